From an optimization exercise on the open Yosys and OpenROAD flow, aimed at small area; shortcuts taken in it are not production practice.
Function was checked by simulation only, so behaviour that the tests miss may differ from the original.
Runs are listed by start time; runs that overlapped did not see each other's results, and the first one shown may already differ from the original design.
The series may have gaps, and a smaller design here may also do less where the tests do not look.
Power figures rest on the tool's default switching activity, not on a simulated workload.

==> design/flow/design.v <==
module baud_gen #(
    parameter DIV_WIDTH = 20
)(
    input  wire                 clk,
    input  wire                 rst_n,
    input  wire [DIV_WIDTH-1:0] divisor,
    output reg                  tick_16x
);
    reg [DIV_WIDTH-1:0] counter;
    always @(posedge clk or negedge rst_n) begin
        if (!rst_n) begin
            counter  <= 0;
            tick_16x <= 0;
        end else begin
            if (divisor <= 1) begin
                tick_16x <= 1'b0;
                counter  <= 0;
            end
            else if (counter == divisor - 1) begin
                tick_16x <= 1'b1;
                counter  <= 0;
            end 
            else begin
                tick_16x <= 1'b0;
                counter  <= counter + 1;
            end
        end
    end
endmodule
module sync_fifo #(
    parameter DATA_WIDTH = 8,
    parameter DEPTH      = 16
)(
    input  wire                  clk,
    input  wire                  rst_n,
    input  wire                  wr_en,
    input  wire [DATA_WIDTH-1:0] din,
    input  wire                  rd_en,
    output wire [DATA_WIDTH-1:0] dout,  
    output wire                  full,
    output wire                  empty
);
    localparam PTR_WIDTH = $clog2(DEPTH);
    reg [DATA_WIDTH-1:0] mem [0:DEPTH-1];
    reg [PTR_WIDTH:0]    count;
    reg [PTR_WIDTH-1:0]  wr_ptr, rd_ptr;
    assign dout  = mem[rd_ptr];
    assign full  = (count == DEPTH);
    assign empty = (count == 0);
    always @(posedge clk or negedge rst_n) begin
        if (!rst_n) begin
            count  <= 0;
            wr_ptr <= 0;
            rd_ptr <= 0;
        end else begin
            case ({wr_en && !full, rd_en && !empty})
                2'b10: begin  
                    mem[wr_ptr] <= din;
                    wr_ptr      <= (wr_ptr == DEPTH-1) ? 0 : wr_ptr + 1;
                    count       <= count + 1;
                end
                2'b01: begin  
                    rd_ptr      <= (rd_ptr == DEPTH-1) ? 0 : rd_ptr + 1;
                    count       <= count - 1;
                end
                2'b11: begin  
                    mem[wr_ptr] <= din;
                    wr_ptr      <= (wr_ptr == DEPTH-1) ? 0 : wr_ptr + 1;
                    rd_ptr      <= (rd_ptr == DEPTH-1) ? 0 : rd_ptr + 1;
                end
                default: ; 
            endcase
        end
    end
endmodule
module uart_tx (
    input  wire       clk,
    input  wire       rst_n,
    input  wire       tx_start,     
    input  wire [7:0] din,          
    input  wire       s_tick,
    output reg        tx_busy,     
    output reg        tx
);
    localparam [1:0] IDLE=0, START=1, DATA=2, STOP=3;
    reg [1:0] state, next_state;
    reg [3:0] s_count;
    reg [2:0] n_count;
    reg [7:0] tx_reg;
    always @(posedge clk or negedge rst_n) begin
        if (!rst_n) begin
            state   <= IDLE;
            s_count <= 0;
            n_count <= 0;
            tx_reg  <= 0;
            tx      <= 1'b1;
        end else begin
            state <= next_state;
            case (state)
                IDLE: begin
                    tx <= 1'b1;
                    if (tx_start) begin
                        tx_reg  <= din;
                        s_count <= 0;
                    end
                end
                START: begin
                    tx <= 1'b0;
                    n_count <= 0; 
                    if (s_tick) s_count <= (s_count == 15) ? 0 : s_count + 1;
                end
                DATA: begin
                    tx <= tx_reg[0];  
                    if (s_tick) begin
                        if (s_count == 15) begin
                            s_count <= 0;
                            tx_reg  <= tx_reg >> 1;
                            if (n_count < 7) n_count <= n_count + 1;
                        end else s_count <= s_count + 1;
                    end
                end
                STOP: begin
                    tx <= 1'b1;
                    if (s_tick) begin
                        if (s_count == 15) s_count <= 0;
                        else s_count <= s_count + 1;
                    end
                end
            endcase
        end
    end
    always @(*) begin
        next_state = state;
        tx_busy    = 1'b1; 
        case (state)
            IDLE: begin
                tx_busy = 1'b0; 
                if (tx_start) next_state = START;
            end
            START: if (s_tick && s_count == 15) next_state = DATA;
            DATA:  if (s_tick && s_count == 15 && n_count == 7) next_state = STOP;
            STOP:  if (s_tick && s_count == 15) next_state = IDLE;
        endcase
    end
endmodule
module uart_rx (
    input  wire       clk,
    input  wire       rst_n,
    input  wire       rx,          
    input  wire       s_tick,
    output reg  [7:0] dout,
    output reg        rx_done_tick
);
    localparam [1:0] IDLE=0, START=1, DATA=2, STOP=3;
    reg [1:0] state, next_state;
    reg [3:0] s_count;
    reg [2:0] n_count;
    reg [7:0] rx_reg;
    always @(posedge clk or negedge rst_n) begin
        if (!rst_n) begin
            state   <= IDLE;
            s_count <= 0;
            n_count <= 0;
            rx_reg  <= 0;
            dout    <= 0;
            rx_done_tick <= 0;
        end else begin
            state <= next_state;
            rx_done_tick <= 1'b0;
            case (state)
                IDLE: if (~rx) s_count <= 0;
                START: begin
                    n_count <= 0;  
                    if (s_tick) s_count <= (s_count == 7) ? 0 : s_count + 1;
                end
                DATA: if (s_tick) begin
                    if (s_count == 15) begin
                        s_count <= 0;
                        rx_reg <= {rx, rx_reg[7:1]};
                        if (n_count < 7) n_count <= n_count + 1;
                    end else s_count <= s_count + 1;
                end
                STOP: if (s_tick) begin
                    if (s_count == 15) begin
                         rx_done_tick <= 1'b1;
                         dout <= rx_reg;
                         s_count <= 0;
                    end else s_count <= s_count + 1;
                end
            endcase
        end
    end
    always @(*) begin
        next_state = state;
        case (state)
            IDLE:  if (~rx) next_state = START;
            START: if (s_tick && s_count == 7) next_state = (~rx) ? DATA : IDLE;
            DATA:  if (s_tick && s_count == 15 && n_count == 7) next_state = STOP;
            STOP:  if (s_tick && s_count == 15) next_state = IDLE;
        endcase
    end
endmodule
    module apb_uart (
    input  wire        pclk,
    input  wire        presetn,
    input  wire [31:0] paddr,
    input  wire        psel,
    input  wire        penable,
    input  wire        pwrite,
    input  wire [31:0] pwdata,
    output reg  [31:0] prdata,
    output wire        pready,
    output wire        pslverr,
    output wire        tx_o,
    input  wire        rx_i
);
    initial begin
        if (16 < 2) $error("FIFO DEPTH must be >= 2");
    end
    wire rst_n = presetn; 
    assign pready  = 1'b1;   
    assign pslverr = 1'b0;
    reg rx_sync1, rx_sync2;
    always @(posedge pclk or negedge rst_n) begin
        if (!rst_n) begin
            rx_sync1 <= 1'b1;
            rx_sync2 <= 1'b1;
        end else begin
            rx_sync1 <= rx_i;
            rx_sync2 <= rx_sync1; 
        end
    end
    reg  [19:0] baud_divisor;
    wire        s_tick;
    wire [7:0]  tx_fifo_out, rx_fifo_out, rx_data_raw;
    wire        tx_full, tx_empty, rx_full, rx_empty;
    wire        rx_done_tick;
    wire        uart_tx_busy;
    reg         tx_fifo_rd_en;
    reg         uart_tx_start;
    reg  [7:0]  uart_tx_data_latched;
    wire wr_en = psel & penable & pwrite;
    wire rd_en = psel & penable & ~pwrite;
    wire [3:0] addr = paddr[3:0];
    localparam [1:0] S_TX_IDLE = 0, S_TX_POP = 1, S_TX_START = 2;
    reg [1:0] tx_fsm_state;
    always @(posedge pclk or negedge rst_n) begin
        if (!rst_n) begin
            tx_fsm_state   <= S_TX_IDLE;
            tx_fifo_rd_en  <= 0;
            uart_tx_start  <= 0;
            uart_tx_data_latched <= 0;
        end else begin
            tx_fifo_rd_en <= 0;
            uart_tx_start <= 0;
            case (tx_fsm_state)
                S_TX_IDLE: begin
                    if (!tx_empty && !uart_tx_busy && !uart_tx_start) begin  
                        tx_fifo_rd_en <= 1; 
                        uart_tx_data_latched <= tx_fifo_out;
                        tx_fsm_state <= S_TX_START;
                    end
                end
                S_TX_START: begin
                    uart_tx_start <= 1; 
                    tx_fsm_state  <= S_TX_IDLE;
                end
                default: tx_fsm_state <= S_TX_IDLE;
            endcase
        end
    end
    always @(posedge pclk or negedge rst_n) begin
        if (!rst_n) baud_divisor <= 20'd325;
        else if (wr_en && addr == 4'h08) baud_divisor <= pwdata[19:0];
    end
    always @(*) begin
        prdata = 32'b0;
        case (addr)
            4'h00: prdata = {24'b0, rx_fifo_out}; 
            4'h04: prdata = {30'b0, rx_empty, tx_full};
            4'h08: prdata = {12'b0, baud_divisor};
            default: prdata = 32'b0;
        endcase
    end
    baud_gen #(.DIV_WIDTH(20)) u_baud (
        .clk(pclk), .rst_n(rst_n),
        .divisor(baud_divisor), .tick_16x(s_tick)
    );
    sync_fifo #(.DATA_WIDTH(8), .DEPTH(16)) u_tx_fifo (
        .clk(pclk), .rst_n(rst_n),
        .wr_en(wr_en && (addr == 4'h00)),
        .din(pwdata[7:0]),
        .rd_en(tx_fifo_rd_en), 
        .dout(tx_fifo_out), 
        .full(tx_full), .empty(tx_empty)
    );
    uart_tx u_tx (
        .clk(pclk), .rst_n(rst_n),
        .tx_start(uart_tx_start),
        .din(uart_tx_data_latched),
        .s_tick(s_tick),
        .tx_busy(uart_tx_busy),
        .tx(tx_o)
    );
    sync_fifo #(.DATA_WIDTH(8), .DEPTH(16)) u_rx_fifo (
        .clk(pclk), .rst_n(rst_n),
        .wr_en(rx_done_tick),
        .din(rx_data_raw),
        .rd_en(rd_en && (addr == 4'h00)),
        .dout(rx_fifo_out),
        .full(rx_full), .empty(rx_empty)
    );
    uart_rx u_rx (
        .clk(pclk), .rst_n(rst_n),
        .rx(rx_sync2), 
        .s_tick(s_tick),
        .dout(rx_data_raw),
        .rx_done_tick(rx_done_tick)
    );
endmodule
==> design/flow/run.sh <==
#!/bin/bash
# synth_recipe.tcl (not shown) runs the flow's synth.tcl, then flattens the netlist and writes it again
# the make line also repeats each setting of config.mk as NAME=value (left out here)
make -C /OpenROAD-flow-scripts/flow DESIGN_CONFIG=/design/flow/config.mk WORK_HOME=/design/flow/orfs CLKGATE_MAP_FILE= SYNTH_SCRIPT=/design/flow/synth_recipe.tcl finish
==> design/flow/config.mk <==
export PLATFORM = sky130hd
export DESIGN_NAME = apb_uart
export DESIGN_NICKNAME = apb_uart
export VERILOG_FILES = /design/flow/design.v
export SDC_FILE = /design/flow/constraint.sdc
export NUM_CORES = 4
export LEC_CHECK = 0
export CAP_MARGIN = 20
export CORE_MARGIN = 2
export CORE_UTILIZATION = 40
export SLEW_MARGIN = 20
==> design/flow/constraint.sdc <==
create_clock -name core_clock -period 6.0 [get_ports {pclk}]
set_input_delay 1.2000 -clock core_clock [delete_from_list [all_inputs] [get_ports {pclk}]]
set_output_delay 1.2000 -clock core_clock [all_outputs]
set_load 0.01 [all_outputs]
==> results of run 1 <==
-- critical path, delay by kind of cell (launching register included) --
family	cells	cell delay, ps
AO/OA/AOI/OAI	4	810
adder cells (fa/ha/maj)	1	410
buffers and inverters	3	1050
flip-flops	1	400
AND/OR/NAND/NOR	2	620
-- cells in the mapped netlist (14+ instances only) --
cell type	count	area, um^2
and3_1	23	144
mux2i_1	23	230
mux2_2	35	394
buf_1	19	71.3
ha_1	42	526
a31oi_1	19	119
a22oi_1	24	180
a222oi_1	22	220
nor3_1	31	155
a21oi_1	43	215
nor2_1	64	240
nand2_1	130	488
o21ai_0	73	365
xnor2_1	35	307
a221oi_1	17	149
clkbuf_1	48	180
nand3_1	37	185
dfrtp_1	117	2930
edfxtp_1	256	7690
a22o_1	14	123
inv_1	38	143
buf_4	14	105
xor2_1	27	236
-- layer usage --
| layer | share of wire [%] | vias up | GRT usage (%) | routed length, um |
|---|---|---|---|---|
| met4 | 2.6 | 0 | 6.23 | 1030 |
| li1 | - | 4971 | - | - |
| met5 | 0 | - | 0 | 0 |
| met2 | 47 | 359 | 29.6 | 18800 |
| met3 | 6.1 | 50 | 3.07 | 2450 |
| met1 | 44 | 5340 | 25.4 | 17700 |
-- stage by stage --
step / std cells / util (%) / worst slack (ps)
after floorplan: 1316 / - / 2250
after global placement: 1844 / 42.7 / 1380
after detailed placement: 1844 / 42.7 / 1370
after CTS: 1917 / 45.7 / 931
after global routing: 1919 / 45.8 / 731
final: 1919 / 45.8 / 925
-- cell type report --
type	instances	area, um^2	area share (%)
clock buffer	52	1120	5.87
clock inverter	21	131	0.689
inverter	39	146	0.768
multi-input combinational	811	5490	28.8
sequential	380	10800	56.6
tap	539	674	3.54
timing repair buffer	77	708	3.71
-- worst min-delay path by stage --
stage,from,to,slack [ps]
3_3_place_gp,rx_sync1,rx_sync2,350
4_1_cts,rx_sync1,rx_sync2,360
6_report,rx_sync1,rx_sync2,360
3_5_place_dp,rx_sync1,rx_sync2,350
5_1_grt,rx_sync1,rx_sync2,360
2_1_floorplan,rx_sync1,rx_sync2,350
-- power by group through the flow --
| stage | clock [uW] | sequential [uW] | combinational [uW] |
|---|---|---|---|
| 2_1_floorplan | 0 | 3130 | 998 |
| 3_3_place_gp | 0 | 3180 | 1360 |
| 3_5_place_dp | 0 | 3190 | 1390 |
| 4_1_cts | 2430 | 3140 | 1400 |
| 5_1_grt | 2540 | 3170 | 1540 |
| 6_report | 2380 | 3140 | 1390 |
-- cell families after synthesis --
logic type,Yosys count,synth area share (%)
flip-flops,380,64.3
XOR/XNOR,62,3.23
multiplexers,61,4.12
other,2,0.0447
buffers and inverters,125,3.34
AO/OA/AOI/OAI,278,11.4
adder cells (fa/ha/maj),44,3.37
AND/OR/NAND/NOR,352,10.2
==> flow_summary.toml, run 1 <==
[global_routing]
grt_usage_pct = 18.4
grt_pass1_wl_mm = 61.9
grt_pass1_vias = 10500
grt_max_degree = 76
antenna_found_initial = 0
overflow = 0

[sta]
setup_viol = 0
fin_crit_sh_pct = 84.6
worst_pin_slew_ps = 1090
relSlewSlack_pct = 26.8
rsz0062_at_grt = "no"
report.final.slew_viol_count = 0
fin_worst_skew_ps = 19.3
fmax_mhz = 197
holdWs_ps = 356
post-route-min-period_ps = 5080
setup-tns-final_ps = 0
hold_viol = 0

[placed_design]
portBuffers = 50
placed_cell_area_um2 = 17800
dp_hpwl_mm = 25.0
gp_congestion = 0.828

[critical_path]
cp.required_ps = 4800
r2r_slack_ps = 2400
r2r-start = "u_tx_fifo.count[1]"
setup.worst_path.class = "reg -> out"
cpMaxStageDelayCell = "clkdlybuf4s50_1"
crit_path_start_kind = "register"
endpoint = "prdata[1]"
cp_common_cell = "a221o_1"
crit_chain = "inv_1 -> ha_1 -> buf_4 -> nor3_1 -> and2_1 -> a221o_1 -> a21oi_1 -> a221o_1 -> a211oi_1 -> clkdlybuf4s50_1"
critPathMaxFanout = 18
worstSetupEndpointType = "primary output"
critPathArrivalTime_ps = 3880
r2r_end = "u_tx_fifo.mem[10][6]"
cpPeakStageDelay_ps = 630
worstSetupStartpoint = "u_rx_fifo.rd_ptr[0]"
reg2regPathDepth = 7

[yosys]
synthCells = 1304
ys_seq_elements = 380
yosys.cell_types.count = 77
syn_area_um2 = 16800
yosys_warnings = 6
syn-mean-instance-area_um2 = 12.9
ys_async_sr_fraction_pct = 32.6
synth_flop_cell = "edfxtp_1"
synth-seq-area-share_pct = 64.3
synth_edf_count = 256

[die]
core_um2 = 41700
pin_count = 105
initial_core_util_pct = 40.3
die_w_um = 209
dieArea_um2 = 43700
rows = 75
die-height_um = 209

[routing]
postRouteAntennaNets = 0
via_per_inst = 5.59
dr.pass1.iters = 6
post-route-drc-count = 0
vias = 10700
wire_per_inst_um = 20.8
drtIter0Drc = 1036
wirelength_mm = 39.9

[clocking]
clkTransAtPathRegs_ps = 60
clock_sinks = 380
cts_inserted_buffers = 40
tritoncts = "built"
cts_root_buffer = "clkbuf_16"
ctsResizeCount = 0
cts_max_level = 2
post_cts_buffers = 0
cts_buffer_depth = 3
clock_latency_ps = 560
hold_buffers = 0

[worst_hold_path]
hold_depth = 0
hold_class = "reg -> reg"

[power_and_ir_drop]
switching_power_uw = 2040
comb_power_share_pct = 20.1
pwr-share-seq_pct = 45.5
power_frac_clock_pct = 34.4
p_int_uw = 4870
power.density_nw_per_um2 = 362
netSwitchingFraction_pct = 29.5
p_total_uw = 6900
peakVddDrop_uv = 221
power_leakage_uw = 0.00715

[finish]
fillers = 3728
final_common_cell = "edfxtp_1"
n_antenna_cell = 0
design_area_um2 = 19100
drive_gt1_share_pct = 10.7
top_regs = "u_rx_fifo.mem x128, u_tx_fifo.mem x128"
synthToLayoutAreaGrowth_pct = 13.5
final_cell_mix = "edfxtp_1, nand2_1, dfrtp_1"
fin_nets = 1463

[status]
status = "no timing/DRC/antenna violations"

[job]
cap_violations = 0
==> inputs of run 2 (changes only) <==
==> design/flow/design.v (replaced) <==
module baud_gen #(
    parameter DIV_WIDTH = 20
)(
    input  wire                 clk,
    input  wire                 rst_n,
    input  wire [DIV_WIDTH-1:0] divisor,
    output reg                  tick_16x
);
    reg  [DIV_WIDTH-1:0] counter;
    wire [DIV_WIDTH-1:0] next = counter + 1'b1;
    wire off   = ~|divisor[DIV_WIDTH-1:1];
    wire match = (next == divisor);
    always @(posedge clk or negedge rst_n) begin
        if (!rst_n) begin
            counter  <= 0;
            tick_16x <= 0;
        end else begin
            tick_16x <= ~off & match;
            counter  <= (off | match) ? {DIV_WIDTH{1'b0}} : next;
        end
    end
endmodule
module sync_fifo #(
    parameter DATA_WIDTH = 8,
    parameter DEPTH      = 16
)(
    input  wire                  clk,
    input  wire                  rst_n,
    input  wire                  wr_en,
    input  wire [DATA_WIDTH-1:0] din,
    input  wire                  rd_en,
    output wire [DATA_WIDTH-1:0] dout,
    output wire                  full,
    output wire                  empty
);
    localparam PTR_WIDTH = $clog2(DEPTH);
    reg [DATA_WIDTH-1:0] mem [0:DEPTH-1];
    reg [PTR_WIDTH:0]    last;
    assign dout  = mem[last[PTR_WIDTH-1:0]];
    assign empty = last[PTR_WIDTH];
    assign full  = (last == DEPTH-1);
    wire push = wr_en & ~full;
    wire pop  = rd_en & ~empty;
    always @(posedge clk or negedge rst_n) begin
        if (!rst_n)
            last <= {(PTR_WIDTH+1){1'b1}};
        else if (push & ~pop)
            last <= last + 1'b1;
        else if (pop & ~push)
            last <= last - 1'b1;
    end
    integer i;
    always @(posedge clk) begin
        if (push) begin
            mem[0] <= din;
            for (i = 1; i < DEPTH; i = i + 1)
                mem[i] <= mem[i-1];
        end
    end
endmodule
module uart_tx (
    input  wire       clk,
    input  wire       rst_n,
    input  wire       fifo_empty,
    input  wire [7:0] fifo_dout,
    input  wire       s_tick,
    output wire       fifo_pop,
    output reg        tx
);
    localparam [7:0] C_IDLE = 8'd253, C_POP = 8'd254, C_LAST = 8'd159;
    reg [7:0] c;
    reg [7:0] rot;    
    wire       idle  = (c == C_IDLE);
    wire       pre   = &c[7:2];       
    wire [3:0] slot  = c[7:4];
    assign fifo_pop = (c == C_POP);
    always @(posedge clk or negedge rst_n) begin
        if (!rst_n) begin
            c  <= C_IDLE;
            tx <= 1'b1;
        end else begin
            if (idle) begin
                if (!fifo_empty) c <= c + 1'b1;
            end else if (pre) begin
                c <= c + 1'b1;
            end else if (s_tick) begin
                c <= (c == C_LAST) ? C_IDLE : c + 1'b1;
            end
            if (slot == 4'd0)
                tx <= 1'b0;
            else if (slot <= 4'd8)
                tx <= rot[slot[2:0]];
            else
                tx <= 1'b1;
        end
    end
    always @(posedge clk) begin
        if (idle) rot <= {fifo_dout[6:0], fifo_dout[7]};
    end
endmodule
module uart_rx (
    input  wire       clk,
    input  wire       rst_n,
    input  wire       rx,          
    input  wire       s_tick,
    output reg  [7:0] dout,        
    output reg        rx_done_tick
);
    localparam [1:0] IDLE=0, START=1, DATA=2, STOP=3;
    reg [1:0] state;
    reg [3:0] s_count;
    wire ev = s_tick & (&s_count);
    always @(posedge clk or negedge rst_n) begin
        if (!rst_n) begin
            state        <= IDLE;
            rx_done_tick <= 1'b0;
        end else begin
            rx_done_tick <= (state == STOP) & ev;
            case (state)
                IDLE:  if (~rx) state <= START;
                START: if (ev) state <= rx ? IDLE : DATA;
                DATA:  if (ev & dout[0]) state <= STOP;
                STOP:  if (ev) state <= IDLE;
            endcase
        end
    end
    always @(posedge clk) begin
        if (state == IDLE) begin
            s_count <= 4'd8;
            dout    <= 8'h80;
        end else begin
            if (s_tick) s_count <= s_count + 1'b1;
            if (state == DATA && ev) dout <= {rx, dout[7:1]};
        end
    end
endmodule
module apb_uart (
    input  wire        pclk,
    input  wire        presetn,
    input  wire [31:0] paddr,
    input  wire        psel,
    input  wire        penable,
    input  wire        pwrite,
    input  wire [31:0] pwdata,
    output reg  [31:0] prdata,
    output wire        pready,
    output wire        pslverr,
    output wire        tx_o,
    input  wire        rx_i
);
    wire rst_n = presetn;
    assign pready  = 1'b1;
    assign pslverr = 1'b0;
    reg rx_sync1, rx_sync2;
    always @(posedge pclk or negedge rst_n) begin
        if (!rst_n) begin
            rx_sync1 <= 1'b1;
            rx_sync2 <= 1'b1;
        end else begin
            rx_sync1 <= rx_i;
            rx_sync2 <= rx_sync1;
        end
    end
    reg  [19:0] baud_divisor;
    wire        s_tick;
    wire [7:0]  tx_fifo_out, rx_fifo_out, rx_data;
    wire        tx_full, tx_empty, rx_full, rx_empty;
    wire        rx_done_tick;
    wire        tx_fifo_pop;
    wire wr_en = psel & penable & pwrite;
    wire rd_en = psel & penable & ~pwrite;
    wire [3:0] addr = paddr[3:0];
    wire a0 = (addr == 4'h0);
    wire a4 = (addr == 4'h4);
    wire a8 = (addr == 4'h8);
    always @(posedge pclk or negedge rst_n) begin
        if (!rst_n) baud_divisor <= 20'd325;
        else if (wr_en && a8) baud_divisor <= pwdata[19:0];
    end
    always @(*) begin
        prdata = 32'b0;
        prdata[19:0] = {20{a8}} & baud_divisor;
        prdata[7:0]  = prdata[7:0] | ({8{a0}} & rx_fifo_out);
        prdata[1:0]  = prdata[1:0] | ({2{a4}} & {rx_empty, tx_full});
    end
    baud_gen #(.DIV_WIDTH(20)) u_baud (
        .clk(pclk), .rst_n(rst_n),
        .divisor(baud_divisor), .tick_16x(s_tick)
    );
    sync_fifo #(.DATA_WIDTH(8), .DEPTH(16)) u_tx_fifo (
        .clk(pclk), .rst_n(rst_n),
        .wr_en(wr_en & a0),
        .din(pwdata[7:0]),
        .rd_en(tx_fifo_pop),
        .dout(tx_fifo_out),
        .full(tx_full), .empty(tx_empty)
    );
    uart_tx u_tx (
        .clk(pclk), .rst_n(rst_n),
        .fifo_empty(tx_empty),
        .fifo_dout(tx_fifo_out),
        .s_tick(s_tick),
        .fifo_pop(tx_fifo_pop),
        .tx(tx_o)
    );
    sync_fifo #(.DATA_WIDTH(8), .DEPTH(16)) u_rx_fifo (
        .clk(pclk), .rst_n(rst_n),
        .wr_en(rx_done_tick),
        .din(rx_data),
        .rd_en(rd_en & a0),
        .dout(rx_fifo_out),
        .full(rx_full), .empty(rx_empty)
    );
    uart_rx u_rx (
        .clk(pclk), .rst_n(rst_n),
        .rx(rx_sync2),
        .s_tick(s_tick),
        .dout(rx_data),
        .rx_done_tick(rx_done_tick)
    );
endmodule
==> run 2 against run 1 <==
  * Largest cell class unchanged
  * Sequential share of layout area grew 1.0 points
  * Total power shrank 22%
  * Still clean on timing, DRC and antenna
  * Clock skew grew 2.8 ps
  * Critical endpoint is now prdata[2]
==> flow_summary.toml, run 2 <==
[status]
status = "no timing/DRC/antenna violations"

[yosys]
yosys.area.top_type = "edfxtp_1"
synth_xor_area_share_pct = 3.23
yosys_warnings = 6
synth_top_area_share_pct = 53.0
syn_area_um2 = 15000
synth-seq-area-share_pct = 65.7
synth_adder_area_share_pct = 1.77
ys_seq_elements = 341
syn-mean-instance-area_um2 = 13.5
ys_async_sr_fraction_pct = 19.1
post-synth-top-count-cell = "edfxtp_1"
synthSimpleGateAreaFrac_pct = 10.3
synth_mux_area_share_pct = 6.06
synth_flop_cell = "edfxtp_1"
synth.area.top_cells = "edfxtp_1, dfrtp_1, dfstp_2"
synth_top_family_by_area = "simple AND/OR/NAND/NOR gates"
yosys.cell_types.count = 72
synth_compound_area_share_pct = 9.97
synthCells = 1106
synth_edf_count = 264
ys_top_cells_by_count = "edfxtp_1, nand2_1, nor2_1"

[critical_path]
crit_path_start_kind = "register"
cp.required_ps = 4800
cpMaxStageDelayCell = "dfstp_2"
worstSetupEndpointType = "primary output"
critPathArrivalTime_ps = 4000
cpPeakStageDelay_ps = 950
critPathMaxFanout = 25
crit_chain = "inv_1 -> nor2_1 -> a22o_1 -> a21oi_1 -> o22a_1 -> a21oi_1 -> a21o_1 -> clkdlybuf4s50_1"
setup.worst_path.class = "reg -> out"
cp_common_cell = "a21oi_1"

[routing]
dr.pass1.iters = 5
wirelength_mm = 34.0
postRouteAntennaNets = 0
post-route-drc-count = 0
vias = 9317
wire_per_inst_um = 20.7
drtIter0Drc = 942
via_per_inst = 5.66

[die]
pin_count = 105
rows = 70
initial_core_util_pct = 40.8
core_um2 = 36700
dieArea_um2 = 39000
die-height_um = 197
die_w_um = 197

[placed_design]
portBuffers = 50
dp.cells = 1580
gp_congestion = 0.862
dp_hpwl_mm = 22.0

[sta]
setup_viol = 0
fin_crit_sh_pct = 86.7
report.final.slew_viol_count = 0
fin_worst_skew_ps = 22.1
hold_viol = 0
worst_pin_slew_ps = 1100
relSlewSlack_pct = 26.2
post-route-min-period_ps = 5200
fmax_mhz = 192
rsz0062_at_grt = "no"

[clocking]
post_cts_buffers = 0
cts_max_level = 2
clkTransAtPathRegs_ps = 60
ctsResizeCount = 0
clock_sinks = 341
cts_inserted_buffers = 37
clock_latency_ps = 530
cts_root_buffer = "clkbuf_16"
hold_buffers = 0
tritoncts = "built"
cts_buffer_depth = 3

[finish]
drive_gt1_share_pct = 12.8
fillers = 3236
fin_nets = 1242
top_regs = "u_rx_fifo.mem x128, u_tx_fifo.mem x128"
final_cell_mix = "edfxtp_1, nand2_1, nor2_1"
seq_area_um2 = 9820
post-route-util_pct = 46.5
synthToLayoutAreaGrowth_pct = 14.0
multiInputGateArea_um2 = 4810
final_common_cell = "edfxtp_1"
n_antenna_cell = 0
fin_cells = 1646

[global_routing]
overflow = 0
use_met2_pct = 27.3
grt.busiest_layer = "met2"
antenna_found_initial = 0
met3_usage_pct = 3.38
grt_pass1_wl_mm = 53.2
grt_max_degree = 129
groute.layer.met1.usage_pct = 25.1
grt_pass1_vias = 9193
grt_usage_pct = 17.6

[power_and_ir_drop]
power.density_nw_per_um2 = 318
peakVddDrop_uv = 208
power_leakage_uw = 0.00555

[job]
cap_violations = 0

[worst_hold_path]
hold_class = "reg -> reg"
==> run 2: cell types whose count changed after synthesis, sizes merged, moves of 14 or more <==
cell    previous run  this run
o21ai             73        48
a222oi            22         6
dfstp              7        24
dfrtp            117        41
inv               38        21
nand2            131        73
ha                42        18
and2               6        20
==> run 2: metrics by stage <==
step | setup TNS [ps] | power (uW) | setup slack [ps] | hold WS [ps] | cell area, um^2
after floorplan | -1940 | 3180 | -657 | 345 | 15100
after global placement | 0 | 3380 | 1140 | 346 | 15900
after detailed placement | 0 | 3380 | 1130 | 349 | 15900
after CTS | 0 | 5470 | 758 | 361 | 17000
after global routing | 0 | 5640 | 546 | 357 | 17000
final | 0 | 5420 | 795 | 358 | 17000
==> run 2: final timing paths <==
kind                                         from                  to  slack [ps]  cells past startpoint
worst max register to register  u_rx_fifo.last[3]   u_rx_fifo.last[4]        2270                     11
worst min register to register           rx_sync1            rx_sync2         360                      0
max in group asynchronous                 presetn           u_tx.c[1]        4580                      2
min in group asynchronous                 presetn  u_baud.counter[16]         880                      2
worst min-delay path                     rx_sync1            rx_sync2         360                      0
worst max-delay path            u_rx_fifo.last[2]           prdata[2]         800                      8
==> run 2: layer usage <==
metal  routed length (um)  vias up
met3                 2140       59
met4                  837        0
li1                     -     4302
met5                    0        -
met1                15500     4683
met2                15600      273
==> run 2: area by class of cell <==
| cell class | count | share of cell area (%) |
|---|---|---|
| multi-input combinational | 681 | 28.2 |
| sequential | 341 | 57.6 |
| clock inverter | 20 | 0.756 |
| tap | 468 | 3.44 |
| inverter | 25 | 0.551 |
| timing repair buffer | 66 | 3.82 |
| clock buffer | 45 | 5.61 |
==> run 2: kinds of logic after synthesis <==
group / count (synthesis)
buf+inv: 96
fa+ha+maj: 20
simple gates: 303
other cells: 2
compound gates: 215
mux: 77
flops: 341
xor+xnor: 52
==> run 2: report_power, final <==
group	internal, uW	leakage, uW	total, uW	switching [uW]
clock	1180	0.000533	2080	902
sequential	2590	0.00297	2690	94.1
combinational	272	0.00204	647	374
total	4050	0.00555	5420	1370
==> run 2: critical path, delay by kind of cell (launching register included) <==
family / cells / cell delay, ps
flip-flops: 1 / 950
AO/OA/AOI/OAI: 5 / 920
AND/OR/NAND/NOR: 1 / 550
buffers and inverters: 2 / 1040
==> inputs of run 3 (changes only) <==
--- a/design/flow/config.mk
+++ b/design/flow/config.mk
@@ -8,4 +8,5 @@
 export CAP_MARGIN = 20
 export CORE_MARGIN = 2
 export CORE_UTILIZATION = 40
+export CTS_BUF_LIST = sky130_fd_sc_hd__clkbuf_2 sky130_fd_sc_hd__clkbuf_4
 export SLEW_MARGIN = 20
==> run 3 against run 2 <==
  * Sequential share of layout area fell by 0.27 points
  * Die area did not move
  * Worst setup slack got worse by 240 ps
  * Final area rose by 0.48%
  * Non-clock buffer count did not move
  * Largest power group unchanged
==> flow_summary.toml, run 3 <==
[clocking]
tritoncts = "built"
cts_buffer_depth = 3
cts_max_level = 3
hold_buffers = 0
clkTransAtPathRegs_ps = 60
clock_latency_ps = 750
cts_inserted_buffers = 89
ctsResizeCount = 0
cts_root_buffer = "clkbuf_4"
post_cts_buffers = 0
clock_sinks = 341

[die]
die_w_um = 197
rows = 70
die-height_um = 197
pin_count = 105
dieArea_um2 = 39000
initial_core_util_pct = 40.8
core_um2 = 36700

[finish]
drive_gt1_share_pct = 19.7
design_area_um2 = 17100
fin_nets = 1294
synthToLayoutAreaGrowth_pct = 14.5
final_cell_mix = "edfxtp_1, clkbuf_4, nand2_1"
final_common_cell = "edfxtp_1"
top_regs = "u_rx_fifo.mem x128, u_tx_fifo.mem x128"

[yosys]
yosys_warnings = 6
synthCells = 1106
post-synth-top-count-cell = "edfxtp_1"
ys_top_cells_by_count = "edfxtp_1, nand2_1, nor2_1"
yosys.cell_types.count = 72
synth-seq-area-share_pct = 65.7
synth_top_area_share_pct = 53.0
ys_seq_elements = 341
ys_async_sr_fraction_pct = 19.1
syn-mean-instance-area_um2 = 13.5
synth_flop_cell = "edfxtp_1"
synth.area.top_cells = "edfxtp_1, dfrtp_1, dfstp_2"
synth_edf_count = 264
yosys.area.top_type = "edfxtp_1"
syn_area_um2 = 15000

[sta]
fmax_mhz = 184
report.final.slew_viol_count = 0
fin_ws_ps = 555
fin_worst_skew_ps = 56.5
post-route-min-period_ps = 5440
holdWs_ps = 356
fin_crit_sh_pct = 90.7
rsz0062_at_grt = "no"
hold_viol = 0
worst_pin_slew_ps = 1050
setup_viol = 0
relSlewSlack_pct = 29.5

[placed_design]
dp_slack_ps = 1130
gp_congestion = 0.862
dp_hpwl_mm = 22.0
placed_cell_area_um2 = 15900
portBuffers = 50

[status]
status = "no timing/DRC/antenna violations"

[global_routing]
grt_pass1_wl_mm = 54.6
grt_usage_pct = 18.0
antenna_found_initial = 2
grt_max_degree = 129
overflow = 0
grt_pass1_vias = 9773

[critical_path]
setup.worst_path.class = "reg -> out"
cp.required_ps = 4800
cpMaxStageDelayCell = "dfstp_2"
crit_path_start_kind = "register"
r2r_slack_ps = 2240
cp_common_cell = "a21oi_1"
cpPeakStageDelay_ps = 950
crit_chain = "inv_1 -> nor2_1 -> a22o_1 -> a21oi_1 -> o22a_1 -> a21oi_1 -> a21o_1 -> clkdlybuf4s50_1"
critPathMaxFanout = 25
worstSetupEndpointType = "primary output"
r2r-start = "u_rx_fifo.last[3]"
critPathArrivalTime_ps = 4240
r2r_end = "u_rx_fifo.last[4]"
reg2regPathDepth = 11

[routing]
drtIter0Drc = 822
dr.pass1.iters = 5
postRouteAntennaNets = 0
wire_per_inst_um = 20.0
via_per_inst = 5.53
wirelength_mm = 34.9
post-route-drc-count = 0
vias = 9660

[power_and_ir_drop]
p_total_uw = 5370
power_leakage_uw = 0.00571
peakVddDrop_uv = 158
power.density_nw_per_um2 = 313

[worst_hold_path]
hp-start = "rx_sync1"
hold_depth = 0
hold_class = "reg -> reg"
holdPathEnd = "rx_sync2"

[job]
cap_violations = 0
run 3: critical path, delay by kind of cell (launching register included):
family                 cells  cell delay [ps]
AOI/OAI and AO/OA          5              960
buffers and inverters      2             1040
DFF                        1              950
and+or+nand+nor            1              540
run 3: routing by layer:
layer  global-route usage [%]  vias up  share of wire, %  wire, um
met2                     27.9      309                47     16200
met5                        0        -                 0         0
met1                     25.1     4843                45     15800
li1                         -     4468                 -         -
met3                     4.39       40               6.8      2390
met4                     5.85        0               1.3       453
run 3: logic make-up (layout without fill, tap and decap cells):
logic type | count (synthesis) | after routing | synth area share, %
buffers and inverters | 96 | 253 | 2.93
flip-flops | 341 | 341 | 65.7
AND/OR/NAND/NOR | 303 | 303 | 10.3
XOR/XNOR | 52 | 52 | 3.23
other | 2 | 18 | 0.0502
AO/OA/AOI/OAI | 215 | 215 | 9.97
multiplexers | 77 | 77 | 6.06
adder cells (fa/ha/maj) | 20 | 20 | 1.77
run 3: layout make-up:
cell class              count  area (um^2)
fillers                  3294        19600
flip-flops and latches    341         9820
multi-input cells         681         4810
clock buffers             143         1070
repair buffers             66          652
well taps                 468          586
inverters                  25         93.8
clock inverters            19         82.6
diodes                      4         10.0
run 3: through the flow:
step	std cells	TNS, ps	util [%]
4_1_cts	1742	0	46.6
3_5_place_dp	1580	0	43.4
6_report	1747	0	46.7
3_3_place_gp	1580	0	43.4
2_1_floorplan	1118	-1940	-
5_1_grt	1747	0	46.7
run 3: worst max-delay path by stage:
stage	slack (ps)	end	cells past startpoint	from
2_1_floorplan	-660	u_tx_fifo.last[4]	11	paddr[2]
3_3_place_gp	1140	prdata[2]	6	paddr[0]
3_5_place_dp	1130	prdata[2]	6	paddr[0]
4_1_cts	550	prdata[2]	8	u_rx_fifo.last[2]
5_1_grt	330	prdata[2]	8	u_rx_fifo.last[2]
6_report	560	prdata[2]	8	u_rx_fifo.last[2]
run 3: where the power goes:
part           internal [uW]  switching [uW]
clock                   1080             951
combinational            272             377
sequential              2590            93.6
==> inputs of run 4 (changes only) <==
--- a/design/flow/config.mk
+++ b/design/flow/config.mk
@@ -8,5 +8,7 @@
 export CAP_MARGIN = 20
 export CORE_MARGIN = 2
 export CORE_UTILIZATION = 40
-export CTS_BUF_LIST = sky130_fd_sc_hd__clkbuf_2 sky130_fd_sc_hd__clkbuf_4
+export CTS_BUF_LIST = sky130_fd_sc_hd__clkbuf_8
+export CTS_CLUSTER_DIAMETER = 60
+export CTS_CLUSTER_SIZE = 18
 export SLEW_MARGIN = 20
==> run 4 against run 3 <==
  * Utilization shrank 1.4 points
  * Register-to-register slack is essentially flat
  * Critical path depth is the same
  * Die area is the same
  * Clock skew shrank 9.1 ps
  * Non-clock buffer count is the same
  * Clock power shrank 27%
  * Area after synthesis is the same
  * Global-route usage shrank 0.73 points
  * Final cell count shrank 6.4%
  * First-iteration DRC count grew 25%
  * Wire length shrank 2.7%
==> flow_summary.toml, run 4 <==
[global_routing]
grt_pass1_vias = 9076
grt_pass1_wl_mm = 52.9
grt_usage_pct = 17.3
overflow = 0
antenna_found_initial = 1
grt_max_degree = 129

[placed_design]
dp_hpwl_mm = 22.0
gp_congestion = 0.862
portBuffers = 50
dp.cells = 1580

[yosys]
synth_mux_area_share_pct = 6.06
synth-seq-area-share_pct = 65.7
synth_flop_cell = "edfxtp_1"
yosys_warnings = 6
yosys.cell_types.count = 72
syn-mean-instance-area_um2 = 13.5
synth_top_area_share_pct = 53.0
synth_xor_area_share_pct = 3.23
syn_area_um2 = 15000
post-synth-top-count-cell = "edfxtp_1"
yosys.area.top_type = "edfxtp_1"
synth_top_family_by_area = "simple AND/OR/NAND/NOR gates"
ys_async_sr_fraction_pct = 19.1
synth.area.top_cells = "edfxtp_1, dfrtp_1, dfstp_2"
synthCells = 1106
synth_edf_count = 264
synth_adder_area_share_pct = 1.77
synth_compound_area_share_pct = 9.97
ys_top_cells_by_count = "edfxtp_1, nand2_1, nor2_1"
synthSimpleGateAreaFrac_pct = 10.3
ys_seq_elements = 341

[sta]
setup_viol = 0
fmax_mhz = 191
fin_worst_skew_ps = 47.3
hold_viol = 0
post-route-min-period_ps = 5230
worst_pin_slew_ps = 1030
rsz0062_at_grt = "no"
holdWs_ps = 363
report.final.slew_viol_count = 0
fin_crit_sh_pct = 87.2
relSlewSlack_pct = 31.1

[critical_path]
cp_common_cell = "a21oi_1"
r2r-start = "u_rx_fifo.last[3]"
r2r_slack_ps = 2240
setup.worst_path.class = "reg -> out"
worstSetupEndpointType = "primary output"
r2r_end = "u_rx_fifo.last[4]"
cp.required_ps = 4800
cp_top_family = "buffers and inverters"
crit_chain = "inv_1 -> nor2_1 -> a22o_1 -> a21oi_1 -> o22a_1 -> a21oi_1 -> a21o_1 -> clkdlybuf4s50_1"
critPathArrivalTime_ps = 4030
reg2regPathDepth = 11
cpPeakStageDelay_ps = 960
cpMaxStageDelayCell = "dfstp_2"
crit_path_start_kind = "register"
critPathMaxFanout = 25
critical_path_buf_inv_count = 2

[status]
status = "no timing/DRC/antenna violations"

[routing]
postRouteAntennaNets = 0
via_per_inst = 5.67
drtIter0Drc = 1024
wire_per_inst_um = 20.8
vias = 9264
dr.pass1.iters = 5
post-route-drc-count = 0
wirelength_mm = 34.0

[clocking]
tritoncts = "built"
clock_latency_ps = 610
cts_root_buffer = "clkbuf_8"
cts_inserted_buffers = 29
hold_buffers = 0
cts_buffer_depth = 3
cts_max_level = 1
ctsResizeCount = 0
clock_sinks = 341
clkTransAtPathRegs_ps = 100
post_cts_buffers = 0

[finish]
fin_nets = 1234
synthToLayoutAreaGrowth_pct = 11.1
fin_cells = 1635
final_common_cell = "edfxtp_1"
drive_gt1_share_pct = 13.0
top_regs = "u_rx_fifo.mem x128, u_tx_fifo.mem x128"
final_cell_mix = "edfxtp_1, nand2_1, nor2_1"

[power_and_ir_drop]
comb_power_share_pct = 13.5
peakVddDrop_uv = 178
netSwitchingFraction_pct = 27.4
p_int_uw = 3500
power.density_nw_per_um2 = 290
power_frac_clock_pct = 30.8
p_total_uw = 4820
switching_power_uw = 1320
pwr-share-seq_pct = 55.7
power_leakage_uw = 0.00536

[die]
pin_count = 105
rows = 70
dieArea_um2 = 39000
core_um2 = 36700
initial_core_util_pct = 40.8
die-height_um = 197
die_w_um = 197

[worst_hold_path]
hold_depth = 0
hold_class = "reg -> reg"
holdPathEnd = "rx_sync2"
hp-start = "rx_sync1"

[job]
cap_violations = 0
[run 4: cell counts after synthesis]
Identical to the previous run, type by type.
[run 4: worst reg2reg max path, stage by stage, from the launching register on]
cell	delay [ps]
dfstp_2	990
and2_1	370
nor2b_1	630
a21boi_4	280
ha_1	290
inv_1	150
ha_1	290
a21o_1	190
a21oi_1	170
xnor2_1	140
nor2_1	70
xnor2_1	140
[run 4: worst max path at each step]
stage | from | to | slack [ps] | cells past startpoint
2_1_floorplan | paddr[2] | u_tx_fifo.last[4] | -660 | 11
4_1_cts | u_rx_fifo.last[2] | prdata[2] | 710 | 8
6_report | u_rx_fifo.last[2] | prdata[2] | 770 | 8
5_1_grt | u_rx_fifo.last[2] | prdata[2] | 500 | 8
3_5_place_dp | paddr[0] | prdata[2] | 1130 | 6
3_3_place_gp | paddr[0] | prdata[2] | 1140 | 6
[run 4: metrics by stage]
step	util, %	cell area [um^2]	setup TNS (ps)	worst slack [ps]
2_1_floorplan	-	15100	-1940	-657
3_3_place_gp	43.4	15900	0	1140
3_5_place_dp	43.4	15900	0	1130
4_1_cts	45.2	16600	0	714
5_1_grt	45.3	16600	0	498
6_report	45.3	16600	0	769
[run 4: area by class of cell]
type | instances | area [um^2]
fillers | 3264 | 20100
flip-flops and latches | 341 | 9820
multi-input cells | 681 | 4810
repair buffers | 66 | 652
well taps | 468 | 586
clock buffers | 30 | 413
clock inverters | 23 | 244
inverters | 25 | 93.8
diodes | 1 | 2.50
[run 4: logic make-up after synthesis]
kind of cell / count (synthesis)
other: 2
adder cells (fa/ha/maj): 20
AO/OA/AOI/OAI: 215
flip-flops: 341
multiplexers: 77
AND/OR/NAND/NOR: 303
buffers and inverters: 96
XOR/XNOR: 52
[run 4: layer usage]
layer	track usage, %	vias to the layer above	wire length (um)
met2	27.2	264	15600
li1	-	4267	-
met5	0	-	0
met4	3.79	0	541
met3	2.66	40	1990
met1	25.4	4693	15800
[run 4: power groups by stage]
| stage | registers [uW] | logic (uW) | clock network (uW) |
|---|---|---|---|
| 2_1_floorplan | 2680 | 496 | 0 |
| 3_3_place_gp | 2740 | 640 | 0 |
| 3_5_place_dp | 2740 | 644 | 0 |
| 4_1_cts | 2690 | 647 | 1530 |
| 5_1_grt | 2700 | 717 | 1610 |
| 6_report | 2680 | 650 | 1480 |
==> inputs of run 5 (changes only) <==
--- a/design/flow/config.mk
+++ b/design/flow/config.mk
@@ -8,7 +8,7 @@
 export CAP_MARGIN = 20
 export CORE_MARGIN = 2
 export CORE_UTILIZATION = 40
-export CTS_BUF_LIST = sky130_fd_sc_hd__clkbuf_8
-export CTS_CLUSTER_DIAMETER = 60
-export CTS_CLUSTER_SIZE = 18
+export CTS_BUF_LIST = sky130_fd_sc_hd__clkbuf_16
+export CTS_CLUSTER_DIAMETER = 80
+export CTS_CLUSTER_SIZE = 22
 export SLEW_MARGIN = 20
==> run 5 against run 4 <==
  * Final area fell by 0.29%
  * Area after synthesis is the same
  * Critical path type unchanged
  * Clock power is 3% lower
  * Clock skew decreased by 24 ps
  * Still clean
  * Largest cell class unchanged
==> flow_summary.toml, run 5 <==
[status]
status = "no timing/DRC/antenna violations"

[yosys]
yosys.cell_types.count = 72
ys_async_sr_fraction_pct = 19.1
synth_flop_cell = "edfxtp_1"
post-synth-top-count-cell = "edfxtp_1"
yosys.area.top_type = "edfxtp_1"
synth_top_area_share_pct = 53.0
synth-seq-area-share_pct = 65.7
synthCells = 1106
yosys_warnings = 6
synth.area.top_cells = "edfxtp_1, dfrtp_1, dfstp_2"
ys_top_cells_by_count = "edfxtp_1, nand2_1, nor2_1"
syn-mean-instance-area_um2 = 13.5
ys_seq_elements = 341
syn_area_um2 = 15000
synth_edf_count = 264

[sta]
post-route-min-period_ps = 5190
fmax_mhz = 193
setup_viol = 0
holdWs_ps = 360
fin_crit_sh_pct = 86.5
worst_pin_slew_ps = 1080
fin_worst_skew_ps = 23.4
report.final.slew_viol_count = 0
relSlewSlack_pct = 27.3
rsz0062_at_grt = "no"
hold_viol = 0

[routing]
via_per_inst = 5.71
wire_per_inst_um = 20.8
postRouteAntennaNets = 0
drtIter0Drc = 956
wirelength_mm = 33.7
post-route-drc-count = 0
dr.pass1.iters = 5
vias = 9236

[clocking]
clkTransAtPathRegs_ps = 90
clock_latency_ps = 540
cts_root_buffer = "clkbuf_16"
cts_inserted_buffers = 20
cts_buffer_depth = 3
clock_sinks = 341
cts_max_level = 1
hold_buffers = 0
ctsResizeCount = 0
post_cts_buffers = 0
tritoncts = "built"

[finish]
top_regs = "u_rx_fifo.mem x128, u_tx_fifo.mem x128"
final_common_cell = "edfxtp_1"
fillers = 3269
design_area_um2 = 16600
seq_area_um2 = 9820
multiInputGateArea_um2 = 4810
drive_gt1_share_pct = 11.1
synthToLayoutAreaGrowth_pct = 10.8
fin_nets = 1225
final_cell_mix = "edfxtp_1, nand2_1, nor2_1"
n_antenna_cell = 0
post-route-util_pct = 45.2

[critical_path]
r2r_slack_ps = 2240
crit_chain = "inv_1 -> nor2_1 -> a22o_1 -> a21oi_1 -> o22a_1 -> a21oi_1 -> a21o_1 -> clkdlybuf4s50_1"
worstSetupEndpointType = "primary output"
cp_top_family = "buffers and inverters"
critPathMaxFanout = 25
cpPeakStageDelay_ps = 960
critPathArrivalTime_ps = 3990
cp_num_cells = 8
crit_path_start_kind = "register"
cpMaxStageDelayCell = "dfstp_2"
setup.worst_path.class = "reg -> out"
critical_path_buf_inv_count = 2
cp_common_cell = "a21oi_1"
cp.required_ps = 4800
reg2regPathDepth = 11

[power_and_ir_drop]
peakVddDrop_uv = 204
pwr-share-seq_pct = 56.3
power_frac_clock_pct = 30.1
p_total_uw = 4770
power.density_nw_per_um2 = 288
switching_power_uw = 1250
comb_power_share_pct = 13.6
netSwitchingFraction_pct = 26.3
power_leakage_uw = 0.00535
p_int_uw = 3510

[worst_hold_path]
hold_class = "reg -> reg"
hold_depth = 0

[placed_design]
placed_cell_area_um2 = 15900
dp_hpwl_mm = 22.0
portBuffers = 50
gp_congestion = 0.862

[die]
core_um2 = 36700
rows = 70
pin_count = 105
dieArea_um2 = 39000
initial_core_util_pct = 40.8
die-height_um = 197
die_w_um = 197

[job]
cap_violations = 0

[global_routing]
grt_pass1_wl_mm = 52.7
grt_pass1_vias = 9043
antenna_found_initial = 0
grt_usage_pct = 17.3
overflow = 0
grt_max_degree = 129
==> run 5: cell counts after synthesis <==
No cell type changed its count.
==> run 5: layout make-up <==
cell class | instances | area share, %
multi-input cells | 681 | 29.0
clock inverters | 15 | 0.521
clock buffers | 21 | 3.17
flip-flops and latches | 341 | 59.3
inverters | 25 | 0.566
repair buffers | 66 | 3.93
well taps | 468 | 3.53
==> run 5: cell families (layout without fill, tap and decap cells) <==
family / count (synthesis) / count (layout) / synth area share (%)
other: 2 / 14 / 0.0502
adder cells (fa/ha/maj): 20 / 20 / 1.77
buffers and inverters: 96 / 127 / 2.93
flip-flops: 341 / 341 / 65.7
AO/OA/AOI/OAI: 215 / 215 / 9.97
multiplexers: 77 / 77 / 6.06
AND/OR/NAND/NOR: 303 / 303 / 10.3
XOR/XNOR: 52 / 52 / 3.23
==> run 5: path summary, 6_finish.rpt <==
check                                  startpoint                end
worst max-delay path            u_rx_fifo.last[2]          prdata[2]
worst min-delay path                     rx_sync1           rx_sync2
worst max register to register  u_rx_fifo.last[3]  u_rx_fifo.last[4]
worst min register to register           rx_sync1           rx_sync2
max in group asynchronous                 presetn   baud_divisor[19]
min in group asynchronous                 presetn  u_baud.counter[9]
==> run 5: worst register-to-register path: cells and delay by family (launching register included) <==
family | cells | cell delay, ps
adder cells (fa/ha/maj) | 2 | 580
AO/OA/AOI/OAI | 3 | 650
XOR/XNOR | 2 | 280
AND/OR/NAND/NOR | 3 | 1050
flip-flops | 1 | 990
buffers and inverters | 1 | 150
==> run 5: per-layer routing <==
layer | track usage, % | routed length [um]
met2 | 27.0 | 15400
met1 | 25.5 | 15800
met4 | 4.29 | 666
met5 | 0 | 0
met3 | 2.46 | 1860
==> run 5: power by group through the flow <==
| stage | Combinational (uW) | Clock, uW | Sequential (uW) |
|---|---|---|---|
| 2_1_floorplan | 496 | 0 | 2680 |
| 3_3_place_gp | 640 | 0 | 2740 |
| 3_5_place_dp | 644 | 0 | 2740 |
| 4_1_cts | 647 | 1480 | 2690 |
| 5_1_grt | 717 | 1550 | 2700 |
| 6_report | 648 | 1430 | 2680 |
==> run 5: metrics by stage <==
stage                     setup TNS, ps  setup WS (ps)  cells
final                                 0            812   1617
after global routing                  0            576   1617
after CTS                             0            801   1616
after detailed placement              0           1130   1580
after global placement                0           1140   1580
after floorplan                   -1940           -657   1118
==> inputs of run 6 (changes only) <==
--- a/design/flow/design.v
+++ b/design/flow/design.v
@@ -7,9 +7,18 @@
     output reg                  tick_16x
 );
     reg  [DIV_WIDTH-1:0] counter;
-    wire [DIV_WIDTH-1:0] next = counter + 1'b1;
+    reg  [DIV_WIDTH-1:0] next;
+    reg  [DIV_WIDTH:0]   cy;
+    integer i;
+    always @(*) begin
+        cy[0] = 1'b1;
+        for (i = 0; i < DIV_WIDTH; i = i + 1) begin
+            next[i]  = counter[i] ^ cy[i];
+            cy[i+1]  = counter[i] & cy[i];
+        end
+    end
     wire off   = ~|divisor[DIV_WIDTH-1:1];
-    wire match = (next == divisor);
+    wire match = &(next ~^ divisor);
     always @(posedge clk or negedge rst_n) begin
         if (!rst_n) begin
             counter  <= 0;
@@ -41,13 +50,22 @@
     assign full  = (last == DEPTH-1);
     wire push = wr_en & ~full;
     wire pop  = rd_en & ~empty;
+    wire dn = pop & ~push;
+    reg  [PTR_WIDTH:0]   last_nx;
+    reg  [PTR_WIDTH+1:0] cy;
+    integer j;
+    always @(*) begin
+        cy[0] = push ^ pop;
+        for (j = 0; j <= PTR_WIDTH; j = j + 1) begin
+            last_nx[j] = last[j] ^ cy[j];
+            cy[j+1]    = cy[j] & (last[j] ^ dn);
+        end
+    end
     always @(posedge clk or negedge rst_n) begin
         if (!rst_n)
             last <= {(PTR_WIDTH+1){1'b1}};
-        else if (push & ~pop)
-            last <= last + 1'b1;
-        else if (pop & ~push)
-            last <= last - 1'b1;
+        else
+            last <= last_nx;
     end
     integer i;
     always @(posedge clk) begin
@@ -70,6 +88,16 @@
     localparam [7:0] C_IDLE = 8'd253, C_POP = 8'd254, C_LAST = 8'd159;
     reg [7:0] c;
     reg [7:0] rot;    
+    reg  [7:0] c_inc;
+    reg  [8:0] cy;
+    integer j;
+    always @(*) begin
+        cy[0] = 1'b1;
+        for (j = 0; j < 8; j = j + 1) begin
+            c_inc[j] = c[j] ^ cy[j];
+            cy[j+1]  = cy[j] & c[j];
+        end
+    end
     wire       idle  = (c == C_IDLE);
     wire       pre   = &c[7:2];       
     wire [3:0] slot  = c[7:4];
@@ -80,11 +108,11 @@
             tx <= 1'b1;
         end else begin
             if (idle) begin
-                if (!fifo_empty) c <= c + 1'b1;
+                if (!fifo_empty) c <= c_inc;
             end else if (pre) begin
-                c <= c + 1'b1;
+                c <= c_inc;
             end else if (s_tick) begin
-                c <= (c == C_LAST) ? C_IDLE : c + 1'b1;
+                c <= (c == C_LAST) ? C_IDLE : c_inc;
             end
             if (slot == 4'd0)
                 tx <= 1'b0;
@@ -129,7 +157,8 @@
             s_count <= 4'd8;
             dout    <= 8'h80;
         end else begin
-            if (s_tick) s_count <= s_count + 1'b1;
+            if (s_tick) s_count <= {s_count[3] ^ (&s_count[2:0]), s_count[2] ^ (&s_count[1:0]),
+                                   s_count[1] ^ s_count[0], ~s_count[0]};
             if (state == DATA && ev) dout <= {rx, dout[7:1]};
         end
     end
==> design/flow/flow/run.sh (new file) <==
#!/bin/bash
# Own layout flow: the standard synthesis, then the combinational logic
# between its registers re-mapped by ABC for area (registers untouched:
# same instances, names and cell types), then the standard ORFS layout with
# smaller port buffers and a leaner clock tree.
set -euo pipefail
W=$(pwd)
F=$W/flow
R=$W/orfs/results/${FLOW_PLATFORM:-sky130hd}/apb_uart/base
LIB=$FLOW_HOME/platforms/sky130hd/lib/sky130_fd_sc_hd__tt_025C_1v80.lib
YOSYS=$(command -v yosys || echo "$FLOW_HOME/../tools/install/yosys/bin/yosys")

bash standard.sh synth > "$W/log_1_standard_synth.txt" 2>&1
cp "$R/1_2_yosys.v" "$W/standard_synth.v"

DU=""
for c in sky130_fd_sc_hd__probe_p_8 sky130_fd_sc_hd__probec_p_8 'sky130_fd_sc_hd__lpflow_*'; do
  DU="$DU -dont_use $c"
done
SEQ=$(tr '\n' ' ' < "$F/seqcells.txt")
cat > "$W/remap.ys" <<EOY
read_liberty -ignore_miss_func $LIB
blackbox $SEQ
read_verilog $W/standard_synth.v
hierarchy -top $FLOW_TOP
flatten
opt_clean -purge
abc -liberty $LIB $DU -script $F/remap.abc
opt_clean -purge
write_verilog -noattr -nohex -nodec -selected $W/remap_abc.v
design -reset
read_liberty -lib $LIB
read_verilog $W/remap_abc.v
hierarchy -top $FLOW_TOP
hilomap -hicell sky130_fd_sc_hd__conb_1 HI -locell sky130_fd_sc_hd__conb_1 LO
splitnets
opt_clean -purge
rename -enumerate -pattern _r%_
tee -o $W/remap_stat.txt stat -liberty $LIB
check -assert -mapped
write_verilog -noattr -nohex -nodec $W/remapped.v
EOY
"$YOSYS" -s "$W/remap.ys" > "$W/log_2_remap.txt" 2>&1
cp "$W/remapped.v" "$R/1_2_yosys.v"
touch "$R/1_2_yosys.v"

bash standard.sh \
  "BUFFER_PORTS_ARGS=-buffer_cell sky130_fd_sc_hd__buf_1" \
  "CTS_ARGS=-sink_clustering_enable -repair_clock_nets -dont_use_dummy_load -buf_list sky130_fd_sc_hd__clkbuf_16 -sink_clustering_size 22 -sink_clustering_max_diameter 80" \
  finish > "$W/log_3_layout.txt" 2>&1
==> design/flow/flow/remap.abc (new file) <==
strash
dc2
&get -n
&dch -f
&nf -a -R 1000
&put
topo
==> design/flow/flow/seqcells.txt (new file) <==
sky130_fd_sc_hd__dfbbn_1
sky130_fd_sc_hd__dfbbn_2
sky130_fd_sc_hd__dfbbp_1
sky130_fd_sc_hd__dfrbp_1
sky130_fd_sc_hd__dfrbp_2
sky130_fd_sc_hd__dfrtn_1
sky130_fd_sc_hd__dfrtp_1
sky130_fd_sc_hd__dfrtp_2
sky130_fd_sc_hd__dfrtp_4
sky130_fd_sc_hd__dfsbp_1
sky130_fd_sc_hd__dfsbp_2
sky130_fd_sc_hd__dfstp_1
sky130_fd_sc_hd__dfstp_2
sky130_fd_sc_hd__dfstp_4
sky130_fd_sc_hd__dfxbp_1
sky130_fd_sc_hd__dfxbp_2
sky130_fd_sc_hd__dfxtp_1
sky130_fd_sc_hd__dfxtp_2
sky130_fd_sc_hd__dfxtp_4
sky130_fd_sc_hd__dlclkp_1
sky130_fd_sc_hd__dlclkp_2
sky130_fd_sc_hd__dlclkp_4
sky130_fd_sc_hd__dlrbn_1
sky130_fd_sc_hd__dlrbn_2
sky130_fd_sc_hd__dlrbp_1
sky130_fd_sc_hd__dlrbp_2
sky130_fd_sc_hd__dlrtn_1
sky130_fd_sc_hd__dlrtn_2
sky130_fd_sc_hd__dlrtn_4
sky130_fd_sc_hd__dlrtp_1
sky130_fd_sc_hd__dlrtp_2
sky130_fd_sc_hd__dlrtp_4
sky130_fd_sc_hd__dlxbn_1
sky130_fd_sc_hd__dlxbn_2
sky130_fd_sc_hd__dlxbp_1
sky130_fd_sc_hd__dlxtn_1
sky130_fd_sc_hd__dlxtn_2
sky130_fd_sc_hd__dlxtn_4
sky130_fd_sc_hd__dlxtp_1
sky130_fd_sc_hd__edfxbp_1
sky130_fd_sc_hd__edfxtp_1
sky130_fd_sc_hd__lpflow_inputisolatch_1
sky130_fd_sc_hd__sdfbbn_1
sky130_fd_sc_hd__sdfbbn_2
sky130_fd_sc_hd__sdfbbp_1
sky130_fd_sc_hd__sdfrbp_1
sky130_fd_sc_hd__sdfrbp_2
sky130_fd_sc_hd__sdfrtn_1
sky130_fd_sc_hd__sdfrtp_1
sky130_fd_sc_hd__sdfrtp_2
sky130_fd_sc_hd__sdfrtp_4
sky130_fd_sc_hd__sdfsbp_1
sky130_fd_sc_hd__sdfsbp_2
sky130_fd_sc_hd__sdfstp_1
sky130_fd_sc_hd__sdfstp_2
sky130_fd_sc_hd__sdfstp_4
sky130_fd_sc_hd__sdfxbp_1
sky130_fd_sc_hd__sdfxbp_2
sky130_fd_sc_hd__sdfxtp_1
sky130_fd_sc_hd__sdfxtp_2
sky130_fd_sc_hd__sdfxtp_4
sky130_fd_sc_hd__sdlclkp_1
sky130_fd_sc_hd__sdlclkp_2
sky130_fd_sc_hd__sdlclkp_4
sky130_fd_sc_hd__sedfxbp_1
sky130_fd_sc_hd__sedfxbp_2
sky130_fd_sc_hd__sedfxtp_1
sky130_fd_sc_hd__sedfxtp_2
sky130_fd_sc_hd__sedfxtp_4
==> design/flow/standard.sh (new file) <==
#!/bin/bash
# synth_recipe.tcl (not shown) runs the flow's synth.tcl, then flattens the netlist and writes it again
# the make line also repeats each setting of config.mk as NAME=value (left out here)
make -C /OpenROAD-flow-scripts/flow DESIGN_CONFIG=/design/flow/config.mk WORK_HOME=/design/flow/orfs CLKGATE_MAP_FILE= SYNTH_SCRIPT=/design/flow/synth_recipe.tcl "${@:-finish}"
==> design/flow/config.mk (replaced) <==
export PLATFORM = sky130hd
export DESIGN_NAME = apb_uart
export DESIGN_NICKNAME = apb_uart
export VERILOG_FILES = /design/flow/design.v
export SDC_FILE = /design/flow/constraint.sdc
export NUM_CORES = 4
export LEC_CHECK = 0
export ABC_AREA = 1
export CAP_MARGIN = 20
export CORE_MARGIN = 2
export CORE_UTILIZATION = 40
export SLEW_MARGIN = 20
removed: design/flow/run.sh
==> run 6 against run 5 <==
  * Worst setup slack gained 710 ps
  * Die area shrank 13%
  * Sequential share of layout area grew 9.3 points
  * Hold slack gained 0.59 ps
==> flow_summary.toml, run 6 <==
[status]
status = "no timing/DRC/antenna violations"

[finish]
top_regs = "u_rx_fifo.mem x128, u_tx_fifo.mem x128"
synthToLayoutAreaGrowth_pct = 10.3
final_cell_mix = "edfxtp_1, nor2_1, a222oi_1"
fillers = 2795
fin_nets = 967
drive_gt1_share_pct = 7.60
n_antenna_cell = 0
final_common_cell = "edfxtp_1"

[sta]
fmax_mhz = 224
relSlewSlack_pct = 28.4
setup_viol = 0
worst_pin_slew_ps = 1070
hold_viol = 0
post-route-min-period_ps = 4470
fin_worst_skew_ps = 17.9
report.final.slew_viol_count = 0
setup-tns-final_ps = 0
rsz0062_at_grt = "no"
fin_crit_sh_pct = 74.6

[routing]
post-route-drc-count = 0
wirelength_mm = 28.5
drtIter0Drc = 882
postRouteAntennaNets = 0
dr.pass1.iters = 9
via_per_inst = 5.85
vias = 7588
wire_per_inst_um = 22.0

[power_and_ir_drop]
power.density_nw_per_um2 = 315
power_leakage_uw = 0.00493
p_total_uw = 4520
peakVddDrop_uv = 253

[die]
rows = 65
die_w_um = 184
initial_core_util_pct = 40.9
dieArea_um2 = 33900
die-height_um = 184
core_um2 = 31700
pin_count = 105

[placed_design]
dp_hpwl_mm = 17.9
portBuffers = 50
gp_congestion = 0.782

[clocking]
ctsResizeCount = 0
cts_inserted_buffers = 19
clock_latency_ps = 510
cts_root_buffer = "clkbuf_16"
hold_buffers = 0
cts_max_level = 1
cts_buffer_depth = 3
tritoncts = "built"
post_cts_buffers = 0
clkTransAtPathRegs_ps = 90
clock_sinks = 341

[global_routing]
overflow = 0
grt_pass1_wl_mm = 43.7
antenna_found_initial = 0
grt_usage_pct = 16.9
grt_pass1_vias = 7256
grt_max_degree = 131

[critical_path]
cp.required_ps = 4800
worstSetupEndpointType = "primary output"
crit_path_start_kind = "register"
setup.worst_path.class = "reg -> out"
critPathMaxFanout = 15
critPathArrivalTime_ps = 3270

[worst_hold_path]
hold_class = "reg -> reg"

[yosys]
syn_area_um2 = 13000
synthCells = 810
yosys_warnings = 6
syn-mean-instance-area_um2 = 16.0

[job]
cap_violations = 0
run 6: layout make-up:
type	count	area [um^2]	area share (%)
clock buffers	19	475	3.32
repair buffers	66	322	2.25
flip-flops and latches	341	9820	68.6
well taps	402	503	3.51
inverters	7	28.8	0.201
multi-input cells	462	3160	22.1
run 6: critical path, stage by stage (launching register included):
cell	delay, ps
dfstp_2	740
nand2_1	200
nor2_1	760
a222oi_1	280
and4_1	270
a21oi_1	220
a21o_1	110
buf_1	180
run 6: path summary, 6_finish.rpt:
check	from	to	slack [ps]	depth (start not counted)
hold / removal	rx_sync1	rx_sync2	360	0
setup / recovery	u_rx_fifo.last[1]	prdata[7]	1530	7
hold reg to reg	rx_sync1	rx_sync2	360	0
setup reg to reg	u_baud.counter[0]	u_baud.counter[12]	2200	17
max in group asynchronous	presetn	baud_divisor[9]	4590	2
min in group asynchronous	presetn	baud_divisor[12]	870	2
run 6: through the flow:
stage | setup slack (ps) | util, % | cell area [um^2] | hold WS (ps) | cells
final | 1530 | 45.1 | 14300 | 361 | 1297
after global routing | 1350 | 45.1 | 14300 | 363 | 1297
after CTS | 1480 | 45.1 | 14300 | 361 | 1297
after detailed placement | 1700 | 43.6 | 13800 | 349 | 1278
after global placement | 1810 | 43.6 | 13800 | 347 | 1278
after floorplan | 706 | - | 13000 | 345 | 810
run 6: routing by layer:
layer	vias up	track usage (%)	share of wire (%)
met5	-	0	0
met4	0	4.00	2.1
met3	48	2.11	7.6
met2	305	26.2	46
met1	3843	25.5	44
li1	3392	-	-
run 6: power by group:
| part | switching, uW | internal, uW | total, uW |
|---|---|---|---|
| logic | 315 | 204 | 519 |
| clock network | 717 | 567 | 1280 |
| registers | 100 | 2610 | 2710 |
==> inputs of run 7 (changes only) <==
--- a/design/flow/flow/run.sh
+++ b/design/flow/flow/run.sh
@@ -46,5 +46,5 @@
 
 bash standard.sh \
   "BUFFER_PORTS_ARGS=-buffer_cell sky130_fd_sc_hd__buf_1" \
-  "CTS_ARGS=-sink_clustering_enable -repair_clock_nets -dont_use_dummy_load -buf_list sky130_fd_sc_hd__clkbuf_16 -sink_clustering_size 22 -sink_clustering_max_diameter 80" \
+  "CTS_ARGS=-sink_clustering_enable -repair_clock_nets -dont_use_dummy_load -buf_list sky130_fd_sc_hd__clkbuf_16 -root_buf sky130_fd_sc_hd__clkbuf_8 -tree_buf sky130_fd_sc_hd__clkbuf_8 -sink_clustering_size 30 -sink_clustering_max_diameter 100" \
   finish > "$W/log_3_layout.txt" 2>&1
==> run 7 against run 6 <==
  * Clock power is 15% lower
  * Critical endpoint unchanged
  * Fmax is 1.1% lower
  * Synthesized cell count stayed put
  * Count of clock-buffer cells in the layout is 4 lower
  * Register-to-register slack hardly changed
  * First-iteration DRC count is 17% higher
  * Critical path type unchanged
  * Final area is 0.94% lower
  * Non-clock buffer count stayed put
  * Hold slack better by 2.2 ps
  * Total power is 4.3% lower
  * Sequential cell count stayed put
  * Utilization is 0.42 points lower
==> flow_summary.toml, run 7 <==
[global_routing]
grt_pass1_vias = 7243
grt_pass1_wl_mm = 43.3
overflow = 0
grt_max_degree = 131
grt_usage_pct = 16.7
antenna_found_initial = 0

[clocking]
cts_max_level = 1
cts_root_buffer = "clkbuf_8"
cts_buffer_depth = 3
tritoncts = "built"
ctsResizeCount = 0
clock_sinks = 341
clkTransAtPathRegs_ps = 110
post_cts_buffers = 0
hold_buffers = 0
clock_latency_ps = 550
cts_inserted_buffers = 15

[sta]
report.final.slew_viol_count = 0
hold_viol = 0
rsz0062_at_grt = "no"
fin_ws_ps = 1480
post-route-min-period_ps = 4520
worst_pin_slew_ps = 1080
fmax_mhz = 221
setup-tns-final_ps = 0
fin_worst_skew_ps = 49.5
setup_viol = 0
relSlewSlack_pct = 27.7
fin_crit_sh_pct = 75.4

[critical_path]
crit_chain = "nand2_1 -> nor2_1 -> a222oi_1 -> and4_1 -> a21oi_1 -> a21o_1 -> buf_1"
worstSetupEndpointType = "primary output"
r2r_end = "u_baud.counter[12]"
worstSetupStartpoint = "u_rx_fifo.last[1]"
critical_path_buf_inv_count = 1
setup.worst_path.class = "reg -> out"
cp_top_family = "simple AND/OR/NAND/NOR gates"
endpoint = "prdata[7]"
cp.required_ps = 4800
r2r_slack_ps = 2190
cp_num_cells = 7
r2r-start = "u_baud.counter[0]"
cpPeakStageDelay_ps = 750
critPathArrivalTime_ps = 3320
cpMaxStageDelayCell = "dfstp_2"
reg2regPathDepth = 17
crit_path_start_kind = "register"
critPathMaxFanout = 15

[yosys]
synthCells = 810
syn_area_um2 = 13000
yosys_warnings = 6
syn-mean-instance-area_um2 = 16.0

[power_and_ir_drop]
power_leakage_uw = 0.00487
peakVddDrop_uv = 200
p_total_uw = 4320
power.density_nw_per_um2 = 305

[placed_design]
dp.cells = 1278
portBuffers = 50
placed_cell_area_um2 = 13800
dp_slack_ps = 1700
dp_hpwl_mm = 17.9
gp_congestion = 0.782

[die]
dieArea_um2 = 33900
rows = 65
die-height_um = 184
die_w_um = 184
pin_count = 105
core_um2 = 31700
initial_core_util_pct = 40.9

[worst_hold_path]
hold_depth = 0
hold_class = "reg -> reg"

[finish]
fin_cells = 1293
final_cell_mix = "edfxtp_1, nor2_1, a222oi_1"
fin_nets = 963
final_common_cell = "edfxtp_1"
design_area_um2 = 14200
n_antenna_cell = 0
top_regs = "u_rx_fifo.mem x128, u_tx_fifo.mem x128"
drive_gt1_share_pct = 7.18
synthToLayoutAreaGrowth_pct = 9.26

[status]
status = "no timing/DRC/antenna violations"

[routing]
dr.pass1.iters = 6
wirelength_mm = 28.5
post-route-drc-count = 0
postRouteAntennaNets = 0
drtIter0Drc = 1028
wire_per_inst_um = 22.0
vias = 7503
via_per_inst = 5.80

[job]
cap_violations = 0
run 7: cell count changes in the layout (fill, tap and decap cells not counted):
cell,previous run,this run
clkbuf_16,19,12
clkbuf_8,0,3
run 7: per-layer routing:
layer	track usage [%]	part of all wire (%)	vias to the layer above
met5	0	0	-
met4	3.42	1.6	0
li1	-	-	3381
met3	2.05	7.4	37
met2	26.2	46	305
met1	25.2	45	3780
run 7: report_power, final:
group	total (uW)	switching (uW)	leakage, uW	internal [uW]
clock	1090	686	0.000169	408
sequential	2710	101	0.00343	2610
combinational	516	311	0.00128	204
run 7: per-stage QoR:
step	util [%]	hold slack (ps)
after floorplan	-	345
after global placement	43.6	347
after detailed placement	43.6	349
after CTS	44.7	364
after global routing	44.7	366
final	44.7	363
run 7: cell type report:
type | instances | area (um^2)
Clock buffer | 15 | 342
Tap cell | 402 | 503
Timing Repair Buffer | 66 | 322
Fill cell | 2807 | 17500
Multi-Input combinational cell | 462 | 3160
Sequential cell | 341 | 9820
Inverter | 7 | 28.8
run 7: worst min path at each step:
stage	startpoint	to	slack, ps
after detailed placement	rx_sync1	rx_sync2	350
after global routing	rx_sync1	rx_sync2	370
after global placement	rx_sync1	rx_sync2	350
final	rx_sync1	rx_sync2	360
after floorplan	rx_sync1	rx_sync2	350
after CTS	rx_sync1	rx_sync2	360
run 7: worst register-to-register path: cells and delay by family, from the launching register on:
family                 cells  cell delay, ps
AO/OA/AOI/OAI              1             100
XOR/XNOR                   2             410
buffers and inverters      1             250
flip-flops                 1             440
AND/OR/NAND/NOR           13            2510
==> inputs of run 8 (changes only) <==
--- a/design/flow/design.v
+++ b/design/flow/design.v
@@ -85,7 +85,7 @@
     output wire       fifo_pop,
     output reg        tx
 );
-    localparam [7:0] C_IDLE = 8'd253, C_POP = 8'd254, C_LAST = 8'd159;
+    localparam [7:0] C_IDLE = 8'd253;
     reg [7:0] c;
     reg [7:0] rot;    
     reg  [7:0] c_inc;
@@ -98,10 +98,11 @@
             cy[j+1]  = cy[j] & c[j];
         end
     end
-    wire       idle  = (c == C_IDLE);
-    wire       pre   = &c[7:2];       
+    wire       pre   = &c[7:2];               
+    wire       idle  = pre & ~c[1];           
+    wire       last  = c[7] & c[4] & (&c[3:0]);  
     wire [3:0] slot  = c[7:4];
-    assign fifo_pop = (c == C_POP);
+    assign fifo_pop = pre & c[1] & ~c[0];     
     always @(posedge clk or negedge rst_n) begin
         if (!rst_n) begin
             c  <= C_IDLE;
@@ -112,14 +113,14 @@
             end else if (pre) begin
                 c <= c_inc;
             end else if (s_tick) begin
-                c <= (c == C_LAST) ? C_IDLE : c_inc;
+                c <= last ? C_IDLE : c_inc;
             end
             if (slot == 4'd0)
                 tx <= 1'b0;
-            else if (slot <= 4'd8)
+            else if (slot[3] & slot[0])
+                tx <= 1'b1;
+            else
                 tx <= rot[slot[2:0]];
-            else
-                tx <= 1'b1;
         end
     end
     always @(posedge clk) begin
==> run 8 against run 7 <==
  * Largest power group unchanged
  * Sequential power about the same
  * Synthesized cell count rose by 1.7%
  * Highest routed layer unchanged
  * Sequential share of layout area is 0.15 points higher
  * Still clean on timing, DRC and antenna
  * Non-clock buffer count decreased by 5
  * Sequential cell count stayed put
  * Clock skew increased by 0.97 ps
  * Count of clock-buffer cells in the layout unchanged
==> flow_summary.toml, run 8 <==
[sta]
setup-tns-final_ps = 0
fin_crit_sh_pct = 74.7
report.final.slew_viol_count = 0
post-route-min-period_ps = 4480
relSlewSlack_pct = 30.1
fmax_mhz = 223
fin_ws_ps = 1520
rsz0062_at_grt = "no"
hold_viol = 0
setup_viol = 0
fin_worst_skew_ps = 50.4
worst_pin_slew_ps = 1040

[critical_path]
r2r_end = "u_baud.counter[14]"
cpMaxStageDelayCell = "nor2_1"
r2r-start = "u_baud.counter[0]"
endpoint = "prdata[5]"
setup.worst_path.class = "reg -> out"
r2r_slack_ps = 1780
crit_path_start_kind = "register"
cpPeakStageDelay_ps = 770
critPathArrivalTime_ps = 3280
worstSetupStartpoint = "u_rx_fifo.last[1]"
reg2regPathDepth = 17
crit_chain = "nand2b_1 -> nor2_1 -> a222oi_1 -> nand3_1 -> o221ai_1 -> nand2_1 -> buf_1"
cp.required_ps = 4800
worstSetupEndpointType = "primary output"
critPathMaxFanout = 10

[job]
cap_violations = 0

[worst_hold_path]
hp-start = "rx_sync1"
hold_depth = 0
hold_class = "reg -> reg"

[placed_design]
gp_congestion = 0.766
dp_slack_ps = 1730
dp_hpwl_mm = 17.9
portBuffers = 50

[power_and_ir_drop]
power_leakage_uw = 0.00477
peakVddDrop_uv = 190
power.density_nw_per_um2 = 290

[routing]
post-route-drc-count = 0
dr.pass1.iters = 6
postRouteAntennaNets = 0
wirelength_mm = 28.3
wire_per_inst_um = 21.8
vias = 7540
via_per_inst = 5.79
drtIter0Drc = 900

[clocking]
cts_buffer_depth = 3
clkTransAtPathRegs_ps = 110
post_cts_buffers = 0
cts_inserted_buffers = 15
clock_latency_ps = 560
ctsResizeCount = 0
hold_buffers = 0
cts_max_level = 1
clock_sinks = 341
cts_root_buffer = "clkbuf_8"
tritoncts = "built"

[global_routing]
antenna_found_initial = 0
grt_max_degree = 73
grt_usage_pct = 16.8
overflow = 0
grt_pass1_wl_mm = 43.4
grt_pass1_vias = 7277

[die]
core_um2 = 31700
rows = 65
die-height_um = 184
die_w_um = 184
pin_count = 105
dieArea_um2 = 33800
initial_core_util_pct = 40.8

[finish]
top_regs = "u_rx_fifo.mem x128, u_tx_fifo.mem x128"
fin_nets = 972
drive_gt1_share_pct = 7.22
final_cell_mix = "edfxtp_1, nand2_1, nor2_1"
synthToLayoutAreaGrowth_pct = 9.27
final_common_cell = "edfxtp_1"
n_antenna_cell = 0

[status]
status = "no timing/DRC/antenna violations"

[yosys]
syn-mean-instance-area_um2 = 15.7
syn_area_um2 = 13000
yosys_warnings = 6
synthCells = 824
-- run 8: cell types whose count changed in the layout (fill, tap and decap cells not counted), moves of 4 or more --
cell      before  now
nand2_1       44   60
a22oi_1       16   30
a21oi_1       10   19
nand2b_1      16    7
a221oi_1      13    8
a222oi_1      54   49
and4_1         7    2
buf_4         15   10
xor2_1        21   16
a211o_1        0    4
a22o_1        13    9
and3_1         9   13
nor3_2         4    8
xnor2_1       32   28
-- run 8: per-layer routing --
layer | share of wire (%) | GRT usage [%]
met4 | 1.9 | 4.29
met2 | 46 | 25.9
met3 | 8.2 | 2.56
met5 | 0 | 0
met1 | 44 | 25.0
-- run 8: area by class of cell --
| type | count | area, um^2 |
|---|---|---|
| Inverter | 9 | 38.8 |
| Timing Repair Buffer | 61 | 284 |
| Tap cell | 402 | 503 |
| Fill cell | 2841 | 17600 |
| Sequential cell | 341 | 9820 |
| Clock buffer | 15 | 342 |
| Multi-Input combinational cell | 474 | 3160 |
-- run 8: metrics by stage --
step | hold WS [ps] | instances | power, uW | utilization [%] | area [um^2]
after detailed placement | 354 | 1287 | 3070 | 43.5 | 13800
after CTS | 370 | 1302 | 4130 | 44.6 | 14100
after global placement | 349 | 1287 | 3060 | 43.5 | 13800
after floorplan | 345 | 824 | 2940 | - | 13000
final | 366 | 1302 | 4100 | 44.6 | 14200
after global routing | 373 | 1302 | 4250 | 44.6 | 14200
-- run 8: worst min-delay path by stage --
stage | end | slack (ps)
5_1_grt | rx_sync2 | 370
3_3_place_gp | rx_sync2 | 350
3_5_place_dp | rx_sync2 | 350
2_1_floorplan | rx_sync2 | 350
4_1_cts | rx_sync2 | 370
6_report | rx_sync2 | 370
-- run 8: worst max-delay path: cells and delay by family (launching register included) --
family                 cells  cell delay [ps]
flip-flops                 1              680
AND/OR/NAND/NOR            4             1290
buffers and inverters      1              160
AO/OA/AOI/OAI              2              600
-- run 8: report_power, final --
part,switching (uW),leakage [uW],internal (uW)
combinational,195,0.00128,140
sequential,85.5,0.00332,2600
clock,671,0.000169,408
==> inputs of run 9 (changes only) <==
==> design/flow/flow/remap.abc (replaced) <==
strash
dc2
&get -n
&dch -f
&nf -a -R 1000
&put
strash
&get -n
&dch -f
&nf -a -R 1000
&put
strash
&get -n
&dch -f
&nf -a -R 1000
&put
strash
&get -n
&dch -f
&nf -a -R 1000
&put
strash
&get -n
&dch -f
&nf -a -R 1000
&put
topo
==> run 9 against run 8 <==
  * Still clean on timing, DRC and antenna
  * Area after synthesis is 0.44% lower
  * Critical path depth increased by 3
  * Utilization down 0.071 points
  * Sequential share of layout area rose by 0.29 points
  * Final area fell by 0.42%
  * Die area fell by 0.43%
  * Synthesized cell count fell by 1.6%
  * Hold slack worse by 1.2 ps
  * Combinational power rose by about 50%
  * Register-to-register slack gained 30 ps
  * Non-clock buffer count up 7
  * Sequential power about the same
  * Highest routed layer unchanged
==> flow_summary.toml, run 9 <==
[finish]
n_antenna_cell = 0
final_cell_mix = "edfxtp_1, nor2_1, a222oi_1"
design_area_um2 = 14100
post-route-util_pct = 44.5
fin_nets = 966
drive_gt1_share_pct = 7.27
synthToLayoutAreaGrowth_pct = 9.31
fillers = 2768
top_regs = "u_rx_fifo.mem x128, u_tx_fifo.mem x128"
final_common_cell = "edfxtp_1"

[global_routing]
antenna_found_initial = 0
overflow = 0
grt_pass1_wl_mm = 42.3
grt_usage_pct = 16.3
grt_max_degree = 87
grt_pass1_vias = 7115

[sta]
worst_pin_slew_ps = 1140
rsz0062_at_grt = "no"
setup_viol = 0
setup-tns-final_ps = 0
hold_viol = 0
post-route-min-period_ps = 4580
report.final.slew_viol_count = 0
relSlewSlack_pct = 23.6
fmax_mhz = 218
holdWs_ps = 365
fin_crit_sh_pct = 76.3
fin_worst_skew_ps = 50.6

[job]
cap_violations = 0

[placed_design]
portBuffers = 50
placed_cell_area_um2 = 13800
gp_congestion = 0.748
dp_hpwl_mm = 17.7

[power_and_ir_drop]
p_int_uw = 3230
power_frac_clock_pct = 25.1
switching_power_uw = 1060
comb_power_share_pct = 11.8
netSwitchingFraction_pct = 24.7
p_total_uw = 4280
peakVddDrop_uv = 228
power.density_nw_per_um2 = 304
power_leakage_uw = 0.00463
pwr-share-seq_pct = 63.2

[yosys]
synthCells = 811
syn-mean-instance-area_um2 = 15.9
syn_area_um2 = 12900
yosys_warnings = 6

[clocking]
cts_inserted_buffers = 15
ctsResizeCount = 0
hold_buffers = 0
clkTransAtPathRegs_ps = 110
cts_buffer_depth = 3
cts_max_level = 1
tritoncts = "built"
post_cts_buffers = 0
clock_sinks = 341
clock_latency_ps = 550
cts_root_buffer = "clkbuf_8"

[routing]
postRouteAntennaNets = 0
wirelength_mm = 27.6
wire_per_inst_um = 21.3
drtIter0Drc = 895
post-route-drc-count = 0
via_per_inst = 5.82
vias = 7541
dr.pass1.iters = 7

[status]
status = "no timing/DRC/antenna violations"

[die]
initial_core_util_pct = 40.8
dieArea_um2 = 33700
rows = 65
die_w_um = 184
pin_count = 105
core_um2 = 31600
die-height_um = 184

[critical_path]
cp.required_ps = 4800
critPathMaxFanout = 12
crit_path_start_kind = "register"
setup.worst_path.class = "reg -> out"
critPathArrivalTime_ps = 3380
worstSetupEndpointType = "primary output"

[worst_hold_path]
hold_class = "reg -> reg"
run 9: worst max-delay path, cell delays in order, from the launching register on:
cell and delay (ps):
dfstp_2 670, nand2_1 170, nor3_1 730, buf_4 280, a222oi_1 70, nand2_1 130, a221oi_1 50, nand3_1 140
a221oi_1 60, o21ai_0 330, buf_1 200
run 9: area by class of cell:
type	count	area, um^2	share of cell area, %
Sequential cell	341	9820	69.7
Tap cell	402	503	3.57
Multi-Input combinational cell	464	3080	21.8
Clock buffer	15	342	2.42
Timing Repair Buffer	68	324	2.30
Inverter	6	25.0	0.178
run 9: power by group through the flow:
stage / Sequential [uW] / Combinational [uW] / Clock, uW
6_report: 2710 / 504 / 1070
5_1_grt: 2720 / 559 / 1180
4_1_cts: 2710 / 503 / 1110
3_5_place_dp: 2760 / 500 / 0
3_3_place_gp: 2760 / 492 / 0
2_1_floorplan: 2730 / 340 / 0
run 9: routing by layer:
layer | vias to the layer above | global-route usage, % | share of wire, %
met5 | - | 0 | 0
met4 | 0 | 4.10 | 2.0
met3 | 35 | 2.38 | 7.6
met2 | 290 | 25.0 | 46
met1 | 3795 | 24.4 | 45
li1 | 3421 | - | -
run 9: stage by stage:
step	instances	worst slack, ps
2_1_floorplan	811	792
4_1_cts	1296	1330
3_3_place_gp	1281	1920
5_1_grt	1296	1240
6_report	1296	1420
3_5_place_dp	1281	1850
run 9: worst paths after layout:
check	startpoint	end	slack, ps	cells past startpoint
min in group asynchronous	presetn	baud_divisor[12]	830	2
worst min-delay path	rx_sync1	rx_sync2	360	0
worst max register to register	u_baud.counter[0]	u_baud.counter[8]	1810	16
worst min register to register	rx_sync1	rx_sync2	360	0
worst max-delay path	u_rx_fifo.last[2]	prdata[1]	1420	10
max in group asynchronous	presetn	asynchronous set/reset pin	4600	2
==> inputs of run 10 (changes only) <==
--- a/design/flow/design.v
+++ b/design/flow/design.v
@@ -44,7 +44,8 @@
 );
     localparam PTR_WIDTH = $clog2(DEPTH);
     reg [DATA_WIDTH-1:0] mem [0:DEPTH-1];
-    reg [PTR_WIDTH:0]    last;
+    reg  [PTR_WIDTH:0]   lastn;
+    wire [PTR_WIDTH:0]   last = ~lastn;
     assign dout  = mem[last[PTR_WIDTH-1:0]];
     assign empty = last[PTR_WIDTH];
     assign full  = (last == DEPTH-1);
@@ -63,9 +64,9 @@
     end
     always @(posedge clk or negedge rst_n) begin
         if (!rst_n)
-            last <= {(PTR_WIDTH+1){1'b1}};
+            lastn <= {(PTR_WIDTH+1){1'b0}};
         else
-            last <= last_nx;
+            lastn <= ~last_nx;
     end
     integer i;
     always @(posedge clk) begin
==> run 10 against run 9 <==
  * Still clean on timing, DRC and antenna
  * Critical path depth decreased by 1
  * Fmax decreased by 0.42%
  * Clock skew about the same
  * Final area unchanged
  * Utilization unchanged
  * Final cell count decreased by 0.62%
  * Combinational power decreased by 41%
  * Critical endpoint unchanged
==> flow_summary.toml, run 10 <==
[critical_path]
critPathMaxFanout = 11
cpMaxStageDelayCell = "nor2_1"
cpPeakStageDelay_ps = 880
cp_num_cells = 9
worstSetupStartpoint = "u_rx_fifo.lastn[2]"
r2r_slack_ps = 2250
r2r_end = "u_baud.counter[18]"
cp_common_cell = "o211ai_1"
crit_path_start_kind = "register"
setup.worst_path.class = "reg -> out"
cp.required_ps = 4800
endpoint = "prdata[1]"
cp_top_family = "simple AND/OR/NAND/NOR gates"
critPathArrivalTime_ps = 3400
worstSetupEndpointType = "primary output"
crit_chain = "nand2b_1 -> nor2_1 -> a222oi_1 -> nand3_1 -> a221oi_1 -> nand4_1 -> o211ai_1 -> o211ai_1 -> buf_1"
reg2regPathDepth = 15
critical_path_buf_inv_count = 1
r2r-start = "u_baud.counter[0]"

[die]
core_um2 = 31600
die-height_um = 183
pin_count = 105
initial_core_util_pct = 40.6
rows = 65
dieArea_um2 = 33600
die_w_um = 183

[placed_design]
dp_slack_ps = 1610
gp_congestion = 0.775
portBuffers = 50
dp_hpwl_mm = 18.0

[sta]
setup-tns-final_ps = 0
fin_crit_sh_pct = 76.6
relSlewSlack_pct = 25.8
rsz0062_at_grt = "no"
holdWs_ps = 364
fin_worst_skew_ps = 50.6
report.final.slew_viol_count = 0
post-route-min-period_ps = 4600
worst_pin_slew_ps = 1110
fin_ws_ps = 1400
setup_viol = 0
hold_viol = 0
fmax_mhz = 218

[finish]
top_regs = "u_rx_fifo.mem x128, u_tx_fifo.mem x128"
fin_nets = 958
drive_gt1_share_pct = 6.43
n_antenna_cell = 0
synthToLayoutAreaGrowth_pct = 9.60
final_common_cell = "edfxtp_1"
final_cell_mix = "edfxtp_1, nor2_1, dfrtp_1"
seq_area_um2 = 9810
fillers = 2778
multiInputGateArea_um2 = 3120
post-route-util_pct = 44.5

[clocking]
post_cts_buffers = 0
ctsResizeCount = 0
tritoncts = "built"
clkTransAtPathRegs_ps = 110
cts_root_buffer = "clkbuf_8"
cts_inserted_buffers = 15
clock_sinks = 341
hold_buffers = 0
cts_max_level = 1
cts_buffer_depth = 3
clock_latency_ps = 550

[global_routing]
grt_pass1_vias = 7294
grt_usage_pct = 16.8
grt.busiest_layer = "met2"
antenna_found_initial = 0
use_met2_pct = 26.5
groute.layer.met1.usage_pct = 24.3
grt_max_degree = 131
grt_pass1_wl_mm = 43.4
overflow = 0
met3_usage_pct = 3.32

[routing]
via_per_inst = 5.85
postRouteAntennaNets = 0
vias = 7529
dr.pass1.iters = 6
wire_per_inst_um = 22.0
wirelength_mm = 28.3
drtIter0Drc = 1192
post-route-drc-count = 0

[power_and_ir_drop]
power_leakage_uw = 0.00494
peakVddDrop_uv = 189
power.density_nw_per_um2 = 286

[yosys]
syn_area_um2 = 12900
syn-mean-instance-area_um2 = 15.9
synthCells = 807
yosys_warnings = 6

[status]
status = "no timing/DRC/antenna violations"

[worst_hold_path]
hold_depth = 0
hold_class = "reg -> reg"

[job]
cap_violations = 0
[run 10: cell types whose count changed in the layout (fill, tap and decap cells not counted), moves of 9 or more]
cell     change
dfstp_2     -10
a21oi_1      -9
dfrtp_1     +10
and2_0      -11
nand2_1      +9
and3_1      +13
[run 10: how the worst min path moves through the flow]
stage,endpoint,from
4_1_cts,rx_sync2,rx_sync1
5_1_grt,rx_sync2,rx_sync1
6_report,rx_sync2,rx_sync1
2_1_floorplan,rx_sync2,rx_sync1
3_3_place_gp,rx_sync2,rx_sync1
3_5_place_dp,rx_sync2,rx_sync1
[run 10: power breakdown]
| part | switching, uW | total (uW) | internal, uW |
|---|---|---|---|
| logic | 167 | 299 | 132 |
| registers | 71.6 | 2660 | 2580 |
| clock network | 670 | 1080 | 408 |
| total | 909 | 4030 | 3120 |
[run 10: cell type report]
| type | instances | area share [%] |
|---|---|---|
| clock buffer | 15 | 2.42 |
| inverter | 2 | 0.0533 |
| multi-input combinational | 464 | 22.2 |
| sequential | 341 | 69.6 |
| tap | 402 | 3.57 |
| timing repair buffer | 64 | 2.18 |
[run 10: routing by layer]
metal / routed length, um / part of all wire, %
met5: 0 / 0
met1: 12300 / 43
met3: 2640 / 9.3
met4: 461 / 1.6
met2: 13000 / 46
[run 10: worst register-to-register path, delay by kind of cell, from the launching register on]
family / cells / cell delay, ps
AND/OR/NAND/NOR: 7 / 1520
flip-flops: 1 / 470
XOR/XNOR: 1 / 150
AO/OA/AOI/OAI: 6 / 1220
buffers and inverters: 1 / 250
[run 10: per-stage QoR]
stage | cell area, um^2 | instances | power, uW
2_1_floorplan | 12900 | 807 | 2890
3_3_place_gp | 13800 | 1273 | 3000
3_5_place_dp | 13800 | 1273 | 3000
4_1_cts | 14100 | 1288 | 4050
5_1_grt | 14100 | 1288 | 4180
6_report | 14100 | 1288 | 4030
==> inputs of run 11 (changes only) <==
--- a/design/flow/flow/run.sh
+++ b/design/flow/flow/run.sh
@@ -46,5 +46,5 @@
 
 bash standard.sh \
   "BUFFER_PORTS_ARGS=-buffer_cell sky130_fd_sc_hd__buf_1" \
-  "CTS_ARGS=-sink_clustering_enable -repair_clock_nets -dont_use_dummy_load -buf_list sky130_fd_sc_hd__clkbuf_16 -root_buf sky130_fd_sc_hd__clkbuf_8 -tree_buf sky130_fd_sc_hd__clkbuf_8 -sink_clustering_size 30 -sink_clustering_max_diameter 100" \
+  "CTS_ARGS=-sink_clustering_enable -repair_clock_nets -dont_use_dummy_load -buf_list sky130_fd_sc_hd__clkbuf_16 -root_buf sky130_fd_sc_hd__clkbuf_4 -tree_buf sky130_fd_sc_hd__clkbuf_4 -sink_clustering_size 30 -sink_clustering_max_diameter 100" \
   finish > "$W/log_3_layout.txt" 2>&1
==> run 11 against run 10 <==
  * Combinational power about the same
  * Critical endpoint unchanged
  * Global-route usage unchanged
  * First-iteration DRC count down 8.0%
  * Total power down 0.78%
  * Utilization down 0.051 points
  * Area after synthesis unchanged
  * Final area down 0.11%
  * Register-to-register slack better by 20 ps
  * Clock power about the same
  * Critical path depth unchanged
  * Still clean
  * Hold slack about the same
==> flow_summary.toml, run 11 <==
[finish]
final_common_cell = "edfxtp_1"
synthToLayoutAreaGrowth_pct = 9.48
fin_cells = 1289
drive_gt1_share_pct = 6.43
fin_nets = 958
fillers = 2782
final_cell_mix = "edfxtp_1, nor2_1, dfrtp_1"
top_regs = "u_rx_fifo.mem x128, u_tx_fifo.mem x128"

[clocking]
cts_max_level = 1
clock_sinks = 341
cts_inserted_buffers = 15
cts_buffer_depth = 3
hold_buffers = 0
cts_root_buffer = "clkbuf_4"
tritoncts = "built"
clkTransAtPathRegs_ps = 110
clock_latency_ps = 680
post_cts_buffers = 0
ctsResizeCount = 0

[power_and_ir_drop]
comb_power_share_pct = 7.5
power.density_nw_per_um2 = 284
p_int_uw = 3100
pwr-share-seq_pct = 66.4
peakVddDrop_uv = 187
netSwitchingFraction_pct = 22.6
power_leakage_uw = 0.00493
power_frac_clock_pct = 26.2
switching_power_uw = 905
p_total_uw = 4000

[critical_path]
r2r-start = "u_baud.counter[0]"
crit_chain = "nand2b_1 -> nor2_1 -> a222oi_1 -> nand3_1 -> a221oi_1 -> nand4_1 -> o211ai_1 -> o211ai_1 -> buf_1"
worstSetupStartpoint = "u_rx_fifo.lastn[0]"
crit_path_start_kind = "register"
critPathArrivalTime_ps = 3580
cpPeakStageDelay_ps = 810
critPathMaxFanout = 11
setup.worst_path.class = "reg -> out"
cpMaxStageDelayCell = "nor2_1"
cp.required_ps = 4800
worstSetupEndpointType = "primary output"
cp_common_cell = "o211ai_1"

[placed_design]
dp_hpwl_mm = 18.0
dp_slack_ps = 1610
portBuffers = 50
gp_congestion = 0.775
dp.cells = 1273

[die]
rows = 65
pin_count = 105
die-height_um = 183
die_w_um = 183
initial_core_util_pct = 40.6
dieArea_um2 = 33600
core_um2 = 31600

[job]
cap_violations = 0

[routing]
vias = 7630
postRouteAntennaNets = 0
drtIter0Drc = 1097
wire_per_inst_um = 22.0
dr.pass1.iters = 8
post-route-drc-count = 0
via_per_inst = 5.92
wirelength_mm = 28.4

[yosys]
syn_area_um2 = 12900
synthCells = 807
yosys_warnings = 6
syn-mean-instance-area_um2 = 15.9

[sta]
setup_viol = 0
rsz0062_at_grt = "no"
fin_ws_ps = 1220
setup-tns-final_ps = 0
fin_worst_skew_ps = 49.6
relSlewSlack_pct = 24.0
fmax_mhz = 209
report.final.slew_viol_count = 0
worst_pin_slew_ps = 1140
fin_crit_sh_pct = 79.6
holdWs_ps = 364
hold_viol = 0
post-route-min-period_ps = 4780

[global_routing]
grt_pass1_wl_mm = 43.4
grt_pass1_vias = 7295
antenna_found_initial = 1
grt_max_degree = 131
grt_usage_pct = 16.8
overflow = 0

[worst_hold_path]
hold_class = "reg -> reg"
hp-start = "rx_sync1"

[status]
status = "no timing/DRC/antenna violations"
[run 11: cell types whose count changed in the layout (fill, tap and decap cells not counted)]
cell	before	now
clkbuf_8	3	0
clkbuf_4	0	3
diode_2	0	1
[run 11: critical path, delay by kind of cell, from the launching register on]
kind            cells  cell delay (ps)
compound gates      4              650
buf+inv             1              190
flops               1              550
simple gates        4             1510
[run 11: power groups by stage]
| stage | logic, uW | registers [uW] | clock network (uW) |
|---|---|---|---|
| after CTS | 299 | 2660 | 1070 |
| after global routing | 333 | 2670 | 1150 |
| after global placement | 296 | 2710 | 0 |
| final | 299 | 2660 | 1050 |
| after floorplan | 211 | 2680 | 0 |
| after detailed placement | 296 | 2710 | 0 |
[run 11: final timing paths]
check	to	cells after the start	slack (ps)
min in group asynchronous	u_baud.counter[17]	2	680
setup / recovery	prdata[1]	9	1220
hold reg to reg	rx_sync2	0	360
max in group asynchronous	baud_divisor[19]	2	4760
setup reg to reg	u_baud.counter[5]	15	2270
hold / removal	rx_sync2	0	360
[run 11: layout make-up]
type	instances	area [um^2]	area share, %
antenna	1	2.50	0.0178
clock buffer	15	323	2.29
sequential	341	9810	69.7
multi-input combinational	464	3120	22.2
inverter	2	7.51	0.0533
timing repair buffer	64	307	2.18
tap	402	503	3.57
[run 11: through the flow]
step | util [%] | cell area [um^2]
after floorplan | - | 12900
after global placement | 43.5 | 13800
after detailed placement | 43.5 | 13800
after CTS | 44.5 | 14100
after global routing | 44.5 | 14100
final | 44.5 | 14100
[run 11: metal layers]
| layer | track usage, % | wire length, um | vias up |
|---|---|---|---|
| met2 | 26.5 | 13000 | 399 |
| met4 | 3.58 | 447 | 0 |
| met3 | 3.32 | 2710 | 28 |
| li1 | - | - | 3408 |
| met5 | 0 | 0 | - |
| met1 | 24.3 | 12200 | 3795 |

-- re-timing with driven ports --
Ports are ideal in the flow. The routed layouts listed here were re-timed in OpenROAD. Step 1, drivers: a clkbuf_16 drives pclk and a buf_2 each remaining input, both assumed. Step 2 moves the port delays by t, midway between the first and last clock arrival at a register: inputs arrive t later, outputs are due t later. That takes back most of the time a late clock gives input paths. Slacks: no drivers / after step 1 / after step 2; pairs: no drivers / after step 1.
run | t, ns | setup WS [ns] | hold WS [ns] | worst setup path after step 2
run 1 | 0.603 | 0.925 / 0.870 / 1.266 | 0.356 / 0.356 / 0.356 | input to output
run 2 | 0.570 | 0.795 / 0.745 / 1.084 | 0.358 / 0.358 / 0.358 | input to output
run 3 | 0.760 | 0.555 / 0.512 / 1.039 | 0.356 / 0.356 / 0.356 | input to output
run 4 | 0.637 | 0.769 / 0.724 / 1.110 | 0.363 / 0.363 / 0.363 | input to output
run 5 | 0.577 | 0.812 / 0.763 / 1.090 | 0.360 / 0.360 / 0.360 | input to output
run 6 | 0.552 | 1.526 / 1.477 / 1.730 | 0.361 / 0.361 / 0.361 | input to output
run 7 | 0.578 | 1.478 / 1.432 / 1.721 | 0.363 / 0.363 / 0.363 | input to output
run 8 | 0.571 | 1.517 / 1.477 / 1.731 | 0.366 / 0.366 / 0.366 | input to output
run 9 | 0.571 | 1.423 / 1.382 / 1.813 | 0.365 / 0.365 / 0.365 | register to register
run 10 | 0.574 | 1.404 / 1.358 / 1.606 | 0.364 / 0.364 / 0.364 | input to output
run 11 | 0.702 | 1.223 / 1.178 / 1.583 | 0.364 / 0.364 / 0.364 | input to output
After both steps every run listed still meets setup and hold.
